Source: an optimization exercise on an open RTL-to-GDS flow (aim: small area). Production flows keep margins and buffers that such runs may drop. Function was checked by simulation only, so behaviour that the tests miss may differ from the original. Runs are listed by start time; runs that overlapped did not see each other's results, and the first one shown may already differ from the original design. Some runs may be left out. An edit can pass the tests and still lose a function that they never use. The flow treats the clock pin as an ideal source, which a real chip does not have. Power and IR drop assume default switching activity.

**flow/config.mk**
```make
export PLATFORM = sky130hd
export DESIGN_NAME = slv_reg
export DESIGN_NICKNAME = slv_reg
export VERILOG_FILES = /design/flow/design.v
export SDC_FILE = /design/flow/constraint.sdc
export NUM_CORES = 4
export LEC_CHECK = 0
export CAP_MARGIN = 20
export CORE_MARGIN = 2
export CORE_UTILIZATION = 40
export SLEW_MARGIN = 20
```
**flow/constraint.sdc**
```tcl
create_clock -name core_clock -period 10.0 [get_ports {sysclk}]
set_input_delay 2.0000 -clock core_clock [delete_from_list [all_inputs] [get_ports {sysclk}]]
set_output_delay 2.0000 -clock core_clock [all_outputs]
set_load 0.01 [all_outputs]
```
**flow/design.v**
```verilog
module DFlipFlop_SyncReset(D,clk,en,sync_reset,Q);
input D;  
input clk;  
input en;  
input sync_reset;  
output reg Q;  
always @(posedge clk) 
begin
 if(sync_reset==1'b1)  
  Q <= 1'b0; 
 else if(en)
  Q <= D; 
end 
endmodule
module Clock_divider(reset,clock_in,clock_out
    );
input reset;
input clock_in;  
output reg clock_out;  
reg[27:0] counter;
parameter DIVISOR = 28'd1600;  
always @(posedge clock_in)
begin
  if(reset)
    begin
        clock_out   <= 1'b0;
        counter     <= 28'd0;
    end
  else if(counter>=(DIVISOR-1))
    begin
        counter     <= 28'd0;
        clock_out   <= ~clock_out;  
    end
  else
      counter <= counter + 28'd1;
end
endmodule
module parallel_in_serial_out ( din,clk_out ,en ,reset ,load ,dout);
output dout;  
wire dout;
input [31:0] din ;  
input clk_out ;  
input en ;  
input reset ;  
input load ;  
reg [31:0]temp;  
assign dout = temp[31];
always @ (posedge (clk_out)) begin
if (reset)
    temp <= 0;
else if (en) begin
    if (load)
        temp <= din;  
    else
        temp <= {temp[30:0],1'b0};  
end
end
endmodule
module slv_reg(
        input [31:0] reg0,  
        input [31:0] reg1, 
        input [31:0] reg2,
        input [31:0] reg3,
        input [31:0] reg4,
        input [31:0] reg5,
        input [31:0] reg6,
        input [31:0] reg7,
        input [31:0] reg8,
        input [31:0] reg9,
        input [31:0] reg10,
        input sysclk,  
        output tcclk_out,
        output sout
    );
    parameter   s1=4'd1,
                s2=4'd2,
                s3=4'd3,
                s4=4'd4,
                s5=4'd5,
                s6=4'd6,
                s7=4'd7,
                s8=4'd8,
                s9=4'd9,
                s10=4'd10;
    parameter TRUE = 1'b1,
              FALSE = 1'b0;
wire reset;
assign reset = reg0[1];
 reg load;    
 reg [31:0]temp;  
 reg [3:0]state;   
 reg [5:0] counter;  
 reg [3:0] load2; 
 wire clk_out;  
 assign tcclk_out = clk_out & reg0[0];  
 reg load3;  
 wire dout; 
 assign sout = dout & reg0[0] & load3;  
 reg tcclk_d;  
 always @(posedge sysclk)
 begin
     if(reset)
         tcclk_d <= 1'b0;
     else
         tcclk_d <= tcclk_out;
 end
 wire tick = tcclk_out & ~tcclk_d;  
 wire load_rise = tick & ~load & (counter > 30);  
Clock_divider dut(reset,sysclk,clk_out);  
always @(posedge sysclk)
begin    
    case(state)  
    s1:
        begin 
            temp <=reg1; 
        end
    s2:
        begin
        temp <= reg2;   
        end
    s3:
        begin
        temp <= reg3;      
        end
     s4:
        begin
        temp <= reg4;    
        end
     s5:
        begin
        temp <= reg5;   
        end
    s6:
        begin
        temp <= reg6;   
         end
   s7:
        begin
        temp <= reg7;   
        end
   s8:
        begin
        temp <= reg8;   
        end
   s9:
        begin
        temp <= reg9;  
        end
   s10:
        begin
        temp <= reg10;   
        end
   endcase
end
always @(posedge sysclk)  
begin
    if(reset)
        load2 <= 0;
    else if(!load_rise)
        load2 <= load2;
    else if(load2 > 10)
        load2 <= 0;
    else 
        load2 <= load2 +1;
end
always @(posedge sysclk)
begin
if(reset)
    begin
    counter <= 0;
    load <= FALSE;
    end
else if(!tick)
    begin
    counter <= counter;
    load <= load;
    end
else if(counter > 30)
   begin
    counter <= 0; 
    load<=TRUE; 
    end
else
begin
    counter <= counter +1;
    load <=FALSE;   
end
end
wire Q;
wire Q1;
reg [31:0] temp1;
DFlipFlop_SyncReset sut(load,sysclk,tick,reset,Q);  
DFlipFlop_SyncReset tut(Q,sysclk,tick,reset,Q1);
always @(posedge sysclk)
begin
    if(reset)
        temp1 <= 0;
    else if(tick & Q1)
        temp1 <= temp;  
end
 parallel_in_serial_out uut( temp1,sysclk ,tick ,reset ,load ,dout);
always @(posedge sysclk)
begin
        if(reset)
            begin
            state <= s1;
            load3 <= FALSE;
            end
        else if(!load_rise)
            begin
            state <= state;
            load3 <= load3;
            end
        else if(state > 9)
           begin
           state <= s1;        
            load3 <= TRUE;  
           end
       else if(load2 < 1)
       begin
            state <= s1;
            load3 <= FALSE;
        end
        else
        begin
            state <= state +1;
            load3 <= TRUE;
        end
end 
endmodule
```
**flow/run.sh**
```bash
#!/bin/bash
# synth_recipe.tcl (not shown) runs the flow's synth.tcl, then flattens the netlist and writes it again
# the make line also repeats each setting of config.mk as NAME=value (left out here)
make -C /OpenROAD-flow-scripts/flow DESIGN_CONFIG=/design/flow/config.mk WORK_HOME=/design/flow/orfs CLKGATE_MAP_FILE= SYNTH_SCRIPT=/design/flow/synth_recipe.tcl finish
```
==> impl_metrics.json, run 1 <==
{
  "timing_worst_slew_pin_value_ns": 1.09,
  "start_util_pct": 40.6,
  "drt-wirelength-per-cell_um": 23.7,
  "finalWorstSetupSlack_ns": 4.79,
  "ys_warn_count": 4,
  "global_route_wire_length_before_repair_mm": 45.9,
  "synth_edf_count": 32,
  "std_cell_rows": 49,
  "wirelength_mm": 31.8,
  "min_delay_path_depth": 2,
  "data_required_time_at_the_worst_endpoint_ns": 8.00,
  "cts.path.max_buffers": 2,
  "hpwl_mm": 24.5,
  "route.detailed.drc": 0,
  "drt.antenna.violating_nets": 0,
  "drive_above_1_share_pct": 4.77,
  "holdCritStartpoint": "temp1[25]",
  "cp.arrival_ns": 3.21,
  "die_y_um": 139,
  "regToRegSetupSlack_ns": 7.31,
  "worst_clock_skew_ns": 0.00957,
  "design.portCount": 355,
  "critPathKind": "input port to primary output",
  "grt-ovfl-total": 0,
  "tritoncts_clock_tree": "built",
  "cap_violations": 0,
  "grt_max_degree": 79,
  "setup_viol": 0,
  "routed-via-count": 7679,
  "relSlewSlack_pct": 27.4,
  "timing.final.crit_share_pct": 52.1,
  "p_per_area_mw_per_mm2": 125,
  "r2r-start": "state[2]",
  "p_leak_nw": 3.88,
  "syn_area_cell_um2": 9.13,
  "grt_usage_pct": 31.9,
  "finalCriticalPeriod_ns": 5.21,
  "placement_stage_worst_setup_slack_ns": 4.80,
  "clock_net_sink_count": 144,
  "first_iter_violations": 1043,
  "synth_async_sr_flop_share_pct": 0,
  "floorplan.die_area_mm2": 0.0193,
  "port_buffers": 324,
  "clock_tree.htree_level_count": 4,
  "grt_pass1_vias": 7295,
  "cp-start-kind": "input port",
  "design.final.nets": 1462,
  "gp_routability_congestion": 0.917,
  "ys_types": 49,
  "root_buffer": "clkbuf_16",
  "crit_path_max_fanout": 4,
  "fin_setup_tns_ns": 0,
  "clock_latency_ns": 0.42,
  "synthCells": 796,
  "hold_end": "temp1[25]",
  "core_area_mm2": 0.0179,
  "grt_antenna_before_repair": 5,
  "maxSlewViolCount": 0,
  "fin_worst_hold_slack_ns": 0.455,
  "synth_flop_cell": "dfxtp_1",
  "cts_setup_buffers": 0,
  "die_width_um": 139,
  "fillCellCount": 1557,
  "via_per_inst": 5.72,
  "syn_area_mm2": 0.00727,
  "synth.yosys.seq_area_share_pct": 44.1,
  "worstSetupEndpointType": "primary output",
  "tritoncts.num_buffers": 17,
  "status": "timing/DRC/antenna clean",
  "clk_transition_reported_paths_ns": 0.05,
  "min_path_type": "flop to flop",
  "fmax_mhz": 192,
  "postCtsHoldBufs": 0,
  "detailedRoute.firstPassIterationCount": 10,
  "power.ir.vdd_worst_uv": 129,
  "unrepaired_setup_endpoints_after_global_routing": "false",
  "ff2ff_path_depth": 5,
  "area_delta_synth_final_pct": 54.9,
  "r2r-end": "temp[10]",
  "synth.ff_latch_count": 144,
  "cts_resized": 0,
  "timing_hold_violations_final": 0
}
==> state kept, by name (all words and copies together) (netlist names) <==
register	count
counter	6
dut.clock_out	1
dut.counter	28
load	1
load2	4
load3	1
state	4
sut.Q	1
tcclk_d	1
temp	32
temp1	32
tut.Q	1
uut.temp	32
==> metrics by stage <==
step,std cells,util (%),power (W),cell area (um^2)
floorplan,812,-,0.000672,7330
global placement,1309,59.7,0.000820,10700
detailed placement,1309,59.7,0.000820,10700
CTS,1339,62.8,0.00141,11200
global route,1342,62.9,0.00145,11300
finish,1342,62.9,0.00140,11300
==> power breakdown <==
part | leakage, nW | total [W] | switching [W] | internal, W
combinational | 2.35 | 0.000185 | 0.0000554 | 0.000130
sequential | 1.25 | 0.000626 | 0.0000122 | 0.000614
clock | 0.273 | 0.000591 | 0.000224 | 0.000367
total | 3.88 | 0.00140 | 0.000292 | 0.00111
==> cells in the mapped netlist, drive strengths merged (6+ instances only) <==
cell type | count | share of area [%]
a22o | 6 | 0.72
o21ai | 11 | 0.76
nand4 | 7 | 0.60
and2 | 7 | 0.60
a211oi | 34 | 3.5
mux2i | 35 | 4.8
edfxtp | 32 | 13
a21oi | 47 | 3.2
and3b | 8 | 0.96
a22oi | 84 | 8.7
xor2 | 8 | 0.96
nand2 | 84 | 4.3
buf | 26 | 1.7
ha | 10 | 1.7
dfxtp | 112 | 31
inv | 9 | 0.46
nor2 | 59 | 3.0
nand3 | 58 | 4.0
clkbuf | 46 | 2.4
a222oi | 30 | 4.1
o22a | 26 | 3.1
==> area by class of cell <==
cell class	instances	area [um^2]	share of cell area [%]
diodes	3	7.51	0.0667
repair buffers	340	3360	29.8
inverters	9	33.8	0.300
clock buffers	25	497	4.41
clock inverters	5	55.1	0.489
well taps	229	287	2.55
flip-flops and latches	144	3200	28.5
multi-input cells	587	3810	33.9
==> critical path, cell delays in order <==
cell and delay [ns]:
clkdlybuf4s50_1 0.51, and2_1 0.17, clkdlybuf4s50_1 0.54
==> placed cells by master (no fill, tap or decap), types with 4 or more instances in the layout <==
cell,n
clkbuf_1,5
nor2_1,59
inv_1,9
nor3_1,5
a221oi_1,4
clkdlybuf4s50_1,323
mux2i_1,35
ha_1,10
nand4_1,7
buf_4,16
a22oi_1,84
o21ai_0,8
nand2_1,83
a21oi_1,47
a22o_1,6
dfxtp_1,111
a222oi_1,30
edfxtp_1,32
clkbuf_16,18
and2_1,7
conb_1,17
and3_1,4
xnor2_1,5
o22a_1,26
a41oi_1,4
a211oi_1,34
xor2_1,8
and3b_1,7
nand3_1,58
==> cell families (layout without fill, tap and decap cells) <==
group	after synthesis	after routing	synth area share [%]
AOI/OAI and AO/OA	261	261	26.9
and+or+nand+nor	250	250	16.2
xor gates and xnor gates	13	13	1.57
adders and majority gates	10	10	1.72
buffers and inverters	81	379	4.53
muxes	36	36	4.98
DFF	144	144	44.1
other	1	20	0.0516
==> per-layer routing <==
layer	track usage, %	wire (um)	up-vias
met2	49.2	14500	347
met4	7.18	349	4
met3	11.3	3280	21
li1	-	-	3644
met5	0	25	-
met1	43.1	13600	3663
==> how the worst max path moves through the flow <==
stage / startpoint / to / slack (ns) / cells past startpoint
after CTS: reg0[0] / tcclk_out / 4.80 / 3
after floorplan: reg0[0] / sout / 5.81 / 1
after detailed placement: reg0[0] / tcclk_out / 4.80 / 3
final: reg0[0] / tcclk_out / 4.79 / 3
after global placement: reg0[0] / tcclk_out / 4.81 / 3
after global routing: reg0[0] / tcclk_out / 4.76 / 3
==> run 2, diff against run 1 <==
==> flow/design.v (replaced) <==
module slv_reg(
        input [31:0] reg0,   
        input [31:0] reg1,
        input [31:0] reg2,
        input [31:0] reg3,
        input [31:0] reg4,
        input [31:0] reg5,
        input [31:0] reg6,
        input [31:0] reg7,
        input [31:0] reg8,
        input [31:0] reg9,
        input [31:0] reg10,
        input sysclk,
        output tcclk_out,
        output sout
    );
wire reset = reg0[1];
wire start = reg0[0];
reg [10:0] lfsr;
reg clk_out;
wire term = (lfsr[9:0] == 10'b0100000101);
always @(posedge sysclk)
begin
    if (reset | term)
        lfsr <= 11'd0;
    else
        lfsr <= {lfsr[9:0], ~(lfsr[10] ^ lfsr[1])};
    if (reset)
        clk_out <= 1'b0;
    else if (term)
        clk_out <= ~clk_out;
end
assign tcclk_out = clk_out & start;
reg tcclk_d;
always @(posedge sysclk)
    tcclk_d <= tcclk_out;
wire tick = tcclk_out & ~tcclk_d;
reg [4:0] bitcnt;
always @(posedge sysclk)
begin
    if (reset)
        bitcnt <= 5'd0;
    else if (tick)
        bitcnt <= bitcnt + 5'd1;
end
wire load_rise = tick & (bitcnt == 5'd31);
reg [3:0] wc;
always @(posedge sysclk)
begin
    if (reset)
        wc <= 4'd12;
    else if (load_rise)
        wc <= (wc == 4'd11) ? 4'd0 : (wc == 4'd12) ? 4'd1 : wc + 4'd1;
end
wire fresh = (wc == 4'd12);         
wire en_out = ~fresh & (wc != 4'd1);
wire cap = tick & (bitcnt == 5'd2) & ~fresh;
reg [31:0] word;
always @(*)
begin
    case (wc)
        4'd0, 4'd2:  word = reg2;
        4'd3:        word = reg3;
        4'd4:        word = reg4;
        4'd5:        word = reg5;
        4'd6:        word = reg6;
        4'd7:        word = reg7;
        4'd8:        word = reg8;
        4'd9:        word = reg9;
        4'd10:       word = reg10;
        default:     word = reg1;
    endcase
end
reg [61:0] sr;
always @(posedge sysclk)
begin
    if (cap)
        sr <= {word[0], word[1], word[2], word[3], word[4], word[5], word[6], word[7],
               word[8], word[9], word[10], word[11], word[12], word[13], word[14], word[15],
               word[16], word[17], word[18], word[19], word[20], word[21], word[22], word[23],
               word[24], word[25], word[26], word[27], word[28], word[29], word[30], word[31],
               sr[30:1]};
    else if (tick)
        sr <= {1'b0, sr[61:1]};
end
assign sout = sr[0] & start & en_out;
endmodule
==> run 2 against run 1 <==
  * Total power decreased by 39%
  * Non-clock buffer count decreased by 6
  * Worst hold slack got worse by 0.044 ns
  * Largest power group unchanged
  * Core utilization increased by 1.9 points
==> impl_metrics.json, run 2 <==
{
  "worstSetupEndpointType": "primary output",
  "layout_top_registers": "sr: 62 flops, lfsr: 11 flops, bitcnt: 5 flops",
  "yosysMostFrequentCell": "nand2_1",
  "cp.arrival_ns": 3.34,
  "port_buffers": 324,
  "synth_flop_cell": "edfxtp_1",
  "holdCritStartpoint": "sr[21]",
  "power.ir.vdd_worst_uv": 87.4,
  "die_width_um": 126,
  "floorplan.die_area_mm2": 0.0158,
  "core_area_mm2": 0.0145,
  "finalCriticalPeriod_ns": 5.34,
  "crit_path_max_fanout": 2,
  "synth-compound-area-share_pct": 24.7,
  "synth.area.mux_share_pct": 6.43,
  "largest-register": "sr",
  "design.final.nets": 1284,
  "clk_transition_reported_paths_ns": 0.06,
  "grt_usage_pct": 30.4,
  "first_iter_violations": 750,
  "min_delay_path_depth": 0,
  "area_delta_synth_final_pct": 58.4,
  "route.detailed.drc": 0,
  "drt-wirelength-per-cell_um": 22.4,
  "synth.top_cell.area_share_pct": 31.5,
  "ys_warn_count": 1,
  "postCtsHoldBufs": 0,
  "synth_top_cells_by_area": "edfxtp_1 31%, dfxtp_1 7.4%, mux2i_1 6.4%, nand3_1 4.4%, nand2_1 4.3%",
  "wirelength_mm": 25.0,
  "pwr-share-comb_pct": 17.7,
  "number_of_antenna_repair_diodes": 0,
  "regToRegSetupSlack_ns": 6.46,
  "cap_violations": 0,
  "r2r-start": "wc[0]",
  "synth_edf_count": 62,
  "hold_end": "sr[20]",
  "fin_setup_tns_ns": 0,
  "grt_pass1_vias": 6752,
  "synth_top_family_by_area": "compound AO/OA/AOI/OAI gates",
  "std_cell_rows": 44,
  "grt_antenna_before_repair": 1,
  "post_synth_most_frequent_cells": "67 x nand2_1, 62 x edfxtp_1, 52 x nand3_1",
  "fmax_mhz": 187,
  "synthCells": 649,
  "data_required_time_at_the_worst_endpoint_ns": 8.00,
  "mostFrequentLayoutCell": "clkdlybuf4s50_1",
  "p_per_area_mw_per_mm2": 90.7,
  "worst_clock_skew_ns": 0.00854,
  "cts_setup_buffers": 0,
  "tritoncts.num_buffers": 9,
  "maxSlewViolCount": 0,
  "synth_top_area_cell": "edfxtp_1",
  "clock_tree.htree_level_count": 3,
  "status": "timing/DRC/antenna clean",
  "detailedRoute.firstPassIterationCount": 7,
  "clock_power_share_pct": 38.8,
  "grt_max_degree": 74,
  "critPathKind": "input port to primary output",
  "relSlewSlack_pct": 32.8,
  "ff2ff_path_depth": 8,
  "clock_latency_ns": 0.34,
  "p_int_w": 0.000675,
  "sequentialPowerShare_pct": 43.5,
  "gp_routability_congestion": 0.899,
  "global_route_wire_length_before_repair_mm": 37.7,
  "cts.path.max_buffers": 2,
  "sw_frac_of_total_pct": 20.6,
  "design.portCount": 355,
  "synth.ff_latch_count": 84,
  "syn_area_cell_um2": 9.12,
  "final_cell_mix": "324 x clkdlybuf4s50_1, 67 x nand2_1, 62 x edfxtp_1, 52 x nand3_1, 48 x nor2_1",
  "drive_above_1_share_pct": 4.20,
  "cts_resized": 0,
  "synth_fa_ha_area_share_pct": 1.48,
  "fillCellCount": 1203,
  "timing.final.crit_share_pct": 53.4,
  "net-switching-power_w": 0.000175,
  "fin_worst_hold_slack_ns": 0.410,
  "routed-via-count": 6699,
  "hpwl_mm": 18.3,
  "timing_hold_violations_final": 0,
  "r2r-end": "sr[54]",
  "syn_area_mm2": 0.00592,
  "ys_types": 52,
  "timing_worst_slew_pin_value_ns": 1.01,
  "setup_viol": 0,
  "placement.cell_area_mm2": 0.00908,
  "final_core_util_pct": 64.7,
  "largest_register_ff_count": 62,
  "cp-start-kind": "input port",
  "tritoncts_clock_tree": "built",
  "unrepaired_setup_endpoints_after_global_routing": "false",
  "clock_net_sink_count": 84,
  "synth.yosys.seq_area_share_pct": 38.9,
  "synth_xor_area_share_pct": 0.740,
  "drt.antenna.violating_nets": 0,
  "start_util_pct": 40.9,
  "root_buffer": "clkbuf_16",
  "die_y_um": 126,
  "synth_async_sr_flop_share_pct": 0,
  "grt-ovfl-total": 0,
  "via_per_inst": 6.02,
  "final_instance_area_mm2": 0.00937,
  "synth_simple_gate_area_share_pct": 20.5,
  "min_path_type": "flop to flop",
  "p_leak_nw": 3.54
}
[run 2: cell types whose count changed in the layout (fill, tap and decap cells not counted), moves of 17 or more]
| cell | before | now |
|---|---|---|
| o31ai_1 | 1 | 31 |
| o22ai_1 | 0 | 17 |
| a21oi_1 | 47 | 21 |
| o22a_1 | 26 | 0 |
| edfxtp_1 | 32 | 62 |
| o21ai_0 | 8 | 27 |
| a211oi_1 | 34 | 12 |
| a22oi_1 | 84 | 19 |
| dfxtp_1 | 111 | 20 |
| conb_1 | 17 | 0 |
[run 2: stage by stage]
stage,instances,total power (W),setup slack [ns]
finish,1113,0.000850,4.66
global route,1113,0.000873,4.61
CTS,1113,0.000852,4.65
global placement,1097,0.000525,4.67
floorplan,649,0.000394,5.62
detailed placement,1097,0.000527,4.66
[run 2: worst max path at each step]
stage	endpoint	from	depth (start not counted)	slack (ns)
floorplan	sout	reg0[0]	2	5.62
global placement	sout	reg0[0]	4	4.67
detailed placement	sout	reg0[0]	4	4.66
CTS	sout	reg0[0]	4	4.65
global route	sout	reg0[0]	4	4.61
finish	sout	reg0[0]	4	4.66
[run 2: area by class of cell]
class	count	area, um^2	area share (%)
timing repair buffer	334	3320	35.4
sequential	84	2310	24.6
clock inverter	5	38.8	0.414
multi-input combinational	491	3200	34.2
tap	184	230	2.46
inverter	4	15.0	0.160
clock buffer	11	254	2.71
[run 2: power groups by stage]
stage | Sequential [W] | Combinational (W) | Clock [W]
final | 0.000370 | 0.000150 | 0.000330
after CTS | 0.000370 | 0.000150 | 0.000331
after detailed placement | 0.000377 | 0.000150 | 0
after global routing | 0.000370 | 0.000159 | 0.000344
after floorplan | 0.000378 | 0.0000162 | 0
after global placement | 0.000377 | 0.000148 | 0
[run 2: cell families after synthesis]
kind of cell,Yosys count
simple gates,243
compound gates,198
flops,84
buf+inv,74
mux,38
fa+ha+maj,7
xor+xnor,5
[run 2: worst max-delay path, cell delays in order]
cell             delay [ns]
clkdlybuf4s50_1        0.47
nand2_1                0.06
a221oi_1               0.21
clkdlybuf4s50_1        0.60
[run 2: routing by layer]
layer  GRT usage [%]  vias to the layer above  part of all wire, %
li1                -                     3081                    -
met5               0                        -                    0
met4            8.95                        0                  2.4
met2            52.7                      339                   50
met3            5.06                       39                  6.2
met1            39.2                     3240                   42
==> run 3, diff against run 2 <==
==> flow/flow/run.sh (new file) <==
#!/bin/bash
# Standard ORFS layout, with the port buffers made from the smallest buffer
# cell and CTS without dummy loads. The full output goes to flow.log.
export BUFFER_PORTS_ARGS="-buffer_cell sky130_fd_sc_hd__buf_1"
export CTS_ARGS="-sink_clustering_enable -repair_clock_nets -dont_use_dummy_load"
bash standard.sh > flow.log 2>&1
==> flow/standard.sh (new file) <==
#!/bin/bash
# synth_recipe.tcl (not shown) runs the flow's synth.tcl, then flattens the netlist and writes it again
# the make line also repeats each setting of config.mk as NAME=value (left out here)
make -C /OpenROAD-flow-scripts/flow DESIGN_CONFIG=/design/flow/config.mk WORK_HOME=/design/flow/orfs CLKGATE_MAP_FILE= SYNTH_SCRIPT=/design/flow/synth_recipe.tcl "${@:-finish}"
removed: flow/run.sh
==> run 3 against run 2 <==
  * Sequential share of layout area up 7.1 points
  * First-iteration DRC count down 1.5%
  * Worst hold slack better by 0.0027 ns
  * Total power down 16%
  * Largest cell class is now multi-input combinational cells
  * Core utilization down 14 points
  * Critical path depth unchanged
  * Sequential cell count unchanged
  * Setup slack better by 0.77 ns
  * Combinational power down 54%
  * Critical endpoint unchanged
  * Sequential power about the same
==> impl_metrics.json, run 3 <==
{
  "die_y_um": 126,
  "worstSetupEndpointType": "primary output",
  "wirelength_mm": 22.1,
  "cts.path.max_buffers": 2,
  "routed-via-count": 6450,
  "regToRegSetupSlack_ns": 6.12,
  "drive_above_1_share_pct": 3.58,
  "synth_edf_count": 62,
  "cts_setup_buffers": 0,
  "ys_types": 52,
  "detailedRoute.firstPassIterationCount": 6,
  "largest_register_ff_count": 62,
  "clk_transition_reported_paths_ns": 0.06,
  "critPathMaxStageDelay_ns": 0.20,
  "final_cell_mix": "324 x buf_1, 67 x nand2_1, 62 x edfxtp_1, 52 x nand3_1, 48 x nor2_1",
  "synth.yosys.seq_area_share_pct": 38.9,
  "die_width_um": 126,
  "synth_top_cells_by_area": "edfxtp_1 31%, dfxtp_1 7.4%, mux2i_1 6.4%, nand3_1 4.4%, nand2_1 4.3%",
  "global_route_wire_length_before_repair_mm": 33.5,
  "clock_latency_ns": 0.33,
  "cap_violations": 0,
  "data_required_time_at_the_worst_endpoint_ns": 8.00,
  "fmax_mhz": 219,
  "synth_flop_cell": "edfxtp_1",
  "via_per_inst": 5.83,
  "min_delay_path_depth": 0,
  "grt-ovfl-total": 0,
  "relSlewSlack_pct": 38.1,
  "port_buffers": 324,
  "postCtsHoldBufs": 0,
  "grt_max_degree": 76,
  "area_delta_synth_final_pct": 23.1,
  "power.ir.vdd_worst_uv": 79.4,
  "clock_tree.htree_level_count": 3,
  "r2r-start": "wc[3]",
  "clock_net_sink_count": 84,
  "unrepaired_setup_endpoints_after_global_routing": "false",
  "p_leak_nw": 2.62,
  "status": "timing/DRC/antenna clean",
  "setup_viol": 0,
  "placement.cell_area_mm2": 0.00706,
  "cp.arrival_ns": 2.57,
  "timing_hold_violations_final": 0,
  "maxSlewViolCount": 0,
  "hpwl_mm": 16.4,
  "drt-wirelength-per-cell_um": 19.9,
  "r2r-end": "sr[50]",
  "route.detailed.drc": 0,
  "std_cell_rows": 44,
  "cp-start-kind": "input port",
  "timing_worst_slew_pin_value_ns": 0.926,
  "first_iter_violations": 739,
  "ff2ff_path_depth": 7,
  "drt.antenna.violating_nets": 0,
  "start_util_pct": 40.9,
  "timing.final.crit_share_pct": 45.7,
  "grt_pass1_vias": 6059,
  "mostFrequentLayoutCell": "buf_1",
  "holdCritStartpoint": "sr[27]",
  "crit_chain": "buf_1, nand2_1, a221oi_1, buf_1",
  "fillCellCount": 1504,
  "core_area_mm2": 0.0145,
  "post_synth_most_frequent_cells": "67 x nand2_1, 62 x edfxtp_1, 52 x nand3_1",
  "synth_async_sr_flop_share_pct": 0,
  "min_path_type": "flop to flop",
  "ys_warn_count": 1,
  "grt_usage_pct": 27.4,
  "cts_resized": 0,
  "gp_routability_congestion": 0.829,
  "synth.ff_latch_count": 84,
  "number_of_antenna_repair_diodes": 0,
  "p_per_area_mw_per_mm2": 97.6,
  "critPathKind": "input port to primary output",
  "synthCells": 649,
  "synth.top_cell.area_share_pct": 31.5,
  "dp_cells": 1098,
  "yosysMostFrequentCell": "nand2_1",
  "grt_antenna_before_repair": 0,
  "crit_path_max_fanout": 2,
  "fin_setup_tns_ns": 0,
  "design.final.nets": 1285,
  "layout_top_registers": "sr: 62 flops, lfsr: 11 flops, bitcnt: 5 flops",
  "finalCriticalPeriod_ns": 4.57,
  "power_w": 0.000711,
  "timing.critical_path.mode_cell": "buf_1",
  "root_buffer": "clkbuf_16",
  "synth_top_area_cell": "edfxtp_1",
  "hold_end": "sr[26]",
  "design.portCount": 355,
  "syn_area_mm2": 0.00592,
  "worst_clock_skew_ns": 0.0149,
  "floorplan.die_area_mm2": 0.0158,
  "largest-register": "sr",
  "critical_path.slowest_cell": "a221oi_1",
  "syn_area_cell_um2": 9.12,
  "tritoncts.num_buffers": 9,
  "final_cells": 1107,
  "tritoncts_clock_tree": "built",
  "final_instance_area_mm2": 0.00728
}
[run 3: cells by family (layout without fill, tap and decap cells)]
logic type | Yosys count | in the layout | synth area share (%)
adders and majority gates | 7 | 7 | 1.48
xor gates and xnor gates | 5 | 5 | 0.740
and+or+nand+nor | 243 | 243 | 20.5
DFF | 84 | 84 | 38.9
buffers and inverters | 74 | 348 | 7.25
muxes | 38 | 38 | 6.43
AOI/OAI and AO/OA | 198 | 198 | 24.7
[run 3: layout make-up]
cell class                      count  area, um^2  area share [%]
Inverter                            4        15.0           0.206
Timing Repair Buffer              335        1300            17.8
Sequential cell                    84        2310            31.7
Clock buffer                        9         225            3.09
Tap cell                          184         230            3.16
Multi-Input combinational cell    491        3200            44.0
[run 3: how the worst max path moves through the flow]
stage             from  endpoint  slack, ns  cells past startpoint
2_1_floorplan  reg0[0]      sout       5.62                      2
4_1_cts        reg0[0]      sout       5.43                      4
5_1_grt        reg0[0]      sout       5.35                      4
3_5_place_dp   reg0[0]      sout       5.44                      4
6_report       reg0[0]      sout       5.43                      4
3_3_place_gp   reg0[0]      sout       5.44                      4
[run 3: through the flow]
step	util, %	hold WS [ns]	worst slack (ns)
after floorplan	-	0.400	5.62
after global placement	48.7	0.402	5.44
after detailed placement	48.7	0.405	5.44
after CTS	50.3	0.411	5.43
after global routing	50.3	0.419	5.35
final	50.3	0.413	5.43
[run 3: power breakdown]
part	switching [W]	internal, W
logic	0.0000302	0.0000382
clock network	0.000114	0.000158
registers	0.000000504	0.000370
[run 3: worst max-delay path: cells and delay by family]
kind | cells | cell delay [ns]
AND/OR/NAND/NOR | 1 | 0.06
AO/OA/AOI/OAI | 1 | 0.20
buffers and inverters | 2 | 0.30
[run 3: layer usage]
layer | GRT usage (%) | vias to the layer above | share of wire (%)
met4 | 6.99 | 0 | 1.3
met3 | 4.89 | 17 | 7.5
li1 | - | 3080 | -
met5 | 0 | - | 0
met1 | 38.2 | 3022 | 43
met2 | 44.3 | 331 | 48
==> run 4, diff against run 3 <==
--- a/flow/design.v
+++ b/flow/design.v
@@ -57,29 +57,32 @@
 wire cap = tick & (bitcnt == 5'd2) & ~fresh;
-reg [31:0] word;
+wire [10:1] sel;
+assign sel[1]  = cap & ((wc == 4'd1) | (wc == 4'd11));
+assign sel[2]  = cap & ((wc == 4'd0) | (wc == 4'd2));
+assign sel[3]  = cap & (wc == 4'd3);
+assign sel[4]  = cap & (wc == 4'd4);
+assign sel[5]  = cap & (wc == 4'd5);
+assign sel[6]  = cap & (wc == 4'd6);
+assign sel[7]  = cap & (wc == 4'd7);
+assign sel[8]  = cap & (wc == 4'd8);
+assign sel[9]  = cap & (wc == 4'd9);
+assign sel[10] = cap & (wc == 4'd10);
+wire shift = tick & ~cap;
+wire hold = ~tick;
+reg [61:0] sr;
+wire [61:0] nx = {1'b0, sr[61:1]};
+reg [61:30] sr_d;
+integer i;
 always @(*)
 begin
-    case (wc)
-        4'd0, 4'd2:  word = reg2;
-        4'd3:        word = reg3;
-        4'd4:        word = reg4;
-        4'd5:        word = reg5;
-        4'd6:        word = reg6;
-        4'd7:        word = reg7;
-        4'd8:        word = reg8;
-        4'd9:        word = reg9;
-        4'd10:       word = reg10;
-        default:     word = reg1;
-    endcase
+    for (i = 0; i < 32; i = i + 1)
+        sr_d[30+i] = ((sel[1] & reg1[31-i]) | (sel[2] & reg2[31-i]) | (sel[3] & reg3[31-i]))
+                   | ((sel[4] & reg4[31-i]) | (sel[5] & reg5[31-i]) | (sel[6] & reg6[31-i]))
+                   | ((sel[7] & reg7[31-i]) | (sel[8] & reg8[31-i]) | (sel[9] & reg9[31-i]))
+                   | ((sel[10] & reg10[31-i]) | (shift & nx[30+i]) | (hold & sr[30+i]));
 end
-reg [61:0] sr;
 always @(posedge sysclk)
 begin
-    if (cap)
-        sr <= {word[0], word[1], word[2], word[3], word[4], word[5], word[6], word[7],
-               word[8], word[9], word[10], word[11], word[12], word[13], word[14], word[15],
-               word[16], word[17], word[18], word[19], word[20], word[21], word[22], word[23],
-               word[24], word[25], word[26], word[27], word[28], word[29], word[30], word[31],
-               sr[30:1]};
-    else if (tick)
-        sr <= {1'b0, sr[61:1]};
+    if (tick)
+        sr[29:0] <= sr[30:1];
+    sr[61:30] <= sr_d;
 end
==> flow/flow/run.sh (replaced) <==
#!/bin/bash
# The standard ORFS layout (standard.sh) with three changes:
#  * synthesis maps logic with an area-oriented abc script (flow/synth.tcl);
#  * the port buffers use the smallest buffer cell, buf_1;
#  * CTS uses small clock buffers and no dummy loads.
# The full output of the flow goes to flow.log in the work folder.
set -euo pipefail
export FLOW_WORK=$PWD
export FLOW_ABC_SCRIPT=$PWD/flow/area.abc
export BUFFER_PORTS_ARGS="-buffer_cell sky130_fd_sc_hd__buf_1"
export CTS_ARGS="-sink_clustering_enable -repair_clock_nets -dont_use_dummy_load -buf_list {sky130_fd_sc_hd__clkbuf_2 sky130_fd_sc_hd__clkbuf_4 sky130_fd_sc_hd__clkbuf_8}"
bash standard.sh SYNTH_SCRIPT=$PWD/flow/synth.tcl finish > flow.log 2>&1
==> flow/flow/area.abc (new file) <==
&get -n
&st
&nf -R 1000
&put
==> flow/flow/synth.tcl (new file) <==
# The standard flow's synthesis (synth_recipe.tcl, unchanged) with one difference: abc maps
# the logic with flow/area.abc (structural hashing and area-oriented &nf
# mapping) instead of ORFS's delay-oriented script. Registers are mapped by
# dfflibmap before abc, exactly as in the standard synthesis.
proc abc {args} {
  set i [lsearch $args -script]
  if { $i >= 0 } {
    set args [lreplace $args [expr {$i + 1}] [expr {$i + 1}] $::env(FLOW_ABC_SCRIPT)]
  }
  yosys abc {*}$args
}
source $::env(FLOW_WORK)/synth_recipe.tcl
==> run 4 against run 3 <==
  * Register-to-register slack better by 0.69 ns
  * Global-route usage rose by 8.4 points
  * Worst hold slack better by 0.0033 ns
  * Critical endpoint unchanged
==> impl_metrics.json, run 4 <==
{
  "power_w": 0.000598,
  "clock_latency_ns": 0.36,
  "hold_end": "sr[13]",
  "clock_tree.htree_level_count": 3,
  "drive_above_1_share_pct": 3.85,
  "cts.path.max_buffers": 2,
  "grt_max_degree": 41,
  "timing.final.crit_share_pct": 45.6,
  "status": "timing/DRC/antenna clean",
  "net-switching-power_w": 0.000136,
  "design.portCount": 355,
  "critPathKind": "input port to primary output",
  "relSlewSlack_pct": 45.9,
  "global_route_wire_length_before_repair_mm": 29.3,
  "sequentialPowerShare_pct": 58.9,
  "min_path_type": "flop to flop",
  "data_required_time_at_the_worst_endpoint_ns": 8.00,
  "grt-ovfl-total": 0,
  "tritoncts_clock_tree": "built",
  "p_leak_nw": 1.80,
  "crit_path_max_fanout": 2,
  "core_area_mm2": 0.00973,
  "postCtsHoldBufs": 0,
  "post_synth_most_frequent_cells": "127 x a222oi_1, 54 x dfxtp_1, 32 x nand4_1",
  "cp.arrival_ns": 2.56,
  "synth_async_sr_flop_share_pct": 0,
  "wirelength_mm": 20.3,
  "synth_flop_cell": "dfxtp_1",
  "largest-register": "sr",
  "worstSetupEndpointType": "primary output",
  "holdCritStartpoint": "sr[14]",
  "power.ir.vdd_worst_uv": 57.6,
  "finalCriticalPeriod_ns": 4.56,
  "r2r-start": "wc[0]",
  "start_util_pct": 41.2,
  "cts_setup_buffers": 0,
  "regToRegSetupSlack_ns": 6.81,
  "clk_transition_reported_paths_ns": 0.10,
  "clock_power_share_pct": 31.6,
  "port_buffers": 324,
  "p_per_area_mw_per_mm2": 106,
  "routed-via-count": 5350,
  "yosysMostFrequentCell": "a222oi_1",
  "synth_top_cells_by_area": "a222oi_1 32%, dfxtp_1 27%, edfxtp_1 22%, nand4_1 5.0%, ha_1 2.2%",
  "pwr-share-comb_pct": 9.4,
  "setup_viol": 0,
  "maxSlewViolCount": 0,
  "placement_stage_worst_setup_slack_ns": 4.72,
  "layout_top_registers": "sr: 62 flops, lfsr: 11 flops, bitcnt: 5 flops",
  "detailedRoute.firstPassIterationCount": 10,
  "final_core_util_pct": 57.9,
  "unrepaired_setup_endpoints_after_global_routing": "false",
  "drt-wirelength-per-cell_um": 24.9,
  "syn_area_mm2": 0.00401,
  "cap_violations": 0,
  "fin_setup_tns_ns": 0,
  "final_cells": 813,
  "largest_register_ff_count": 62,
  "cp-start-kind": "input port",
  "first_iter_violations": 1144,
  "grt_antenna_before_repair": 5,
  "via_per_inst": 6.58,
  "clock_net_sink_count": 84,
  "tritoncts.num_buffers": 9,
  "synth.ff_latch_count": 84,
  "r2r-end": "sr[43]",
  "mostFrequentLayoutCell": "buf_1",
  "ys_types": 23,
  "timing_worst_slew_pin_value_ns": 0.812,
  "synth_edf_count": 30,
  "sw_frac_of_total_pct": 22.7,
  "ys_warn_count": 1,
  "final_cell_mix": "324 x buf_1, 127 x a222oi_1, 54 x dfxtp_1, 32 x nand4_1, 30 x edfxtp_1",
  "area_delta_synth_final_pct": 40.5,
  "min_delay_path_depth": 0,
  "fmax_mhz": 219,
  "floorplan.die_area_mm2": 0.0108,
  "die_width_um": 104,
  "synth_top_area_cell": "a222oi_1",
  "synthCells": 330,
  "synth.top_cell.area_share_pct": 31.7,
  "dp_cells": 799,
  "synth.yosys.seq_area_share_pct": 49.4,
  "std_cell_rows": 36,
  "p_int_w": 0.000462,
  "design.final.nets": 1037,
  "hpwl_mm": 15.5,
  "root_buffer": "clkbuf_8",
  "timing_hold_violations_final": 0,
  "grt_pass1_vias": 5013,
  "cts_resized": 0,
  "die_y_um": 104,
  "drt.antenna.violating_nets": 0,
  "finalWorstSetupSlack_ns": 5.44,
  "syn_area_cell_um2": 12.1,
  "grt_usage_pct": 35.8,
  "route.detailed.drc": 0,
  "worst_clock_skew_ns": 0.0295,
  "gp_routability_congestion": 0.933,
  "ff2ff_path_depth": 7
}
==> run 4: worst max path at each step <==
stage	slack (ns)	from	cells after the start	to
CTS	5.05	reg0[0]	8	sr[43]
global route	5.34	reg0[0]	9	sr[56]
floorplan	4.81	reg0[0]	6	sr[30]
global placement	4.74	reg0[0]	8	sr[43]
finish	5.44	reg0[0]	4	sout
detailed placement	4.72	reg0[0]	8	sr[43]
==> run 4: layer usage <==
metal | track usage, % | part of all wire (%) | vias up
met5 | 0 | 0.054 | -
met4 | 11.5 | 2.2 | 2
met3 | 12.3 | 15 | 31
met2 | 53.5 | 44 | 460
met1 | 48.8 | 39 | 2515
li1 | - | - | 2342
==> run 4: power by group through the flow <==
| stage | Clock (W) | Combinational (W) | Sequential (W) |
|---|---|---|---|
| after detailed placement | 0 | 0.0000548 | 0.000360 |
| after global placement | 0 | 0.0000539 | 0.000360 |
| after global routing | 0.000203 | 0.0000617 | 0.000352 |
| after floorplan | 0 | 0.00000203 | 0.000360 |
| final | 0.000189 | 0.0000565 | 0.000352 |
| after CTS | 0.000191 | 0.0000552 | 0.000352 |
==> run 4: logic make-up (layout without fill, tap and decap cells) <==
logic type | count (synthesis) | count (layout) | synth area share (%)
other | 0 | 5 | 0
and+or+nand+nor | 88 | 88 | 12.6
adders and majority gates | 7 | 7 | 2.18
AOI/OAI and AO/OA | 140 | 140 | 33.8
DFF | 84 | 84 | 49.4
buffers and inverters | 4 | 349 | 0.374
xor gates and xnor gates | 7 | 7 | 1.53
==> run 4: cell type report <==
| cell class | count | area [um^2] |
|---|---|---|
| Fill cell | 954 | 4100 |
| Timing Repair Buffer | 336 | 1310 |
| Multi-Input combinational cell | 242 | 2030 |
| Antenna cell | 5 | 12.5 |
| Inverter | 4 | 15.0 |
| Sequential cell | 84 | 1980 |
| Clock buffer | 9 | 124 |
| Tap cell | 133 | 166 |
==> run 4: critical path, cell delays in order <==
cell      delay, ns
buf_1          0.09
nand2_1        0.07
a211oi_1       0.22
buf_1          0.19
==> run 4: metrics by stage <==
step	hold slack (ns)	instance area, um^2
floorplan	0.400	4010
global placement	0.407	5490
detailed placement	0.405	5490
CTS	0.418	5610
global route	0.426	5630
finish	0.416	5630
==> run 5, diff against run 4 <==
==> flow/design.v (replaced) <==
module slv_reg(
        input [31:0] reg0,   
        input [31:0] reg1,
        input [31:0] reg2,
        input [31:0] reg3,
        input [31:0] reg4,
        input [31:0] reg5,
        input [31:0] reg6,
        input [31:0] reg7,
        input [31:0] reg8,
        input [31:0] reg9,
        input [31:0] reg10,
        input sysclk,
        output tcclk_out,
        output sout
    );
reg [10:0] dq;       
reg clk_out;         
reg tcclk_d;         
reg [4:0] bitcnt;    
reg [3:0] wc;        
wire tick;           
wire [10:1] sel;     
wire shift;          
wire hold;           
wire sr0;            
wire n000, n001, n002, n003, n004, n005, n006, n007, n008, n009, n010, n011, n012, n013, n014, n015, n016, n017, n018, n019, n020, n021, n022, n023, n024, n025, n026, n027, n028, n029, n030, n031, n032, n033, n034, n035, n036, n037, n038, n039, n040, n041, n042, n043, n044, n045, n046, n047, n048, n049, n050, n051, n052, n053, n054, n055, n056, n057, n058;
assign tcclk_out = (clk_out&reg0[0]);
assign hold = (tcclk_d) | (~tcclk_out);
assign tick = (~hold);
assign n038 = (wc[1]) | (~wc[0]);
assign n039 = (~bitcnt[4]&~bitcnt[0]);
assign n040 = (~wc[2]) | (~wc[3]);
assign n041 = (~bitcnt[2]&~bitcnt[3]&~hold&n040);
assign n042 = (~bitcnt[1]) | (~n039) | (~n041);
assign n043 = (~n042);
assign n044 = (~wc[3]) | (~n043);
assign sel[9] = (~n038&~n044);
assign sel[8] = (~wc[0]&~wc[1]&~n044);
assign n045 = (~wc[0]) | (~wc[1]);
assign n046 = (~wc[0]) | (~wc[1]) | (~wc[2]);
assign sel[7] = (~wc[3]&~n042&~n046);
assign n047 = (wc[3]) | (~n043) | (~wc[2]);
assign n048 = (wc[0]) | (~wc[1]);
assign sel[6] = (~n047&~n048);
assign sel[5] = (~n038&~n047);
assign sel[4] = (~wc[0]&~wc[1]&~n047);
assign sel[3] = (~wc[2]&~wc[3]&~n042&~n045);
assign sel[2] = (~wc[0]&~wc[2]&~wc[3]&~n042);
assign n049 = (~wc[2]&~wc[3]&~n038);
assign n050 = (~wc[0]&~n049) | (~wc[1]&~n049) | (~wc[3]&~n049);
assign sel[1] = (~n042&~n050);
assign n051 = (dq[6]) | (~dq[7]) | (~dq[9]) | (~dq[8]);
assign n052 = (~dq[0]) | (~dq[1]);
assign n053 = (dq[4]) | (~dq[5]) | (~dq[2]) | (~dq[3]);
assign n054 = (~n051&~n052&~n053);
assign n055 = (~reg0[1]&~n054);
assign n056 = (~dq[1]&~dq[10]) | (dq[1]&dq[10]);
assign n001 = (~reg0[1]&~n054&~n056);
assign sel[10] = (~n044&~n048);
assign shift = (~hold&~n043);
assign n057 = (~reg0[0]) | (~sr0) | (~n040);
assign sout = (~n049&~n057);
assign n058 = (~clk_out&~n054) | (reg0[1]);
assign n000 = (~clk_out&~n058) | (~n054&~n058);
assign n003 = (~dq[0]) | (~n055);
assign n004 = (~dq[1]&~reg0[1]);
assign n005 = (~dq[2]) | (~n055);
assign n006 = (~dq[3]&~reg0[1]);
assign n007 = (~dq[4]) | (~n055);
assign n008 = (~dq[5]&~reg0[1]);
assign n009 = (~dq[6]) | (~n055);
assign n010 = (~dq[7]&~reg0[1]&~n054);
assign n011 = (~dq[8]) | (~n055);
assign n002 = (~dq[9]&~reg0[1]);
assign n021 = (~bitcnt[0]&~bitcnt[1]) | (~tick&~bitcnt[1]);
assign n022 = (bitcnt[0]&bitcnt[1]&tick);
assign n012 = (~reg0[1]&~n021&~n022);
assign n023 = (~bitcnt[0]&~tick) | (bitcnt[0]&tick);
assign n013 = (~reg0[1]&~n023);
assign n024 = (bitcnt[2]&n022);
assign n025 = (bitcnt[2]&bitcnt[3]&n022);
assign n026 = (~bitcnt[4]&~n025);
assign n027 = (~bitcnt[4]) | (~n025);
assign n014 = (~reg0[1]&~n026&n027);
assign n028 = (~wc[0]&~wc[2]) | (~wc[1]&~wc[2]);
assign n029 = (~n027&~n028) | (~wc[3]);
assign n030 = (~wc[3]&~n046&~n027);
assign n031 = (~reg0[1]&~n030);
assign n015 = (~n029) | (~n031);
assign n032 = (wc[3]) | (~n046);
assign n033 = (~wc[2]&~reg0[1]) | (~n027&~reg0[1]);
assign n016 = (~n027&~n028&~n032) | (~n033);
assign n034 = (~wc[2]&~n038&~n027) | (~wc[2]&~n048&~n027) | (~wc[3]&~n038&~n027) | (~wc[3]&~n048&~n027);
assign n017 = (wc[1]&n027) | (n034) | (reg0[1]);
assign n035 = (~wc[0]&~n027) | (~n040&~n027);
assign n018 = (wc[0]&n027) | (n035) | (reg0[1]);
assign n036 = (~bitcnt[3]&~n024);
assign n019 = (~reg0[1]&~n025&~n036);
assign n037 = (~bitcnt[2]&~n022);
assign n020 = (~reg0[1]&~n024&~n037);
always @(posedge sysclk)
begin
    bitcnt[0] <= n013;
    bitcnt[1] <= n012;
    bitcnt[2] <= n020;
    bitcnt[3] <= n019;
    bitcnt[4] <= n014;
    clk_out <= n000;
    dq[0] <= n001;
    dq[10] <= n002;
    dq[1] <= n003;
    dq[2] <= n004;
    dq[3] <= n005;
    dq[4] <= n006;
    dq[5] <= n007;
    dq[6] <= n008;
    dq[7] <= n009;
    dq[8] <= n010;
    dq[9] <= n011;
    tcclk_d <= tcclk_out;
    wc[0] <= n018;
    wc[1] <= n017;
    wc[2] <= n016;
    wc[3] <= n015;
end
reg [61:0] sr;
reg [61:30] sr_d;
integer i;
always @(*)
begin
    for (i = 0; i < 32; i = i + 1)
        sr_d[30+i] = ((sel[1] & reg1[31-i]) | (sel[2] & reg2[31-i]) | (sel[3] & reg3[31-i]))
                   | ((sel[4] & reg4[31-i]) | (sel[5] & reg5[31-i]) | (sel[6] & reg6[31-i]))
                   | ((sel[7] & reg7[31-i]) | (sel[8] & reg8[31-i]) | (sel[9] & reg9[31-i]))
                   | ((sel[10] & reg10[31-i]) | (shift & (i == 31 ? 1'b0 : sr[31+i])) | (hold & sr[30+i]));
end
always @(posedge sysclk)
begin
    if (tick)
        sr[29:0] <= sr[30:1];
    sr[61:30] <= sr_d;
end
assign sr0 = sr[0];
endmodule
==> flow/flow/run.sh (replaced) <==
#!/bin/bash
# The standard ORFS layout (standard.sh) with these changes:
#  * synthesis maps logic with an area-oriented abc script (flow/synth.tcl);
#  * the port buffers use the smallest buffer cell, buf_1;
#  * CTS uses small clock buffers and no dummy loads;
#  * no adder extraction in synthesis (ADDER_MAP_FILE empty).
# The full output of the flow goes to flow.log in the work folder.
set -euo pipefail
export FLOW_WORK=$PWD
export FLOW_ABC_SCRIPT=$PWD/flow/area.abc
export BUFFER_PORTS_ARGS="-buffer_cell sky130_fd_sc_hd__buf_1"
export CTS_ARGS="-sink_clustering_enable -repair_clock_nets -dont_use_dummy_load -buf_list {sky130_fd_sc_hd__clkbuf_2 sky130_fd_sc_hd__clkbuf_4 sky130_fd_sc_hd__clkbuf_8}"
bash standard.sh SYNTH_SCRIPT=$PWD/flow/synth.tcl ADDER_MAP_FILE= finish > flow.log 2>&1
--- a/flow/config.mk
+++ b/flow/config.mk
@@ -9,3 +9,3 @@
 export CORE_MARGIN = 2
-export CORE_UTILIZATION = 40
+export CORE_UTILIZATION = 30
 export SLEW_MARGIN = 20
==> run 5 against run 4 <==
  * Cell area is 1.2% lower
  * Area after synthesis is 3.7% lower
  * Total power is 0.64% lower
  * Worst hold slack worse by 0.052 ns
  * Critical endpoint is now sr[36]
==> impl_metrics.json, run 5 <==
{
  "net-switching-power_w": 0.000132,
  "gp_routability_congestion": 0.938,
  "drt-wirelength-per-cell_um": 23.5,
  "root_buffer": "clkbuf_8",
  "via_per_inst": 6.24,
  "setup_viol": 0,
  "top_layer": "met4",
  "clock_tree.htree_level_count": 3,
  "synth_async_sr_flop_share_pct": 0,
  "core_area_mm2": 0.0126,
  "clk_transition_reported_paths_ns": 0.08,
  "std_cell_rows": 41,
  "critical_path.slowest_cell": "nor3_2",
  "drt.antenna.violating_nets": 0,
  "pwr-share-comb_pct": 9.0,
  "status": "timing/DRC/antenna clean",
  "synth.top_cell.area_share_pct": 32.9,
  "cts_setup_buffers": 0,
  "timing.final.crit_share_pct": 50.9,
  "worst_clock_skew_ns": 0.0149,
  "final_instance_area_mm2": 0.00557,
  "fin_setup_tns_ns": 0,
  "start_util_pct": 30.7,
  "largest_register_ff_count": 62,
  "synth_flop_cell": "dfxtp_1",
  "clock_power_share_pct": 31.7,
  "min_path_type": "flop to flop",
  "data_required_time_at_the_worst_endpoint_ns": 10.28,
  "final_cell_mix": "324 x buf_1, 127 x a222oi_1, 54 x dfxtp_1, 33 x nand4_1, 30 x edfxtp_1",
  "crit_path_max_fanout": 35,
  "timing_hold_violations_final": 0,
  "synth_edf_count": 30,
  "fmax_mhz": 196,
  "post_synth_most_frequent_cells": "127 x a222oi_1, 54 x dfxtp_1, 33 x nand4_1",
  "routed-via-count": 5252,
  "design.portCount": 355,
  "worstSetupEndpointType": "flop",
  "yosysMostFrequentCell": "a222oi_1",
  "sw_frac_of_total_pct": 22.3,
  "crit_chain": "buf_1, and2_0, nand2b_2, nor3_1, nand4_1, nor2_1, nand2_1, nor3_2, buf_4, a222oi_1, nand4_1",
  "routedLengthMet1_mm": 7.78,
  "cap_violations": 0,
  "p_int_w": 0.000462,
  "power_w": 0.000594,
  "tritoncts.num_buffers": 9,
  "placement.cell_area_mm2": 0.00544,
  "synth_top_cells_by_area": "a222oi_1 33%, dfxtp_1 28%, edfxtp_1 23%, nand4_1 5.3%, nor3_1 1.8%",
  "clock_latency_ns": 0.34,
  "dr_wl_met3_mm": 2.08,
  "area_delta_synth_final_pct": 44.2,
  "tritoncts_clock_tree": "built",
  "area.sequential_mm2": 0.00198,
  "cts.path.max_buffers": 2,
  "timing.critical_path.mode_cell": "nand4_1",
  "synthCells": 321,
  "route.detailed.drc": 0,
  "ys_warn_count": 1,
  "cp.arrival_ns": 5.37,
  "drive_above_1_share_pct": 5.25,
  "layout_top_registers": "sr: 62 flops, dq: 11 flops, bitcnt: 5 flops",
  "maxSlewViolCount": 0,
  "p_per_area_mw_per_mm2": 107,
  "wirelength_mm": 19.7,
  "mostFrequentLayoutCell": "buf_1",
  "detailedRoute.firstPassIterationCount": 10,
  "floorplan.die_area_mm2": 0.0138,
  "die_y_um": 117,
  "grt_antenna_before_repair": 2,
  "largest-register": "sr",
  "grt_max_degree": 36,
  "fillCellCount": 1279,
  "syn_area_cell_um2": 12.0,
  "cts_resized": 0,
  "grt_usage_pct": 27.5,
  "timing_worst_slew_pin_value_ns": 1.05,
  "met2WireLength_mm": 9.41,
  "clock_net_sink_count": 84,
  "p_leak_nw": 1.72,
  "finalCriticalPeriod_ns": 5.09,
  "synth_top_area_cell": "a222oi_1",
  "synth.ff_latch_count": 84,
  "relSlewSlack_pct": 29.4,
  "unrepaired_setup_endpoints_after_global_routing": "false",
  "critPathKind": "input port to flop",
  "global_route_wire_length_before_repair_mm": 28.9,
  "postCtsHoldBufs": 0,
  "cp-start-kind": "input port",
  "critPathMaxStageDelay_ns": 0.82,
  "first_iter_violations": 1123,
  "grt-ovfl-total": 0,
  "port_buffers": 324,
  "grt_pass1_vias": 5091,
  "syn_area_mm2": 0.00386,
  "hpwl_mm": 15.1,
  "ys_types": 25,
  "sequentialPowerShare_pct": 59.3,
  "design.final.nets": 1022,
  "power.ir.vdd_worst_uv": 59.6,
  "die_width_um": 117,
  "synth.yosys.seq_area_share_pct": 51.3,
  "multi_input_area_mm2": 0.00192
}
-- run 5: cell types whose count changed in the layout (fill, tap and decap cells not counted), sizes merged, moves of 4 or more --
cell,before,now
nor3,0,14
nor2b,11,0
and3,10,2
nor2,8,16
ha,7,0
and2,6,1
nand2b,1,5
-- run 5: kinds of logic (layout without fill, tap and decap cells) --
kind of cell              after synthesis  count (layout)  synth area share [%]
AOI/OAI and AO/OA                     143             143                  35.5
DFF                                    84              84                  51.3
other                                   0               2                     0
and+or+nand+nor                        90              90                  12.5
buffers and inverters                   2             348                 0.194
xor gates and xnor gates                2               2                 0.454
-- run 5: per-stage QoR --
stage               util [%]  instances  setup WS (ns)  hold slack (ns)
detailed placement      43.3        830           4.20            0.366
finish                  44.3        841           4.91            0.365
global route            44.3        841           4.74            0.392
global placement        43.3        830           4.31            0.356
floorplan                  -        321           3.84            0.353
CTS                     44.3        839           4.58            0.372
-- run 5: power groups by stage --
| stage | combinational [W] | clock [W] | sequential, W |
|---|---|---|---|
| after floorplan | 0.00000215 | 0 | 0.000360 |
| after global placement | 0.0000518 | 0 | 0.000360 |
| after detailed placement | 0.0000529 | 0 | 0.000360 |
| after CTS | 0.0000532 | 0.000195 | 0.000352 |
| after global routing | 0.0000592 | 0.000209 | 0.000352 |
| final | 0.0000538 | 0.000188 | 0.000352 |
-- run 5: critical path: cells and delay by family --
kind                   cells  cell delay, ns
buffers and inverters      2            0.52
AOI/OAI and AO/OA          1            0.19
and+or+nand+nor            8            2.64
-- run 5: path summary, 6_finish.rpt --
kind           start     end  slack [ns]  depth (start not counted)
min reg2reg    dq[4]   dq[5]        0.36                          1
max          reg0[0]  sr[36]        4.91                         11
max reg2reg  clk_out  sr[36]        6.29                         10
min            dq[4]   dq[5]        0.36                          1
-- run 5: per-layer routing --
metal | vias to the layer above | GRT usage (%)
met4 | 0 | 7.98
met1 | 2565 | 34.6
met5 | - | 0
li1 | 2316 | -
met3 | 30 | 9.35
met2 | 341 | 44.8
-- run 5: area by class of cell --
cell class / count / area share [%]
Antenna cell: 2 / 0.0899
Sequential cell: 84 / 35.6
Multi-Input combinational cell: 235 / 34.5
Clock buffer: 9 / 2.23
Timing Repair Buffer: 337 / 23.6
Tap cell: 172 / 3.87
Inverter: 2 / 0.135
==> run 6, diff against run 5 <==
--- a/flow/config.mk
+++ b/flow/config.mk
@@ -7,5 +7,5 @@
 export LEC_CHECK = 0
-export CAP_MARGIN = 20
+export CAP_MARGIN = 0
 export CORE_MARGIN = 2
 export CORE_UTILIZATION = 30
-export SLEW_MARGIN = 20
+export SLEW_MARGIN = 0
==> run 6 against run 5 <==
  * Via count is essentially flat
  * Cell count did not move
  * Count of clock-buffer cells in the layout did not move
  * Sequential power about the same
  * Non-clock buffer count unchanged
  * Sequential share of layout area is the same
  * Fmax is 6.3% lower
  * Sequential cell count did not move
  * Global-route usage unchanged
  * Total power is essentially flat
  * Register-to-register slack got worse by 0.34 ns
  * Largest cell class unchanged
==> impl_metrics.json, run 6 <==
{
  "r2r-start": "clk_out",
  "final_cells": 841,
  "timing_worst_slew_pin_value_ns": 1.10,
  "final_core_util_pct": 44.3,
  "synth.top_cell.area_share_pct": 32.9,
  "ff2ff_path_depth": 9,
  "ys_warn_count": 1,
  "synth_edf_count": 30,
  "largest-register": "sr",
  "core_area_mm2": 0.0126,
  "start_util_pct": 30.7,
  "postCtsHoldBufs": 0,
  "synth.yosys.seq_area_share_pct": 51.3,
  "timing.final.crit_share_pct": 54.4,
  "cts.path.max_buffers": 2,
  "die_width_um": 117,
  "clock_net_sink_count": 84,
  "synth.ff_latch_count": 84,
  "tritoncts.num_buffers": 9,
  "grt-ovfl-total": 0,
  "grt_antenna_before_repair": 2,
  "die_y_um": 117,
  "cts_resized": 0,
  "worst_clock_skew_ns": 0.0145,
  "design.final.nets": 1022,
  "via_per_inst": 6.24,
  "grt-busiest-layer": "met2",
  "drt.antenna.violating_nets": 0,
  "synth_flop_cell": "dfxtp_1",
  "hpwl_mm": 15.1,
  "global_route_wire_length_before_repair_mm": 28.9,
  "detailedRoute.firstPassIterationCount": 10,
  "tritoncts_clock_tree": "built",
  "drt-wirelength-per-cell_um": 23.5,
  "syn_area_mm2": 0.00386,
  "timing_hold_violations_final": 0,
  "worstSetupEndpointType": "flop",
  "power.ir.vdd_worst_uv": 59.6,
  "synth_top_cells_by_area": "a222oi_1 33%, dfxtp_1 28%, edfxtp_1 23%, nand4_1 5.3%, nor3_1 1.8%",
  "fin_worst_hold_slack_ns": 0.365,
  "syn_area_cell_um2": 12.0,
  "r2r-end": "wc[1]",
  "clock_tree.htree_level_count": 3,
  "clk_transition_reported_paths_ns": 0.08,
  "maxSlewViolCount": 0,
  "met1_resource_use_gr_pct": 34.6,
  "fin_setup_tns_ns": 0,
  "synth_top_area_cell": "a222oi_1",
  "wirelength_mm": 19.7,
  "grt_max_degree": 36,
  "yosysMostFrequentCell": "a222oi_1",
  "post_synth_most_frequent_cells": "127 x a222oi_1, 54 x dfxtp_1, 33 x nand4_1",
  "layout_top_registers": "sr: 62 flops, dq: 11 flops, bitcnt: 5 flops",
  "min_delay_path_depth": 1,
  "largest_register_ff_count": 62,
  "cap_violations": 0,
  "root_buffer": "clkbuf_8",
  "unrepaired_setup_endpoints_after_global_routing": "false",
  "grt_pass1_vias": 5091,
  "status": "timing/DRC/antenna clean",
  "cp-start-kind": "input port",
  "mostFrequentLayoutCell": "buf_1",
  "use_met2_pct": 44.8,
  "first_iter_violations": 1123,
  "route.detailed.drc": 0,
  "regToRegSetupSlack_ns": 5.95,
  "min_path_type": "flop to flop",
  "crit_path_max_fanout": 35,
  "floorplan.die_area_mm2": 0.0138,
  "dp_cells": 830,
  "synthCells": 321,
  "clock_latency_ns": 0.34,
  "placement_stage_worst_setup_slack_ns": 4.20,
  "cts_setup_buffers": 0,
  "setup_viol": 0,
  "cp.arrival_ns": 5.65,
  "holdCritStartpoint": "dq[4]",
  "final_cell_mix": "324 x buf_1, 127 x a222oi_1, 54 x dfxtp_1, 33 x nand4_1, 30 x edfxtp_1",
  "port_buffers": 324,
  "data_required_time_at_the_worst_endpoint_ns": 10.21,
  "synth_async_sr_flop_share_pct": 0,
  "critPathKind": "input port to flop",
  "p_leak_nw": 1.71,
  "drive_above_1_share_pct": 5.10,
  "relSlewSlack_pct": 26.1,
  "grt_usage_pct": 27.5,
  "area_delta_synth_final_pct": 44.2,
  "groute.layer.met3.usage_pct": 9.35,
  "fmax_mhz": 184,
  "p_per_area_mw_per_mm2": 107,
  "gp_routability_congestion": 0.938,
  "finalWorstSetupSlack_ns": 4.56,
  "hold_end": "dq[5]",
  "finalCriticalPeriod_ns": 5.44,
  "design.portCount": 355,
  "ys_types": 25,
  "std_cell_rows": 41,
  "routed-via-count": 5250
}
-- run 6: logic make-up (layout without fill, tap and decap cells) --
family          count (synthesis)  in the layout  share of synthesized area, %
flops                          84             84                          51.3
xor+xnor                        2              2                         0.454
buf+inv                         2            348                         0.194
compound gates                143            143                          35.5
simple gates                   90             90                          12.5
other cells                     0              2                             0
-- run 6: metrics by stage --
stage                     power [W]  instance area (um^2)
after CTS                  0.000601                  5560
after global placement     0.000412                  5440
after global routing       0.000620                  5570
after floorplan            0.000362                  3860
final                      0.000594                  5570
after detailed placement   0.000413                  5440
-- run 6: worst max-delay path by stage --
stage / start / to / slack [ns] / cells after the start
final: reg0[0] / wc[1] / 4.56 / 10
after floorplan: reg0[0] / sr[30] / 3.84 / 7
after global placement: reg0[0] / wc[1] / 4.31 / 10
after global routing: reg0[0] / wc[1] / 4.09 / 10
after CTS: reg0[0] / wc[1] / 4.58 / 10
after detailed placement: reg0[0] / wc[1] / 4.20 / 10
-- run 6: critical path, stage by stage --
cell and delay, ns:
buf_1 0.08, and2_0 0.18, nand2b_2 0.57, clkinv_1 1.11, and3_1 0.63, and3_1 0.23, nand2_1 0.25, nor3_1 0.10
a2111oi_0 0.40, nand2b_1 0.09
-- run 6: final cells by class --
| cell class | instances | area, um^2 |
|---|---|---|
| fill | 1279 | 7000 |
| sequential | 84 | 1980 |
| multi-input combinational | 235 | 1920 |
| timing repair buffer | 337 | 1310 |
| tap | 172 | 215 |
| clock buffer | 9 | 124 |
| inverter | 2 | 7.51 |
| antenna | 2 | 5.00 |
-- run 6: layer usage --
metal	vias up	part of all wire [%]
li1	2315	-
met1	2566	39
met2	339	48
met3	30	11
met4	0	2.3
met5	-	0
-- run 6: where the power goes --
part | total (W) | leakage [nW] | switching [W] | internal, W
registers | 0.000352 | 0.710 | 0.000000600 | 0.000352
logic | 0.0000538 | 0.937 | 0.0000243 | 0.0000295
clock network | 0.000188 | 0.0647 | 0.000107 | 0.0000807
==> run 7, diff against run 6 <==
==> flow/flow/run.sh (replaced) <==
#!/bin/bash
# The standard ORFS layout (standard.sh) with these changes:
#  * synthesis maps logic with an area-oriented abc script (flow/synth.tcl);
#  * the port buffers use the smallest buffer cell, buf_1;
#  * no adder extraction in synthesis (ADDER_MAP_FILE empty).
# The full output of the flow goes to flow.log in the work folder.
set -euo pipefail
export FLOW_WORK=$PWD
export FLOW_ABC_SCRIPT=$PWD/flow/area.abc
export BUFFER_PORTS_ARGS="-buffer_cell sky130_fd_sc_hd__buf_1"
export POST_CTS_TCL=$PWD/flow/post_cts.tcl
export CTS_ARGS="-sink_clustering_enable -repair_clock_nets -dont_use_dummy_load -buf_list {sky130_fd_sc_hd__clkbuf_4}"
bash standard.sh SYNTH_SCRIPT=$PWD/flow/synth.tcl ADDER_MAP_FILE= finish > flow.log 2>&1
==> flow/flow/post_cts.tcl (new file) <==
set clk [lindex [all_clocks] 0]
set was_prop [get_property $clk is_propagated]
set_propagated_clock [all_clocks]
estimate_parasitics -placement
set n 0
foreach inst [get_cells *] {
  if { [get_property $inst ref_name] != "sky130_fd_sc_hd__clkbuf_4" } { continue }
  set net [get_nets -of_objects [get_pins -of_objects $inst -filter "direction==output"]]
  set worst 0
  foreach p [get_pins -of_objects $net -filter "direction==input"] {
    foreach prop {slew_max_rise slew_max_fall} {
      set v [get_property $p $prop]
      if { $v > $worst } { set worst $v }
    }
  }
  puts "post_cts: [get_full_name $inst] sink slew [format %.4f $worst]"
  if { $worst > 0.122 } {
    replace_cell $inst sky130_fd_sc_hd__clkbuf_8
    incr n
  }
}
puts "post_cts: upsized $n clock buffers to clkbuf_8"
if { !$was_prop } { unset_propagated_clock [all_clocks] }
detailed_placement
check_placement
estimate_parasitics -placement
--- a/flow/config.mk
+++ b/flow/config.mk
@@ -7,5 +7,6 @@
 export LEC_CHECK = 0
-export CAP_MARGIN = 0
+export CAP_MARGIN = 20
 export CORE_MARGIN = 2
 export CORE_UTILIZATION = 30
-export SLEW_MARGIN = 0
+export GPL_TIMING_DRIVEN = 0
+export SLEW_MARGIN = 20
==> run 7 against run 6 <==
  * Sequential cell count unchanged
  * Wire length decreased by 0.28%
  * Cell count increased by 1.7%
  * Core utilization increased by 1.4 points
  * Clock power decreased by 13%
  * Die area unchanged
  * Synthesized cell count unchanged
  * Clock skew increased by 0.020 ns
  * Via count increased by 1.4%
  * Non-clock buffer count increased by 13
  * First-iteration DRC count increased by 2.7%
  * Fmax increased by 16%
  * Critical path type unchanged
  * Highest routed layer is now met5
==> impl_metrics.json, run 7 <==
{
  "synth_top_family_by_area": "compound AO/OA/AOI/OAI gates",
  "timing_hold_violations_final": 0,
  "power_w": 0.000569,
  "syn_area_mm2": 0.00386,
  "final_cell_mix": "324 x buf_1, 127 x a222oi_1, 54 x dfxtp_1, 33 x nand4_1, 30 x edfxtp_1",
  "synth.ff_latch_count": 84,
  "global_route_wire_length_before_repair_mm": 28.7,
  "largest-register": "sr",
  "finalCriticalPeriod_ns": 4.70,
  "path_buf_inv": 4,
  "cp-startpoint": "reg0[0]",
  "data_required_time_at_the_worst_endpoint_ns": 10.22,
  "ys_types": 25,
  "core_area_mm2": 0.0126,
  "hpwl_mm": 15.9,
  "synth_fa_ha_area_share_pct": 0,
  "p_per_area_mw_per_mm2": 99.1,
  "status": "timing/DRC/antenna clean",
  "relSlewSlack_pct": 51.1,
  "tritoncts_clock_tree": "built",
  "cp.depth": 12,
  "grt_antenna_before_repair": 3,
  "design.portCount": 355,
  "synth.top_cell.area_share_pct": 32.9,
  "routed-via-count": 5321,
  "fin_worst_hold_slack_ns": 0.378,
  "p_leak_nw": 1.81,
  "grt_max_degree": 34,
  "crit_path_max_delay_family": "simple AND/OR/NAND/NOR gates",
  "critical_path.endpoint": "sr[36]",
  "synth.yosys.seq_area_share_pct": 51.3,
  "final_instance_area_mm2": 0.00574,
  "die_width_um": 117,
  "clock_net_sink_count": 84,
  "critPathMaxStageDelay_ns": 0.69,
  "worst_clock_skew_ns": 0.0340,
  "synth_edf_count": 30,
  "worstSetupEndpointType": "flop",
  "synth_simple_gate_area_share_pct": 12.5,
  "fillCellCount": 1252,
  "start_util_pct": 30.7,
  "floorplan.die_area_mm2": 0.0138,
  "design.final.nets": 1035,
  "r2r-end": "sr[36]",
  "std_cell_rows": 41,
  "cp.arrival_ns": 4.92,
  "synth_xor_area_share_pct": 0.454,
  "regToRegSetupSlack_ns": 6.71,
  "drt-wirelength-per-cell_um": 23.0,
  "crit_chain": "buf_1, and2_0, nand2b_2, buf_16, nor3_1, nand4_1, clkinv_1, nand2_1, nor2_4, buf_16, a222oi_1, nand4_1",
  "clock_latency_ns": 0.36,
  "synth_flop_cell": "dfxtp_1",
  "maxSlewViolCount": 0,
  "grt_pass1_vias": 5035,
  "first_iter_violations": 1153,
  "unrepaired_setup_endpoints_after_global_routing": "false",
  "placement.cell_area_mm2": 0.00564,
  "clk_transition_reported_paths_ns": 0.11,
  "grt-ovfl-total": 0,
  "yosysMostFrequentCell": "a222oi_1",
  "r2r-start": "clk_out",
  "largest_register_ff_count": 62,
  "post_synth_most_frequent_cells": "127 x a222oi_1, 54 x dfxtp_1, 33 x nand4_1",
  "via_per_inst": 6.22,
  "cp-start-kind": "input port",
  "final_core_util_pct": 45.7,
  "die_y_um": 117,
  "ff2ff_path_depth": 11,
  "wirelength_mm": 19.7,
  "mostFrequentLayoutCell": "buf_1",
  "synth.area.mux_share_pct": 0,
  "area_delta_synth_final_pct": 48.7,
  "layout_top_registers": "sr: 62 flops, dq: 11 flops, bitcnt: 5 flops",
  "critPathKind": "input port to flop",
  "port_buffers": 324,
  "drt.antenna.violating_nets": 0,
  "synth-compound-area-share_pct": 35.5,
  "fin_setup_tns_ns": 0,
  "cap_violations": 0,
  "synth_top_cells_by_area": "a222oi_1 33%, dfxtp_1 28%, edfxtp_1 23%, nand4_1 5.3%, nor3_1 1.8%",
  "ys_warn_count": 1,
  "grt_usage_pct": 27.1,
  "setup_viol": 0,
  "gp_routability_congestion": 0.935,
  "synth_top_area_cell": "a222oi_1",
  "min_path_type": "flop to flop",
  "detailedRoute.firstPassIterationCount": 14,
  "route.detailed.drc": 0,
  "synthCells": 321,
  "drive_above_1_share_pct": 7.06,
  "timing.final.crit_share_pct": 47.0,
  "timing_worst_slew_pin_value_ns": 0.733,
  "synth_async_sr_flop_share_pct": 0,
  "fmax_mhz": 213,
  "critical_path.slowest_cell": "a222oi_1",
  "crit_path_max_fanout": 18,
  "power.ir.vdd_worst_uv": 54.2,
  "syn_area_cell_um2": 12.0
}
run 7: logic make-up after synthesis:
| family | count (synthesis) |
|---|---|
| AO/OA/AOI/OAI | 143 |
| XOR/XNOR | 2 |
| buffers and inverters | 2 |
| flip-flops | 84 |
| AND/OR/NAND/NOR | 90 |
run 7: report_power, final:
part           internal (W)  switching (W)  total [W]
sequential         0.000352    0.000000579   0.000352
combinational     0.0000295      0.0000235  0.0000530
clock             0.0000596       0.000104   0.000164
run 7: worst register-to-register path: stages (launching register included):
cell      delay (ns)
dfxtp_1         0.32
and2_0          0.20
nand2b_2        0.38
buf_16          0.22
nor3_1          0.06
nand4_1         0.29
clkinv_1        0.21
nand2_1         0.25
nor2_4          0.15
buf_16          0.20
a222oi_1        0.70
nand4_1         0.17
run 7: worst min path at each step:
stage | startpoint | endpoint | slack [ns] | cells after the start
2_1_floorplan | dq[4] | dq[5] | 0.35 | 1
3_3_place_gp | dq[6] | dq[7] | 0.36 | 1
3_5_place_dp | dq[6] | dq[7] | 0.36 | 1
5_1_grt | dq[0] | dq[1] | 0.38 | 1
6_report | dq[0] | dq[1] | 0.38 | 1
run 7: per-layer routing:
| layer | vias up | routed length [um] | track usage, % |
|---|---|---|---|
| met5 | - | 11 | 0 |
| met4 | 2 | 413 | 8.13 |
| met3 | 29 | 2480 | 8.67 |
| met2 | 372 | 9510 | 45.0 |
| met1 | 2567 | 7260 | 33.8 |
| li1 | 2351 | - | - |
run 7: cell type report:
| class | instances | area [um^2] | share of cell area [%] |
|---|---|---|---|
| Timing Repair Buffer | 350 | 1490 | 26.0 |
| Clock buffer | 9 | 92.6 | 1.61 |
| Sequential cell | 84 | 1980 | 34.5 |
| Multi-Input combinational cell | 235 | 1940 | 33.9 |
| Inverter | 2 | 7.51 | 0.131 |
| Tap cell | 172 | 215 | 3.75 |
| Antenna cell | 3 | 7.51 | 0.131 |
run 7: metrics by stage:
stage | instances | worst slack, ns
6_report | 855 | 5.30
5_1_grt | 854 | 5.14
3_5_place_dp | 843 | 4.50
3_3_place_gp | 817 | 0.529
2_1_floorplan | 321 | 3.84
==> run 8, diff against run 7 <==
--- a/flow/config.mk
+++ b/flow/config.mk
@@ -10,3 +10,2 @@
 export CORE_UTILIZATION = 30
-export GPL_TIMING_DRIVEN = 0
 export SLEW_MARGIN = 20
==> run 8 against run 7 <==
  * Worst hold slack improved by 0.0054 ns
  * Count of clock-buffer cells in the layout unchanged
  * Largest power group unchanged
  * Highest routed layer is now met4
  * Still clean on timing, DRC and antenna
  * Register-to-register slack worse by 0.33 ns
  * Area after synthesis stayed put
  * Global-route usage up 0.36 points
  * Synthesized cell count unchanged
  * Critical path depth is 1 lower
  * Fmax shrank 5.0%
==> impl_metrics.json, run 8 <==
{
  "status": "timing/DRC/antenna clean",
  "worstSetupEndpointType": "flop",
  "synthCells": 321,
  "wirelength_mm": 19.7,
  "synth_top_area_cell": "a222oi_1",
  "yosysMostFrequentCell": "a222oi_1",
  "design.portCount": 355,
  "synth_top_cells_by_area": "a222oi_1 33%, dfxtp_1 28%, edfxtp_1 23%, nand4_1 5.3%, nor3_1 1.8%",
  "finalWorstSetupSlack_ns": 5.05,
  "sequentialPowerShare_pct": 62.2,
  "critical_path.slowest_cell": "nor3_2",
  "worst_clock_skew_ns": 0.0395,
  "relSlewSlack_pct": 33.5,
  "core_area_mm2": 0.0126,
  "pwr-share-comb_pct": 9.5,
  "largest_register_ff_count": 62,
  "fin_setup_tns_ns": 0,
  "die_width_um": 117,
  "port_buffers": 324,
  "layout_top_registers": "sr: 62 flops, dq: 11 flops, bitcnt: 5 flops",
  "critPathMaxStageDelay_ns": 0.78,
  "clock_power_share_pct": 28.2,
  "grt_max_degree": 36,
  "path_buf_inv": 2,
  "cap_violations": 0,
  "syn_area_cell_um2": 12.0,
  "largest-register": "sr",
  "std_cell_rows": 41,
  "first_iter_violations": 1029,
  "post_synth_most_frequent_cells": "127 x a222oi_1, 54 x dfxtp_1, 33 x nand4_1",
  "grt_pass1_vias": 5090,
  "synth_async_sr_flop_share_pct": 0,
  "clock_latency_ns": 0.43,
  "mostFrequentLayoutCell": "buf_1",
  "syn_area_mm2": 0.00386,
  "timing.final.crit_share_pct": 49.5,
  "via_per_inst": 6.21,
  "finalCriticalPeriod_ns": 4.95,
  "cp-start-kind": "input port",
  "die_y_um": 117,
  "grt_usage_pct": 27.5,
  "data_required_time_at_the_worst_endpoint_ns": 10.34,
  "area_delta_synth_final_pct": 43.3,
  "start_util_pct": 30.7,
  "placement_stage_worst_setup_slack_ns": 4.20,
  "unrepaired_setup_endpoints_after_global_routing": "false",
  "drt.antenna.violating_nets": 0,
  "net-switching-power_w": 0.000130,
  "p_leak_nw": 1.70,
  "crit_path_max_delay_family": "simple AND/OR/NAND/NOR gates",
  "clk_transition_reported_paths_ns": 0.08,
  "fillCellCount": 1281,
  "cp.arrival_ns": 5.28,
  "critPathKind": "input port to flop",
  "clock_net_sink_count": 84,
  "power.ir.vdd_worst_uv": 47.3,
  "synth_edf_count": 30,
  "detailedRoute.firstPassIterationCount": 8,
  "global_route_wire_length_before_repair_mm": 28.9,
  "synth.yosys.seq_area_share_pct": 51.3,
  "synth.top_cell.area_share_pct": 32.9,
  "drive_above_1_share_pct": 5.25,
  "synth_flop_cell": "dfxtp_1",
  "crit_path_max_fanout": 35,
  "grt_antenna_before_repair": 2,
  "crit_chain": "buf_1, and2_0, nand2b_2, nor3_1, nand4_1, nor2_1, nand2_1, nor3_2, buf_4, a222oi_1, nand4_1",
  "gp_routability_congestion": 0.938,
  "tritoncts_clock_tree": "built",
  "timing_worst_slew_pin_value_ns": 0.992,
  "grt-ovfl-total": 0,
  "sw_frac_of_total_pct": 23.0,
  "routed-via-count": 5232,
  "design.final.nets": 1022,
  "drt-wirelength-per-cell_um": 23.4,
  "ys_warn_count": 1,
  "setup_viol": 0,
  "synth.ff_latch_count": 84,
  "p_int_w": 0.000436,
  "floorplan.die_area_mm2": 0.0138,
  "ys_types": 25,
  "timing_hold_violations_final": 0,
  "p_per_area_mw_per_mm2": 102,
  "timing.critical_path.mode_cell": "nand4_1",
  "final_cell_mix": "324 x buf_1, 127 x a222oi_1, 54 x dfxtp_1, 33 x nand4_1, 30 x edfxtp_1",
  "maxSlewViolCount": 0,
  "hpwl_mm": 15.1,
  "min_path_type": "flop to flop",
  "fmax_mhz": 202,
  "route.detailed.drc": 0
}
## run 8: final cells by class
class	instances	area (um^2)	share of cell area, %
antenna	3	7.51	0.136
tap	172	215	3.89
sequential	84	1980	35.8
timing repair buffer	337	1310	23.8
clock buffer	9	86.3	1.56
inverter	2	7.51	0.136
multi-input combinational	235	1920	34.7
## run 8: cell families (layout without fill, tap and decap cells)
group           after synthesis  in the layout  synth area share, %
simple gates                 90             90                 12.5
buf+inv                       2            348                0.194
other cells                   0              3                    0
flops                        84             84                 51.3
compound gates              143            143                 35.5
xor+xnor                      2              2                0.454
## run 8: worst register-to-register path, cell delays in order, from the launching register on
cell and delay, ns:
dfxtp_1 0.35, and2_0 0.21, nand2b_2 0.46, nor3_1 0.32
nand4_1 0.37, nor2_1 0.19, nand2_1 0.13, nor3_2 0.78
buf_4 0.44, a222oi_1 0.17, nand4_1 0.14
## run 8: metrics by stage
| step | utilization [%] | hold slack [ns] | area [um^2] | power [W] | std cells |
|---|---|---|---|---|---|
| global route | 44.0 | 0.395 | 5530 | 0.000592 | 841 |
| floorplan | - | 0.353 | 3860 | 0.000362 | 321 |
| detailed placement | 43.3 | 0.366 | 5440 | 0.000413 | 830 |
| global placement | 43.3 | 0.356 | 5440 | 0.000412 | 830 |
| finish | 44.0 | 0.383 | 5530 | 0.000566 | 842 |
## run 8: routing by layer
| metal | vias to the layer above | GRT usage, % | wire length, um | part of all wire [%] |
|---|---|---|---|---|
| li1 | 2317 | - | - | - |
| met1 | 2543 | 34.8 | 7670 | 39 |
| met2 | 339 | 44.7 | 9420 | 48 |
| met3 | 33 | 9.35 | 2160 | 11 |
| met4 | 0 | 7.98 | 449 | 2.3 |
| met5 | - | 0 | 0 | 0 |
## run 8: power by group through the flow
stage	registers, W	logic (W)	clock network [W]
after global routing	0.000353	0.0000592	0.000181
after global placement	0.000360	0.0000518	0
after detailed placement	0.000360	0.0000529	0
final	0.000352	0.0000539	0.000160
after floorplan	0.000360	0.00000215	0
## run 8: worst paths after layout
path | from | endpoint | slack [ns] | depth (start not counted)
worst max-delay path | reg0[0] | sr[34] | 5.05 | 11
worst min-delay path | dq[6] | dq[7] | 0.38 | 1
worst max register to register | clk_out | sr[34] | 6.38 | 10
worst min register to register | dq[6] | dq[7] | 0.38 | 1

==> what the ideal ports hide <==
How much do the figures lean on ideal ports? The routed layouts below were timed once more, with nothing changed but the port constraints.
Step 1 sets driving cells, clkbuf_16 on the clock port and buf_2 on the other inputs (assumed; they add their load-dependent delay and slew).
Step 2, shift: input delay + t, output delay - t, t = (earliest + latest rising clock arrival at the registers) / 2. This alone moves slack from input paths to output paths.
a / b / c = ideal ports / drivers / drivers and shift; a / b = the first two.
run	t (ns)	setup slack, ns	worst register clock-pin slew, ns	pins driven straight from the clock port
run 1	0.442	4.790 / 4.762 / 4.762	0.06 / 0.06	1
run 2	0.379	4.660 / 4.623 / 4.623	0.07 / 0.07	1
run 3	0.369	5.432 / 5.394 / 5.394	0.06 / 0.06	1
run 4	0.380	5.439 / 5.417 / 5.119	0.10 / 0.10	1
run 5	0.369	4.907 / 4.916 / 4.546	0.08 / 0.08	1
run 6	0.370	4.565 / 4.576 / 4.206	0.08 / 0.08	1
run 7	0.381	5.302 / 5.317 / 4.936	0.11 / 0.11	1
run 8	0.449	5.052 / 5.061 / 4.612	0.12 / 0.12	1
After both steps setup and hold are still met in every run listed. The setup slack of run 8, which loses most, moves by +0.009 ns with the drivers and by -0.440 ns with both steps.
